This design comes from an exercise in tuning for small area on the open sky130 flow, not from production work. Function was checked by simulation only, so behaviour that the tests miss may differ from the original. The runs stand in the order in which they began. Some may have run side by side, so a run need not build on the results above it, and the first need not be the original design. Some runs may be left out. An edit can pass the tests and still lose a function that they never use. Power figures rest on the tool's default switching activity, not on a simulated workload.

[flow/run.sh]
#!/bin/bash
# synth_recipe.tcl (not shown) runs the flow's synth.tcl, then flattens the netlist and writes it again
# the make line also repeats each setting of config.mk as NAME=value (left out here)
make -C /OpenROAD-flow-scripts/flow DESIGN_CONFIG=/design/flow/config.mk WORK_HOME=/design/flow/orfs CLKGATE_MAP_FILE= SYNTH_SCRIPT=/design/flow/synth_recipe.tcl finish
[flow/config.mk]
export PLATFORM = sky130hd
export DESIGN_NAME = control
export DESIGN_NICKNAME = control
export VERILOG_FILES = /design/flow/design.v
export SDC_FILE = /design/flow/constraint.sdc
export NUM_CORES = 4
export LEC_CHECK = 0
export CAP_MARGIN = 20
export CORE_MARGIN = 2
export CORE_UTILIZATION = 40
export PLACE_DENSITY = 0.6
export SLEW_MARGIN = 20
[flow/constraint.sdc]
create_clock -name core_clock -period 10.0 [get_ports {pclk}]
set_input_delay 2.0000 -clock core_clock [delete_from_list [all_inputs] [get_ports {pclk}]]
set_output_delay 2.0000 -clock core_clock [all_outputs]
set_load 0.01 [all_outputs]
[flow/design.v]
module control(
    input pclk,
    input resetn,
    output tx_rinc,
    input [7:0] tx_rdata,
    input tx_rempty,
    output tx,
    output rx_winc,
    output [7:0] rx_wdata,
    input rx_wfull,
    input rx
);
    function [5:0] enc6;
        input [3:0] n;
        case (n)
            4'h0: enc6 = 6'b001110; 4'h1: enc6 = 6'b001101;
            4'h2: enc6 = 6'b010011; 4'h3: enc6 = 6'b010110;
            4'h4: enc6 = 6'b010101; 4'h5: enc6 = 6'b100011;
            4'h6: enc6 = 6'b100110; 4'h7: enc6 = 6'b100101;
            4'h8: enc6 = 6'b011001; 4'h9: enc6 = 6'b011010;
            4'ha: enc6 = 6'b011100; 4'hb: enc6 = 6'b110001;
            4'hc: enc6 = 6'b110010; 4'hd: enc6 = 6'b101001;
            4'he: enc6 = 6'b101010; default: enc6 = 6'b101100;
        endcase
    endfunction
    function [3:0] dec6;
        input [5:0] w;
        case (w)
            6'b001110: dec6 = 4'h0; 6'b001101: dec6 = 4'h1;
            6'b010011: dec6 = 4'h2; 6'b010110: dec6 = 4'h3;
            6'b010101: dec6 = 4'h4; 6'b100011: dec6 = 4'h5;
            6'b100110: dec6 = 4'h6; 6'b100101: dec6 = 4'h7;
            6'b011001: dec6 = 4'h8; 6'b011010: dec6 = 4'h9;
            6'b011100: dec6 = 4'ha; 6'b110001: dec6 = 4'hb;
            6'b110010: dec6 = 4'hc; 6'b101001: dec6 = 4'hd;
            6'b101010: dec6 = 4'he; 6'b101100: dec6 = 4'hf;
            default:   dec6 = 4'h0;
        endcase
    endfunction
    localparam [3:0] E_IDLE = 4'd0, E_SH = 4'd1, E_SL = 4'd2, E_D0 = 4'd3, E_D11 = 4'd14;
    localparam [2:0] C_IDLE = 3'd0, C_WAIT = 3'd1, C_SEND = 3'd2, C_LOW = 3'd3, C_GAP = 3'd4;
    reg [12:0] pwm;         
    reg        encoding;    
    reg        curTx;
    reg [3:0]  est;
    reg [7:0]  cnt;         
    reg [4:0]  sym;         
    reg [7:0]  dbuf;        
    reg [2:0]  cst;
    reg [9:0]  lowcnt;
    wire e_sl   = (est == E_SL);
    wire e_last = (est == E_D11);
    wire sym23  = sym[4] & sym[2] & sym[1] & sym[0];
    wire cnt2   = (cnt == 8'd2);
    wire cnt49  = cnt[5] & cnt[4] & cnt[0];              
    wire cnt249 = &cnt[7:3] & cnt[0];                     
    wire ready  = cnt2 & (e_sl | (e_last & ~sym23));
    wire frameEnd = e_last & cnt49 & sym23;
    wire c_idle = (cst == C_IDLE);
    wire c_wait = (cst == C_WAIT);
    wire c_send = (cst == C_SEND);
    wire c_low  = (cst == C_LOW);
    wire c_gap  = (cst == C_GAP);
    wire low_done = lowcnt[9] & lowcnt[8] & lowcnt[6] & lowcnt[4] & lowcnt[0];             
    wire gap_done = lowcnt[9] & lowcnt[6] & lowcnt[4] & lowcnt[2] & lowcnt[1] & lowcnt[0];  
    reg encode;
    reg [2:0] cst_n;
    always @(*) begin
        cst_n = cst;
        encode = 1'b0;
        case (cst)
            C_IDLE: if (~tx_rempty) begin
                        if (pwm[12]) begin cst_n = C_WAIT; encode = 1'b1; end
                        else cst_n = C_LOW;
                    end
            C_LOW:  if (low_done) begin cst_n = C_WAIT; encode = 1'b1; end
            C_WAIT: begin encode = 1'b1; if (ready) cst_n = C_SEND; end
            C_SEND: begin
                        encode = ~(ready & tx_rempty);
                        if (frameEnd) cst_n = C_GAP;
                        else if (ready & tx_rempty) cst_n = C_IDLE;
                    end
            C_GAP:  if (gap_done) cst_n = C_IDLE;
            default: cst_n = C_IDLE;
        endcase
    end
    assign tx_rinc = ready & (c_wait | (c_send & ~tx_rempty));
    always @(posedge pclk or negedge resetn) begin
        if (~resetn) cst <= C_IDLE;
        else cst <= cst_n;
    end
    always @(posedge pclk) begin
        if (c_low | c_gap) lowcnt <= lowcnt + 1'b1;
        else lowcnt <= 10'd0;
    end
    wire [3:0] nib = (est >= 4'd9) ? dbuf[7:4] : dbuf[3:0];
    wire [5:0] code = enc6(nib);
    reg  [2:0] bidx;
    always @(*) begin
        case (est)
            4'd3, 4'd9:  bidx = 3'd0;
            4'd4, 4'd10: bidx = 3'd1;
            4'd5, 4'd11: bidx = 3'd2;
            4'd6, 4'd12: bidx = 3'd3;
            4'd7, 4'd13: bidx = 3'd4;
            default:     bidx = 3'd5;
        endcase
    end
    wire dbit = code[bidx];
    reg [3:0] est_n;
    reg [7:0] cnt_n;
    reg [4:0] sym_n;
    reg       tx_n;
    always @(*) begin
        est_n = est;
        cnt_n = cnt + 1'b1;
        sym_n = sym;
        tx_n  = curTx;
        case (est)
            E_IDLE: begin
                tx_n = 1'b0; cnt_n = 8'd0; sym_n = 5'd0;
                if (encode) est_n = E_SH;
            end
            E_SH: begin
                tx_n = 1'b1;
                if (cnt249) begin est_n = E_SL; cnt_n = 8'd0; end
            end
            E_SL: begin
                tx_n = 1'b0;
                if (cnt249) begin est_n = E_D0; cnt_n = 8'd0; end
            end
            default: begin
                if (cnt49) begin
                    cnt_n = 8'd0;
                    if (e_last) begin
                        if (encode & ~sym23) begin est_n = E_D0; sym_n = sym + 1'b1; end
                        else begin est_n = E_IDLE; sym_n = 5'd0; end
                    end else est_n = est + 1'b1;
                end else tx_n = dbit;
            end
        endcase
    end
    always @(posedge pclk or negedge resetn) begin
        if (~resetn) begin
            est <= E_IDLE;
            encoding <= 1'b0;
            pwm <= 13'd0;
        end else begin
            est <= est_n;
            encoding <= (est != E_IDLE);
            if (~encoding) pwm <= pwm + 1'b1;
        end
    end
    always @(posedge pclk) begin
        cnt <= cnt_n;
        sym <= sym_n;
        curTx <= tx_n;
        if ((e_sl & (cnt == 8'd248)) | (e_last & (cnt == 8'd48))) dbuf <= tx_rdata;
    end
    assign tx = encoding ? curTx : pwm[12];
    localparam [4:0] R_IDLE = 5'd0, R_SH0 = 5'd1, R_SH4 = 5'd5, R_PEND = 5'd6,
                     R_SL0 = 5'd7, R_SL1 = 5'd8, R_SL4 = 5'd11, R_D0 = 5'd12, R_D11 = 5'd23,
                     R_V0 = 5'd24, R_V1 = 5'd25;
    reg [1:0]  rs;
    reg [4:0]  rst;
    reg [15:0] c;      
    reg [4:0]  v;      
    reg [5:0]  S;      
    reg [1:0]  m;      
    reg [11:0] raw;
    reg        dv;
    reg        winc_q;
    reg [7:0]  wdata_q;
    wire act  = ~((rst == R_IDLE) | (rst == R_PEND));
    wire live = &S;
    wire win  = (v >= 5'd17) & (v <= 5'd21) & (c[0] == v[0]);
    wire ph22 = (v == 5'd22) & ~c[0];
    wire dec  = ph22 & live;
    wire bitv = &m;
    wire wrapzone = &c[15:6] & (c[5] | c[4]);
    reg pass;
    integer i;
    always @(*) begin
        pass = 1'b1;
        for (i = 0; i < 7; i = i + 1)
            if ((&raw[i +: 6]) | ~(|raw[i +: 6])) pass = 1'b0;
    end
    reg [4:0] rst_n;
    always @(*) begin
        rst_n = rst;
        case (rst)
            R_IDLE: if (&rs) rst_n = R_SH0;
            R_PEND: if (~|rs) rst_n = R_SL0;
            R_SL0:  if (dec & ~bitv) rst_n = R_SL1;
            R_V0:   rst_n = R_V1;
            R_V1:   rst_n = pass ? R_D0 : R_IDLE;
            default: begin
                if (dec) begin
                    if (rst <= R_SH4) rst_n = bitv ? rst + 1'b1 : R_IDLE;
                    else if (rst <= R_SL4) rst_n = ~bitv ? rst + 1'b1 : R_IDLE;
                    else rst_n = rst + 1'b1;
                end
            end
        endcase
    end
    always @(posedge pclk or negedge resetn) begin
        if (~resetn) begin
            rst <= R_IDLE;
            winc_q <= 1'b0;
            wdata_q <= 8'h0;
        end else begin
            rst <= rst_n;
            winc_q <= dv & ~rx_wfull;
            if (dv & ~rx_wfull) wdata_q <= {dec6(raw[11:6]), dec6(raw[5:0])};
        end
    end
    always @(posedge pclk) begin
        rs <= {rs[0], rx};
        dv <= (rst == R_V1) & pass;
        if (~act) begin
            c <= 16'd0;
            v <= 5'd0;
            S <= 6'h3f;
        end else begin
            c <= c + 1'b1;
            v <= (v == 5'd24) ? 5'd0 : v + 1'b1;
            if (ph22) begin
                if (wrapzone) S <= ~c[5:0];
                else if (~live) S <= S - 1'b1;
            end
        end
        m <= win ? (m + {1'b0, rs[1] & ~bitv}) : 2'd0;
        if (dec & (rst >= R_D0) & (rst <= R_D11)) raw <= {bitv, raw[11:1]};
    end
    assign rx_winc = winc_q;
    assign rx_wdata = wdata_q;
endmodule
==> flow_summary_export.csv, run 1 <==
group,metric,value,unit
hold_path,min-delay-path-class,"flop to flop",
clock_tree,worst_setup_hold_path_clk_slew,70,ps
synthesis,mappedNetlistArea,6480,um^2
power,peakVddDrop,87.3,uV
timing,finalCriticalPeriod,5370,ps
synthesis,ffs_w_async_s_r_synth,0.315,
timing,clock.fmax,186,MHz
power,p_seq_frac,0.516,
synthesis,yosys.area.top_type_share,0.154,
power,proportion_of_total_power_due_to_net_switching,0.262,
placed_design,port_buffers,23,
synthesis,synth-seq-cells,111,
power,power_frac_clock,0.358,
detailed_routing,detailroute.via_count,5176,
timing,rsz0062_at_grt,"false",
worst_setup_path,worst_setup_path_start_kind,"primary input",
worst_setup_path,worst_ep_required_time,8000,ps
detailed_routing,drt-pass1-iter-count,5,
clock_tree,cts_inserted_buffers,9,
floorplan,start_util,0.408,
placed_design,post-dp-hpwl,9070,um
grt,number_of_antenna_violations_at_the_first_check_in_global_routing,0,
power,cellPowerDensity,139,nW/um^2
worst_setup_path,worst-setup-path-type,"primary input to output port",
detailed_routing,routed_via_density,5.47,
timing,timing.slew.headroom,0.349,
layout,area_growth_syn_to_layout,9.95,%
run,max-cap-violations,0,
clock_tree,worstSkewPairLatency,350,ps
synthesis,synthMostInstantiatedCell,"sky130_fd_sc_hd__nor2_1",
synthesis,ys_top_cells_by_count,"sky130_fd_sc_hd__nor2_1, sky130_fd_sc_hd__nand2_1, sky130_fd_sc_hd__dfxtp_1",
synthesis,yosysUniqueCellTypes,68,
detailed_routing,remaining_drc_errors,0,
floorplan,chipHeight,131,um
detailed_routing,count_of_antenna_violating_nets_left_after_detailed_routing,0,
timing,timing_worst_slew_pin_value,976,ps
clock_tree,cts_max_level,3,
worst_setup_path,max_fanout_on_critical_path,5,
synthesis,synth_nets,780,
power,post-layout-total-power,0.989,mW
detailed_routing,route.final.wire_length,12700,um
layout,layout.filler_cells,1532,
synthesis,most_used_dff_post_synth,"sky130_fd_sc_hd__dfxtp_1",
power,p_leak,2.81,nW
worst_setup_path,worst-endpoint-arrival,3370,ps
placed_design,gp_congestion,0.793,
timing,totalNegativeSetupSlack,0,ps
grt,grt_first_pass_wirelength,22300,um
grt,first_global_vias,4855,
timing,post-route-period-util,0.537,
timing,final_critical_path_setup_slack,4630,ps
clock_tree,number_of_gates_given_a_new_drive_strength_after_cts,0,
timing,report.final.setup_viol,0,
synthesis,synth_sequential_area_ratio,0.410,
synthesis,postSynthCellCount,728,
layout,final_cell_count_no_fill,946,
worst_setup_path,timing.critical_path.to_type,"output port",
synthesis,yosysTopAreaCell,"sky130_fd_sc_hd__dfxtp_1",
floorplan,fp.dieArea,17200,um^2
placed_design,dp_slack,4630,ps
clock_tree,clock-root-buffer,"sky130_fd_sc_hd__clkbuf_16",
layout,drive_above_1_share,0.0411,
synthesis,synth_warnings,1,
timing,finalClockSkew,6.75,ps
timing,hold_slack,368,ps
layout,design.final.nets,777,
status,outcome,"finished clean",
synthesis,syn_area_per_cell,8.90,um^2
grt,grt_max_degree,36,
grt,groute.usage.overall,0.151,
power,p_switching,0.259,mW
clock_tree,number_of_sinks_on_the_clock_net,111,
detailed_routing,routed_wire_length_per_instance,13.4,um
clock_tree,clockBufferDepth,2,
timing,slew_violations,0,
timing,final_hold_viol_count,0,
clock_tree,post_cts.repair.setup_buffers,0,
floorplan,width_of_the_die,131,um
floorplan,coreArea,15900,um^2
power,p_int,0.730,mW
power,comb_power_share,0.126,
synthesis,synth_edf_count,26,
synthesis,ys_top_cells_by_area,"sky130_fd_sc_hd__dfxtp_1, sky130_fd_sc_hd__dfrtp_1, sky130_fd_sc_hd__edfxtp_1, sky130_fd_sc_hd__ha_1, sky130_fd_sc_hd__nor2_1",
clock_tree,cts_hold_buffers,0,
clock_tree,cts_tree,"yes",
detailed_routing,detail_route.iter0.violations,391,
floorplan,rows,46,
floorplan,top_level_ports,24,
placed_design,placed_cells,930,
grt,grt_remaining_overflow,0,
layout,diodes,0,
cell families after synthesis:
group,count (synthesis),synth area share
AOI/OAI and AO/OA,153,0.161
xor gates and xnor gates,49,0.0662
adders and majority gates,39,0.0753
buffers and inverters,75,0.0438
DFF,111,0.410
muxes,12,0.0199
and+or+nand+nor,289,0.224
worst paths after layout:
path                               startpoint                     end  slack (ps)  depth (start not counted)
min in group asynchronous              resetn  wdata_q[6]$_DFFE_PN0P_        1710                          1
setup / recovery                    tx_rempty                 tx_rinc        4630                          5
hold / removal                  rs[0]$_DFF_P_           rs[1]$_DFF_P_         370                          0
setup reg to reg           est[0]$_DFFE_PN0P_         curTx$_DFFE_PP_        6140                         11
max in group asynchronous              resetn      cst[1]$_DFFE_PN0P_        7790                          1
hold reg to reg                 rs[0]$_DFF_P_           rs[1]$_DFF_P_         370                          0
layout make-up:
type                            count  area [um^2]  area share
Sequential cell                   111         2660       0.373
Inverter                           38          143      0.0200
Timing Repair Buffer               23          225      0.0316
Clock buffer                       11          243      0.0341
Multi-Input combinational cell    542         3540       0.497
Clock inverter                      5         47.5     0.00667
Tap cell                          216          270      0.0379
state kept, by name, summed over array words and instances (netlist names):
signal    count
S             6
c            16
cnt           8
cst           3
curTx         1
dbuf          8
dv            1
encoding      1
est           4
lowcnt       10
m             2
pwm          13
raw          12
rs            2
rst           5
sym           5
v             5
wdata_q       8
winc_q        1
metal layers:
layer  global-route usage  wire length, um  vias up
li1                     -                -     2584
met1                0.202             6150     2477
met2                0.242             5900       90
met3               0.0297              422       25
met4               0.0568              208        0
met5                    0                0        -
metrics by stage:
step	cell area, um^2	utilization
after floorplan	6480	-
after global placement	6830	0.430
after detailed placement	6830	0.430
after CTS	7120	0.448
after global routing	7120	0.448
final	7120	0.448
critical path, stage by stage:
cell and delay, ps:
sky130_fd_sc_hd__clkdlybuf4s50_1 490, sky130_fd_sc_hd__nor2_1 140, sky130_fd_sc_hd__a21oi_1 50, sky130_fd_sc_hd__nor3_1 130, sky130_fd_sc_hd__clkdlybuf4s50_1 560
cells in the final DEF, fill, tap and decap left out, drive strengths merged, types with 4 or more instances in the layout:
master / Yosys / layout
a211oi: 8 / 8
a21oi: 41 / 41
a31oi: 8 / 8
a32oi: 4 / 4
and2: 8 / 8
and3: 24 / 24
clkbuf: 32 / 11
clkdlybuf4s50: 0 / 22
clkinv: 0 / 4
dfrtp: 35 / 35
dfxtp: 50 / 50
edfxtp: 26 / 26
ha: 39 / 39
inv: 38 / 38
mux2: 7 / 7
mux2i: 5 / 5
nand2: 63 / 63
nand2b: 7 / 7
nand3: 29 / 29
nand3b: 4 / 4
nand4: 15 / 15
nor2: 82 / 82
nor2b: 13 / 13
nor3: 14 / 14
nor3b: 7 / 7
o2111ai: 5 / 5
o211ai: 5 / 5
o21ai: 34 / 34
o22ai: 8 / 8
o311ai: 4 / 4
o31ai: 5 / 5
or3: 6 / 6
or4: 4 / 4
xnor2: 28 / 28
xor2: 21 / 21
power groups by stage:
stage	Sequential, mW	Combinational, mW	Clock, mW
floorplan	0.512	0.0970	0
global placement	0.519	0.121	0
detailed placement	0.520	0.126	0
CTS	0.510	0.127	0.366
global route	0.515	0.144	0.386
finish	0.510	0.125	0.354
==> inputs of run 2 (changes only) <==
==> flow/flow/run.sh (new file) <==
#!/bin/bash
# Own layout flow: the standard ORFS flow (standard.sh), with a synthesis script that
# maps the logic for area: no half/full-adder cell extraction and an area-only ABC script.
# Registers, names and the rest of the flow are those of the standard flow.
set -euo pipefail
W=$(pwd)
F=$W/flow
sed "s#@ABC@#$F/area.abc#" "$F/synth_own.tcl" > "$W/synth_own.tcl"
sed "s#SYNTH_SCRIPT=[^ ]*#SYNTH_SCRIPT=$W/synth_own.tcl#" "$W/standard.sh" > "$W/own_standard.sh"
grep -q "SYNTH_SCRIPT=$W/synth_own.tcl" "$W/own_standard.sh"
bash "$W/own_standard.sh" > "$W/orfs_make.log" 2>&1
==> flow/flow/area.abc (new file) <==
strash
ifraig
scorr
dc2
strash
&get -n
&dch -f
&nf -a -R 1000
&put
==> flow/flow/synth_own.tcl (new file) <==
proc synth {args} { yosys synth -nofsm -noshare {*}$args }
set ::env(ADDER_MAP_FILE) ""
proc abc {args} {
  set i [lsearch -exact $args -script]
  if {$i >= 0} { set args [lreplace $args $i [expr {$i + 1}] -script @ABC@] }
  yosys abc {*}$args
}
source $::env(SCRIPTS_DIR)/synth.tcl
# left out here: clear keep_hierarchy, flatten, clean up, hide names made inside functions, write 1_2_yosys.v
==> flow/standard.sh (new file) <==
#!/bin/bash
# synth_recipe.tcl (not shown) runs the flow's synth.tcl, then flattens the netlist and writes it again
# the make line also repeats each setting of config.mk as NAME=value (left out here)
make -C /OpenROAD-flow-scripts/flow DESIGN_CONFIG=/design/flow/config.mk WORK_HOME=/design/flow/orfs CLKGATE_MAP_FILE= SYNTH_SCRIPT=/design/flow/synth_recipe.tcl "${@:-finish}"
removed: flow/run.sh
==> run 2 against run 1 <==
  * Still clean on timing, DRC and antenna
  * Worst setup slack improved by 35 ps
  * Fmax up 0.66%
  * Final cell count shrank 15%
  * Die area down 19%
  * Design area down 16%
  * Largest cell class is now flip-flops and latches
  * Largest power group unchanged
  * Highest routed layer unchanged
==> flow_summary_export.csv, run 2 <==
group,metric,value,unit
detailed_routing,detailroute.via_count,4410,
timing,report.final.setup_viol,0,
synthesis,yosysTopAreaCell,"sky130_fd_sc_hd__dfxtp_1",
synthesis,synth_edf_count,26,
worst_setup_path,longest_individual_stage_delay_on_the_worst_path,550,ps
worst_setup_path,worst-endpoint-arrival,3330,ps
synthesis,yosysUniqueCellTypes,49,
timing,finalClockSkew,7.51,ps
timing,slew_violations,0,
clock_tree,post_cts.repair.setup_buffers,0,
layout,drive_above_1_share,0.0285,
layout,area_growth_syn_to_layout,14.1,%
grt,groute.usage.overall,0.156,
power,cellPowerDensity,198,nW/um^2
detailed_routing,detail_route.iter0.violations,343,
detailed_routing,drt-pass1-iter-count,5,
power,peakVddDrop,107,uV
synthesis,ys_top_cells_by_area,"sky130_fd_sc_hd__dfxtp_1, sky130_fd_sc_hd__dfrtp_1, sky130_fd_sc_hd__edfxtp_1, sky130_fd_sc_hd__nor2_1, sky130_fd_sc_hd__a21oi_1",
power,p_leak,2.32,nW
worst_setup_path,timing.critical_path.max_delay_family,"buffers and inverters",
clock_tree,cts_max_level,3,
synthesis,synth-seq-cells,111,
timing,clock.fmax,187,MHz
layout,most-common-layout-cells,"sky130_fd_sc_hd__nor2_1, sky130_fd_sc_hd__nand2_1, sky130_fd_sc_hd__a21oi_1, sky130_fd_sc_hd__dfxtp_1, sky130_fd_sc_hd__nor3_1",
timing,totalNegativeSetupSlack,0,ps
synthesis,synthMostInstantiatedCell,"sky130_fd_sc_hd__nor2_1",
clock_tree,clock-root-buffer,"sky130_fd_sc_hd__clkbuf_16",
synthesis,synth_warnings,1,
layout,diodes,0,
timing,timing.slew.headroom,0.359,
clock_tree,cts_inserted_buffers,9,
detailed_routing,remaining_drc_errors,0,
synthesis,most_used_dff_post_synth,"sky130_fd_sc_hd__dfxtp_1",
detailed_routing,routed_wire_length_per_instance,13.1,um
grt,grt_max_degree,36,
detailed_routing,count_of_antenna_violating_nets_left_after_detailed_routing,0,
synthesis,postSynthCellCount,590,
worst_setup_path,critical-path-top-cell-by-count,"sky130_fd_sc_hd__nor2_1",
detailed_routing,route.final.wire_length,10500,um
placed_design,gp_congestion,0.873,
status,outcome,"finished clean",
synthesis,ys_top_cells_by_count,"sky130_fd_sc_hd__nor2_1, sky130_fd_sc_hd__nand2_1, sky130_fd_sc_hd__a21oi_1",
timing,post-route-period-util,0.533,
clock_tree,worst_setup_hold_path_clk_slew,70,ps
timing,finalCriticalPeriod,5330,ps
grt,grt_remaining_overflow,0,
floorplan,chipHeight,118,um
floorplan,top_level_ports,24,
layout,design.final.nets,639,
layout,largest_register,"c",
clock_tree,number_of_sinks_on_the_clock_net,111,
synthesis,mappedNetlistArea,5240,um^2
worst_setup_path,cpMaxStageDelayCell,"sky130_fd_sc_hd__clkdlybuf4s50_1",
floorplan,width_of_the_die,118,um
timing,timing_worst_slew_pin_value,953,ps
clock_tree,clockBufferDepth,2,
timing,final_hold_viol_count,0,
timing,rsz0062_at_grt,"false",
clock_tree,worstSkewPairLatency,350,ps
power,post-layout-total-power,1.18,mW
floorplan,start_util,0.411,
worst_setup_path,worstPathBufferInverterCount,2,
layout,largest_register_ffs,16,
worst_setup_path,worst-setup-path-type,"primary input to output port",
synthesis,synth_sequential_area_ratio,0.508,
placed_design,placed_cells,787,
timing,hold_slack,368,ps
floorplan,fp.dieArea,14000,um^2
worst_setup_path,worst_ep_required_time,8000,ps
clock_tree,cts_tree,"yes",
synthesis,yosys.area.top_type_share,0.191,
worst_setup_path,worstPathCellList,"clkdlybuf4s50_1, nor2_1, nor2_1, nor2_1, clkdlybuf4s50_1",
synthesis,synth_nets,603,
floorplan,coreArea,12700,um^2
clock_tree,cts_hold_buffers,0,
placed_design,port_buffers,23,
hold_path,min-delay-path-class,"flop to flop",
layout,top_regs,"c (16), pwm (13), raw (12)",
run,max-cap-violations,0,
grt,number_of_antenna_violations_at_the_first_check_in_global_routing,0,
synthesis,ffs_w_async_s_r_synth,0.315,
worst_setup_path,max_fanout_on_critical_path,3,
worst_setup_path,timing.critical_path.to_type,"output port",
floorplan,rows,41,
grt,first_global_vias,4044,
placed_design,post-dp-hpwl,7420,um
layout,mostFrequentLayoutCell,"sky130_fd_sc_hd__nor2_1",
grt,grt_first_pass_wirelength,18100,um
placed_design,place_area,5700,um^2
clock_tree,number_of_gates_given_a_new_drive_strength_after_cts,0,
layout,final_cell_count_no_fill,803,
detailed_routing,routed_via_density,5.49,
worst_setup_path,worst_setup_path_start_kind,"primary input",
layout,finish.instance_area,5970,um^2
synthesis,syn_area_per_cell,8.87,um^2
-- run 2: changes by cell type after synthesis, sizes merged, moves of 8 or more --
cell / change
nor3: +27
ha: -39
xor2: -11
nand4: -8
xnor2: -11
clkbuf: -32
a21oi: +21
clkinv: +13
nand3: -12
inv: -38
-- run 2: power by group --
part	leakage (nW)	switching (mW)	internal, mW
clock network	0.135	0.163	0.172
registers	1.10	0.0670	0.520
logic	1.08	0.142	0.118
-- run 2: final timing paths --
check | startpoint | end | slack, ps | cells past startpoint
setup / recovery | tx_rempty | tx_rinc | 4670 | 5
hold / removal | rs[0]$_DFF_P_ | rs[1]$_DFF_P_ | 370 | 0
setup reg to reg | est[0]$_DFFE_PN0P_ | curTx$_DFFE_PP_ | 6800 | 9
hold reg to reg | rs[0]$_DFF_P_ | rs[1]$_DFF_P_ | 370 | 0
max in group asynchronous | resetn | rst[4]$_DFFE_PN0P_ | 7770 | 1
min in group asynchronous | resetn | wdata_q[3]$_DFFE_PN0P_ | 1730 | 1
-- run 2: layer usage --
| metal | routed length [um] | part of all wire | global-route usage | vias up |
|---|---|---|---|---|
| met4 | 143 | 0.014 | 0.0506 | 0 |
| met3 | 523 | 0.050 | 0.0458 | 10 |
| met1 | 4970 | 0.47 | 0.198 | 2058 |
| met2 | 4870 | 0.46 | 0.255 | 99 |
| met5 | 0 | 0 | 0 | - |
| li1 | - | - | - | 2243 |
-- run 2: cells by family after synthesis --
logic type | share of synthesized area
AO/OA/AOI/OAI | 0.173
AND/OR/NAND/NOR | 0.260
flip-flops | 0.508
XOR/XNOR | 0.0452
multiplexers | 0.00574
buffers and inverters | 0.00932
-- run 2: area by class of cell --
type	count	area, um^2
clock inverters	5	41.3
multi-input cells	466	2530
well taps	172	215
repair buffers	25	240
inverters	13	48.8
clock buffers	11	233
fillers	1254	6750
flip-flops and latches	111	2660
-- run 2: stage by stage --
step	setup slack, ps	util
6_report	4670	0.469
5_1_grt	4600	0.469
4_1_cts	4660	0.469
3_5_place_dp	4670	0.448
3_3_place_gp	4680	0.448
2_1_floorplan	5650	-
==> inputs of run 3 (changes only) <==
--- a/flow/flow/run.sh
+++ b/flow/flow/run.sh
@@ -9,3 +9,6 @@
 sed "s#SYNTH_SCRIPT=[^ ]*#SYNTH_SCRIPT=$W/synth_own.tcl#" "$W/standard.sh" > "$W/own_standard.sh"
 grep -q "SYNTH_SCRIPT=$W/synth_own.tcl" "$W/own_standard.sh"
+# port buffers: the smallest buffer; clock tree: small buffers, no dummy loads
+export BUFFER_PORTS_ARGS="-buffer_cell sky130_fd_sc_hd__buf_1"
+export CTS_ARGS="-sink_clustering_enable -repair_clock_nets -dont_use_dummy_load -buf_list sky130_fd_sc_hd__clkbuf_8 -root_buf sky130_fd_sc_hd__clkbuf_8"
 bash "$W/own_standard.sh" > "$W/orfs_make.log" 2>&1
==> run 3 against run 2 <==
  * Area after synthesis stayed put
  * Die area stayed put
  * Critical path depth stayed put
  * Power is 12% lower
  * Clock-buffer cell count is 2 lower
  * Non-clock buffer count stayed put
  * Via count is 1.8% lower
  * Register-to-register slack better by 50 ps
  * Sequential cell count stayed put
  * Combinational power is 7% lower
  * Critical endpoint unchanged
==> flow_summary_export.csv, run 3 <==
group,metric,value,unit
synthesis,yosys.area.top_type_share,0.191,
synthesis,yosysTopAreaCell,"sky130_fd_sc_hd__dfxtp_1",
synthesis,mappedNetlistArea,5240,um^2
grt,grt_first_pass_wirelength,17600,um
floorplan,top_level_ports,24,
timing,report.final.setup_viol,0,
clock_tree,worst_setup_hold_path_clk_slew,80,ps
placed_design,post-dp-hpwl,7470,um
floorplan,fp.dieArea,14000,um^2
synthesis,synth_warnings,1,
detailed_routing,detailroute.via_count,4330,
clock_tree,worstSkewPairLatency,380,ps
layout,diodes,0,
clock_tree,cts_tree,"yes",
timing,timing.slew.headroom,0.370,
worst_setup_path,reg2reg_setup_slack,6850,ps
layout,top_regs,"c (16), pwm (13), raw (12)",
worst_setup_path,worst-endpoint-arrival,2580,ps
floorplan,rows,41,
worst_setup_path,worst_setup_path_start_kind,"primary input",
worst_setup_path,worst_ep_required_time,8000,ps
clock_tree,clock-root-buffer,"sky130_fd_sc_hd__clkbuf_8",
detailed_routing,routed_wire_length_per_instance,13.1,um
synthesis,synth_sequential_area_ratio,0.508,
hold_path,min-delay-path-class,"flop to flop",
layout,largest_register_ffs,16,
detailed_routing,drt-pass1-iter-count,5,
status,outcome,"finished clean",
timing,slew_violations,0,
layout,area_growth_syn_to_layout,8.56,%
timing,finalCriticalPeriod,4580,ps
placed_design,port_buffers,23,
floorplan,chipHeight,118,um
clock_tree,cts_hold_buffers,0,
power,p_leak,2.19,nW
floorplan,width_of_the_die,118,um
layout,layout.filler_cells,1296,
run,max-cap-violations,0,
clock_tree,cts_inserted_buffers,9,
detailed_routing,count_of_antenna_violating_nets_left_after_detailed_routing,0,
synthesis,synthMostInstantiatedCell,"sky130_fd_sc_hd__nor2_1",
grt,grt_max_degree,36,
worst_setup_path,max_fanout_on_critical_path,3,
synthesis,ffs_w_async_s_r_synth,0.315,
synthesis,ys_top_cells_by_count,"sky130_fd_sc_hd__nor2_1, sky130_fd_sc_hd__nand2_1, sky130_fd_sc_hd__a21oi_1",
timing,final_hold_viol_count,0,
synthesis,postSynthCellCount,590,
detailed_routing,route.final.wire_length,10400,um
timing,post-route-period-util,0.458,
power,peakVddDrop,74.2,uV
layout,drive_above_1_share,0.0208,
layout,most-common-layout-cells,"sky130_fd_sc_hd__nor2_1, sky130_fd_sc_hd__nand2_1, sky130_fd_sc_hd__a21oi_1, sky130_fd_sc_hd__dfxtp_1, sky130_fd_sc_hd__nor3_1",
synthesis,synth-seq-cells,111,
timing,timing_worst_slew_pin_value,938,ps
timing,clock.fmax,218,MHz
floorplan,coreArea,12700,um^2
placed_design,gp_congestion,0.877,
detailed_routing,remaining_drc_errors,0,
clock_tree,clockBufferDepth,2,
timing,rsz0062_at_grt,"false",
clock_tree,cts_max_level,3,
worst_setup_path,timing.critical_path.to_type,"output port",
synthesis,syn_area_per_cell,8.87,um^2
clock_tree,post_cts.repair.setup_buffers,0,
synthesis,ys_top_cells_by_area,"sky130_fd_sc_hd__dfxtp_1, sky130_fd_sc_hd__dfrtp_1, sky130_fd_sc_hd__edfxtp_1, sky130_fd_sc_hd__nor2_1, sky130_fd_sc_hd__a21oi_1",
synthesis,most_used_dff_post_synth,"sky130_fd_sc_hd__dfxtp_1",
layout,mostFrequentLayoutCell,"sky130_fd_sc_hd__nor2_1",
power,cellPowerDensity,184,nW/um^2
grt,grt_remaining_overflow,0,
floorplan,start_util,0.411,
synthesis,synth_edf_count,26,
layout,design.final.nets,639,
timing,totalNegativeSetupSlack,0,ps
detailed_routing,detail_route.iter0.violations,389,
timing,finalClockSkew,14.8,ps
timing,hold_slack,372,ps
synthesis,yosysUniqueCellTypes,49,
grt,groute.usage.overall,0.152,
layout,largest_register,"c",
grt,number_of_antenna_violations_at_the_first_check_in_global_routing,0,
worst_setup_path,worst-setup-path-type,"primary input to output port",
clock_tree,number_of_sinks_on_the_clock_net,111,
grt,first_global_vias,3943,
detailed_routing,routed_via_density,5.44,
clock_tree,number_of_gates_given_a_new_drive_strength_after_cts,0,
synthesis,synth_nets,603,
run 3: critical path, stage by stage:
cell and delay, ps:
sky130_fd_sc_hd__buf_1 100, sky130_fd_sc_hd__nor2_1 140, sky130_fd_sc_hd__nor2_1 60, sky130_fd_sc_hd__nor2_1 110, sky130_fd_sc_hd__buf_1 170
run 3: worst paths after layout:
kind / from / end / cells past startpoint
min in group asynchronous: resetn / wdata_q[0]$_DFFE_PN0P_ / 1
min reg2reg: rs[0]$_DFF_P_ / rs[1]$_DFF_P_ / 0
max reg2reg: est[0]$_DFFE_PN0P_ / curTx$_DFFE_PP_ / 9
min: rs[0]$_DFF_P_ / rs[1]$_DFF_P_ / 0
max in group asynchronous: resetn / rst[3]$_DFFE_PN0P_ / 1
max: tx_rempty / tx_rinc / 5
run 3: power breakdown:
| group | switching (mW) | total, mW | internal (mW) |
|---|---|---|---|
| Combinational | 0.143 | 0.243 | 0.0999 |
| Clock | 0.132 | 0.213 | 0.0812 |
| Sequential | 0.0682 | 0.588 | 0.520 |
run 3: final cells by class:
type / count / area (um^2) / share of cell area
tap: 172 / 215 / 0.0379
multi-input combinational: 466 / 2530 / 0.446
sequential: 111 / 2660 / 0.468
timing repair buffer: 25 / 103 / 0.0181
clock buffer: 9 / 124 / 0.0218
inverter: 13 / 48.8 / 0.00859
run 3: routing by layer:
| metal | up-vias | global-route usage | share of wire |
|---|---|---|---|
| met2 | 95 | 0.242 | 0.47 |
| met3 | 11 | 0.0343 | 0.045 |
| met4 | 0 | 0.0655 | 0.015 |
| met5 | - | 0 | 0 |
| li1 | 2226 | - | - |
| met1 | 1998 | 0.199 | 0.48 |
run 3: metrics by stage:
| stage | setup WS [ps] | cells | power [mW] | util | area, um^2 |
|---|---|---|---|---|---|
| after global placement | 5420 | 787 | 0.831 | 0.437 | 5560 |
| after CTS | 5420 | 796 | 1.06 | 0.447 | 5680 |
| after global routing | 5370 | 796 | 1.12 | 0.447 | 5680 |
| after detailed placement | 5420 | 787 | 0.844 | 0.437 | 5560 |
| final | 5420 | 796 | 1.04 | 0.447 | 5680 |
| after floorplan | 5650 | 590 | 0.770 | - | 5240 |
run 3: cells by family after synthesis:
| group | count (synthesis) | synth area share |
|---|---|---|
| AO/OA/AOI/OAI | 151 | 0.173 |
| flip-flops | 111 | 0.508 |
| multiplexers | 3 | 0.00574 |
| buffers and inverters | 13 | 0.00932 |
| XOR/XNOR | 27 | 0.0452 |
| AND/OR/NAND/NOR | 285 | 0.260 |
==> inputs of run 4 (changes only) <==
==> flow/design.v (replaced) <==
module control(
    input pclk,
    input resetn,
    output tx_rinc,
    input [7:0] tx_rdata,
    input tx_rempty,
    output tx,
    output rx_winc,
    output [7:0] rx_wdata,
    input rx_wfull,
    input rx
);
    vlc_tx u_tx(.pclk(pclk), .resetn(resetn), .tx_rinc(tx_rinc), .tx_rdata(tx_rdata),
                .tx_rempty(tx_rempty), .tx(tx));
    vlc_rx u_rx(.pclk(pclk), .resetn(resetn), .rx_winc(rx_winc), .rx_wdata(rx_wdata),
                .rx_wfull(rx_wfull), .rx(rx));
endmodule
module vlc_tx(
    input pclk,
    input resetn,
    output tx_rinc,
    input [7:0] tx_rdata,
    input tx_rempty,
    output tx
);
    function [5:0] enc6;
        input [3:0] n;
        case (n)
            4'h0: enc6 = 6'b001110; 4'h1: enc6 = 6'b001101;
            4'h2: enc6 = 6'b010011; 4'h3: enc6 = 6'b010110;
            4'h4: enc6 = 6'b010101; 4'h5: enc6 = 6'b100011;
            4'h6: enc6 = 6'b100110; 4'h7: enc6 = 6'b100101;
            4'h8: enc6 = 6'b011001; 4'h9: enc6 = 6'b011010;
            4'ha: enc6 = 6'b011100; 4'hb: enc6 = 6'b110001;
            4'hc: enc6 = 6'b110010; 4'hd: enc6 = 6'b101001;
            4'he: enc6 = 6'b101010; default: enc6 = 6'b101100;
        endcase
    endfunction
    function [3:0] dec6;
        input [5:0] w;
        case (w)
            6'b001110: dec6 = 4'h0; 6'b001101: dec6 = 4'h1;
            6'b010011: dec6 = 4'h2; 6'b010110: dec6 = 4'h3;
            6'b010101: dec6 = 4'h4; 6'b100011: dec6 = 4'h5;
            6'b100110: dec6 = 4'h6; 6'b100101: dec6 = 4'h7;
            6'b011001: dec6 = 4'h8; 6'b011010: dec6 = 4'h9;
            6'b011100: dec6 = 4'ha; 6'b110001: dec6 = 4'hb;
            6'b110010: dec6 = 4'hc; 6'b101001: dec6 = 4'hd;
            6'b101010: dec6 = 4'he; 6'b101100: dec6 = 4'hf;
            default:   dec6 = 4'h0;
        endcase
    endfunction
    localparam [3:0] E_IDLE = 4'd0, E_SH = 4'd1, E_SL = 4'd2, E_D0 = 4'd3, E_D11 = 4'd14;
    localparam [2:0] C_IDLE = 3'd0, C_WAIT = 3'd1, C_SEND = 3'd2, C_LOW = 3'd3, C_GAP = 3'd4;
    reg [12:0] pwm;         
    reg        encoding;    
    reg        curTx;
    reg [3:0]  est;
    reg [5:0]  cnt;         
    reg [4:0]  sym;         
    reg [7:0]  dbuf;        
    reg [2:0]  cst;
    reg [9:0]  lowcnt;
    wire e_sl   = (est == E_SL);
    wire e_last = (est == E_D11);
    wire sym23  = sym[4] & sym[2] & sym[1] & sym[0];
    wire cnt2   = (cnt == 6'd2);
    wire cnt48  = cnt[5] & cnt[4] & ~cnt[0];
    wire cnt49  = cnt[5] & cnt[4] & cnt[0];
    wire sym4   = sym[2];                                 
    wire ready  = cnt2 & ((e_sl & (sym == 5'd0)) | (e_last & ~sym23));
    wire frameEnd = e_last & cnt49 & sym23;
    wire c_idle = (cst == C_IDLE);
    wire c_wait = (cst == C_WAIT);
    wire c_send = (cst == C_SEND);
    wire c_low  = (cst == C_LOW);
    wire c_gap  = (cst == C_GAP);
    wire low_done = lowcnt[9] & lowcnt[8] & lowcnt[6] & lowcnt[4] & lowcnt[0];             
    wire gap_done = lowcnt[9] & lowcnt[6] & lowcnt[4] & lowcnt[2] & lowcnt[1] & lowcnt[0];  
    reg encode;
    reg [2:0] cst_n;
    always @(*) begin
        cst_n = cst;
        encode = 1'b0;
        case (cst)
            C_IDLE: if (~tx_rempty) begin
                        if (pwm[12]) begin cst_n = C_WAIT; encode = 1'b1; end
                        else cst_n = C_LOW;
                    end
            C_LOW:  if (low_done) begin cst_n = C_WAIT; encode = 1'b1; end
            C_WAIT: begin encode = 1'b1; if (ready) cst_n = C_SEND; end
            C_SEND: begin
                        encode = ~(ready & tx_rempty);
                        if (frameEnd) cst_n = C_GAP;
                        else if (ready & tx_rempty) cst_n = C_IDLE;
                    end
            C_GAP:  if (gap_done) cst_n = C_IDLE;
            default: cst_n = C_IDLE;
        endcase
    end
    assign tx_rinc = ready & (c_wait | (c_send & ~tx_rempty));
    always @(posedge pclk or negedge resetn) begin
        if (~resetn) cst <= C_IDLE;
        else cst <= cst_n;
    end
    always @(posedge pclk) begin
        if (c_low | c_gap) lowcnt <= lowcnt + 1'b1;
        else lowcnt <= 10'd0;
    end
    wire [3:0] nib = (est >= 4'd9) ? dbuf[7:4] : dbuf[3:0];
    wire [5:0] code = enc6(nib);
    reg  [2:0] bidx;
    always @(*) begin
        case (est)
            4'd3, 4'd9:  bidx = 3'd0;
            4'd4, 4'd10: bidx = 3'd1;
            4'd5, 4'd11: bidx = 3'd2;
            4'd6, 4'd12: bidx = 3'd3;
            4'd7, 4'd13: bidx = 3'd4;
            default:     bidx = 3'd5;
        endcase
    end
    wire dbit = code[bidx];
    reg [3:0] est_n;
    reg [5:0] cnt_n;
    reg [4:0] sym_n;
    reg       tx_n;
    always @(*) begin
        est_n = est;
        cnt_n = cnt49 ? 6'd0 : cnt + 1'b1;
        sym_n = sym;
        tx_n  = curTx;
        case (est)
            E_IDLE: begin
                tx_n = 1'b0; cnt_n = 6'd0; sym_n = 5'd0;
                if (encode) est_n = E_SH;
            end
            E_SH: begin
                tx_n = 1'b1;
                if (cnt49) begin
                    if (sym4) begin est_n = E_SL; sym_n = 5'd0; end
                    else sym_n = sym + 1'b1;
                end
            end
            E_SL: begin
                tx_n = 1'b0;
                if (cnt49) begin
                    if (sym4) begin est_n = E_D0; sym_n = 5'd0; end
                    else sym_n = sym + 1'b1;
                end
            end
            default: begin
                if (cnt49) begin
                    if (e_last) begin
                        if (encode & ~sym23) begin est_n = E_D0; sym_n = sym + 1'b1; end
                        else begin est_n = E_IDLE; sym_n = 5'd0; end
                    end else est_n = est + 1'b1;
                end else tx_n = dbit;
            end
        endcase
    end
    always @(posedge pclk or negedge resetn) begin
        if (~resetn) begin
            est <= E_IDLE;
            encoding <= 1'b0;
            pwm <= 13'd0;
        end else begin
            est <= est_n;
            encoding <= (est != E_IDLE);
            if (~encoding) pwm <= pwm + 1'b1;
        end
    end
    always @(posedge pclk) begin
        cnt <= cnt_n;
        sym <= sym_n;
        curTx <= tx_n;
        if (cnt48 & ((e_sl & sym4) | e_last)) dbuf <= tx_rdata;
    end
    assign tx = encoding ? curTx : pwm[12];
endmodule
module vlc_rx(
    input pclk,
    input resetn,
    output rx_winc,
    output [7:0] rx_wdata,
    input rx_wfull,
    input rx
);
    function [5:0] enc6;
        input [3:0] n;
        case (n)
            4'h0: enc6 = 6'b001110; 4'h1: enc6 = 6'b001101;
            4'h2: enc6 = 6'b010011; 4'h3: enc6 = 6'b010110;
            4'h4: enc6 = 6'b010101; 4'h5: enc6 = 6'b100011;
            4'h6: enc6 = 6'b100110; 4'h7: enc6 = 6'b100101;
            4'h8: enc6 = 6'b011001; 4'h9: enc6 = 6'b011010;
            4'ha: enc6 = 6'b011100; 4'hb: enc6 = 6'b110001;
            4'hc: enc6 = 6'b110010; 4'hd: enc6 = 6'b101001;
            4'he: enc6 = 6'b101010; default: enc6 = 6'b101100;
        endcase
    endfunction
    function [3:0] dec6;
        input [5:0] w;
        case (w)
            6'b001110: dec6 = 4'h0; 6'b001101: dec6 = 4'h1;
            6'b010011: dec6 = 4'h2; 6'b010110: dec6 = 4'h3;
            6'b010101: dec6 = 4'h4; 6'b100011: dec6 = 4'h5;
            6'b100110: dec6 = 4'h6; 6'b100101: dec6 = 4'h7;
            6'b011001: dec6 = 4'h8; 6'b011010: dec6 = 4'h9;
            6'b011100: dec6 = 4'ha; 6'b110001: dec6 = 4'hb;
            6'b110010: dec6 = 4'hc; 6'b101001: dec6 = 4'hd;
            6'b101010: dec6 = 4'he; 6'b101100: dec6 = 4'hf;
            default:   dec6 = 4'h0;
        endcase
    endfunction
    localparam [4:0] R_IDLE = 5'd0, R_SH0 = 5'd1, R_SH4 = 5'd5, R_PEND = 5'd6,
                     R_SL0 = 5'd7, R_SL1 = 5'd8, R_SL4 = 5'd11, R_D0 = 5'd12, R_D11 = 5'd23,
                     R_V0 = 5'd24, R_V1 = 5'd25;
    reg [1:0]  rs;
    reg [4:0]  rst;
    reg [15:0] c;      
    reg [4:0]  v;      
    reg [5:0]  S;      
    reg [1:0]  m;      
    reg [11:0] raw;
    reg        dv;
    reg [3:0]  lo_nib;
    reg        winc_q;
    reg [7:0]  wdata_q;
    wire act  = ~((rst == R_IDLE) | (rst == R_PEND));
    wire live = &S;
    wire win  = (v >= 5'd17) & (v <= 5'd21) & (c[0] == v[0]);
    wire ph22 = (v == 5'd22) & ~c[0];
    wire dec  = ph22 & live;
    wire bitv = &m;
    wire wrapzone = &c[15:6] & (c[5] | c[4]);
    reg pass;
    integer i;
    always @(*) begin
        pass = 1'b1;
        for (i = 0; i < 7; i = i + 1)
            if ((&raw[i +: 6]) | ~(|raw[i +: 6])) pass = 1'b0;
    end
    reg [4:0] rst_n;
    always @(*) begin
        rst_n = rst;
        case (rst)
            R_IDLE: if (&rs) rst_n = R_SH0;
            R_PEND: if (~|rs) rst_n = R_SL0;
            R_SL0:  if (dec & ~bitv) rst_n = R_SL1;
            R_V0:   rst_n = R_V1;
            R_V1:   rst_n = pass ? R_D0 : R_IDLE;
            default: begin
                if (dec) begin
                    if (rst <= R_SH4) rst_n = bitv ? rst + 1'b1 : R_IDLE;
                    else if (rst <= R_SL4) rst_n = ~bitv ? rst + 1'b1 : R_IDLE;
                    else rst_n = rst + 1'b1;
                end
            end
        endcase
    end
    always @(posedge pclk or negedge resetn) begin
        if (~resetn) begin
            rst <= R_IDLE;
            winc_q <= 1'b0;
            wdata_q <= 8'h0;
        end else begin
            rst <= rst_n;
            winc_q <= dv & ~rx_wfull;
            if (dv & ~rx_wfull) wdata_q <= {dec6(raw[11:6]), lo_nib};
        end
    end
    always @(posedge pclk) begin
        rs <= {rs[0], rx};
        dv <= (rst == R_V1) & pass;
        if (~act) begin
            c <= 16'd0;
            v <= 5'd0;
            S <= 6'h3f;
        end else begin
            c <= c + 1'b1;
            v <= (v == 5'd24) ? 5'd0 : v + 1'b1;
            if (ph22) begin
                if (wrapzone) S <= ~c[5:0];
                else if (~live) S <= S - 1'b1;
            end
        end
        m <= win ? (m + {1'b0, rs[1] & ~bitv}) : 2'd0;
        if (dec & (rst >= R_D0) & (rst <= R_D11)) raw <= {bitv, raw[11:1]};
        if (dec & (rst == R_D0 + 5'd6)) lo_nib <= dec6(raw[11:6]);
    end
    assign rx_winc = winc_q;
    assign rx_wdata = wdata_q;
endmodule
==> run 4 against run 3 <==
  * Non-clock buffer count is 1 higher
  * First-iteration DRC count is 51% lower
  * Clock power is 38% higher
  * Via count is 7.7% lower
  * Sequential cell count is 2 higher
  * Die area is 3.0% lower
  * Clock skew is 9.6 ps higher
  * Worst hold slack worse by 0.94 ps
  * Critical path type unchanged
  * Largest cell class unchanged
  * Largest power group unchanged
  * Highest routed layer unchanged
==> flow_summary_export.csv, run 4 <==
group,metric,value,unit
synthesis,syn_area_per_cell,9.46,um^2
power,post-layout-total-power,1.03,mW
layout,diodes,0,
layout,area_growth_syn_to_layout,11.1,%
layout,most-common-layout-cells,"sky130_fd_sc_hd__nor2_1, sky130_fd_sc_hd__nand2_1, sky130_fd_sc_hd__a21oi_1, sky130_fd_sc_hd__dfxtp_1, sky130_fd_sc_hd__o21ai_0",
worst_setup_path,timing.critical_path.max_delay_family,"buffers and inverters",
worst_setup_path,worst_ep_required_time,8000,ps
detailed_routing,drt-pass1-iter-count,4,
hold_path,min-delay-path-class,"flop to flop",
synthesis,most_used_dff_post_synth,"sky130_fd_sc_hd__dfxtp_1",
floorplan,coreArea,12500,um^2
clock_tree,clock-root-buffer,"sky130_fd_sc_hd__clkbuf_8",
worst_setup_path,worst_setup_path_start_kind,"primary input",
synthesis,ys_top_cells_by_count,"sky130_fd_sc_hd__nor2_1, sky130_fd_sc_hd__a21oi_1, sky130_fd_sc_hd__nand2_1",
clock_tree,number_of_sinks_on_the_clock_net,113,
synthesis,synth_nets,549,
power,power_frac_clock,0.284,
clock_tree,post_cts.repair.setup_buffers,0,
clock_tree,number_of_gates_given_a_new_drive_strength_after_cts,0,
hold_path,whs_path_depth,0,
status,outcome,"finished clean",
timing,final_hold_viol_count,0,
floorplan,fp.dieArea,13600,um^2
timing,timing.slew.headroom,0.362,
clock_tree,cts_hold_buffers,0,
grt,global_route.usage.met1,0.183,
synthesis,synthSimpleGateAreaFrac,0.241,
detailed_routing,detailroute.via_count,3995,
power,p_switching,0.295,mW
worst_setup_path,reg2reg_setup_slack,7010,ps
power,comb_power_share,0.156,
synthesis,synth_edf_count,30,
layout,mostFrequentLayoutCell,"sky130_fd_sc_hd__nor2_1",
layout,largest_register_ffs,16,
synthesis,synth_sequential_area_ratio,0.540,
clock_tree,worst_setup_hold_path_clk_slew,50,ps
synthesis,main_combinational_cell_family_by_area_after_synthesis,"simple AND/OR/NAND/NOR gates",
run,max-cap-violations,0,
timing,finalClockSkew,24.4,ps
worst_setup_path,worst-setup-path-type,"primary input to output port",
grt,first_global_vias,3592,
worst_setup_path,max_fanout_on_critical_path,3,
synthesis,ffs_w_async_s_r_synth,0.310,
detailed_routing,route.final.wire_length,9410,um
detailed_routing,detail_route.iter0.violations,189,
clock_tree,clockBufferDepth,2,
timing,timing_worst_slew_pin_value,948,ps
power,p_int,0.738,mW
worst_setup_path,worstPathBufferInverterCount,3,
worst_setup_path,longest_individual_stage_delay_on_the_worst_path,160,ps
timing,post-route-period-util,0.449,
clock_tree,worstSkewPairLatency,430,ps
worst_setup_path,worst-endpoint-arrival,2490,ps
grt,grt_remaining_overflow,0,
synthesis,synth_xor_xnor_area_share,0.0328,
layout,drive_above_1_share,0.0380,
hold_path,endpoint_of_the_worst_hold_path,"u_rx.rs[1]$_DFF_P_",
placed_design,port_buffers,23,
power,p_seq_frac,0.560,
synthesis,synth-seq-cells,113,
synthesis,yosysTopAreaCell,"sky130_fd_sc_hd__dfxtp_1",
synthesis,postSynthCellCount,536,
placed_design,post-dp-hpwl,6680,um
layout,top_regs,"u_rx.c (16), u_tx.pwm (13), u_rx.raw (12)",
grt,grt_first_pass_wirelength,15600,um
floorplan,top_level_ports,24,
layout,finish.instance_area,5640,um^2
synthesis,mappedNetlistArea,5070,um^2
synthesis,synth_warnings,2,
grt,grt_util_met2,0.224,
grt,busiest_layer,"met2",
grt,number_of_antenna_violations_at_the_first_check_in_global_routing,0,
clock_tree,cts_inserted_buffers,17,
layout,largest_register,"u_rx.c",
timing,finalCriticalPeriod,4490,ps
clock_tree,cts_max_level,4,
synthesis,ys_top_cells_by_area,"sky130_fd_sc_hd__dfxtp_1, sky130_fd_sc_hd__edfxtp_1, sky130_fd_sc_hd__dfrtp_1, sky130_fd_sc_hd__a21oi_1, sky130_fd_sc_hd__nor2_1",
timing,clock.fmax,223,MHz
detailed_routing,count_of_antenna_violating_nets_left_after_detailed_routing,0,
detailed_routing,routed_via_density,5.32,
worst_setup_path,critical-path-top-cell-by-count,"sky130_fd_sc_hd__buf_1",
grt,grt_max_degree,36,
floorplan,start_util,0.405,
detailed_routing,routed_wire_length_per_instance,12.5,um
synthesis,yosys.area.top_type_share,0.189,
detailed_routing,remaining_drc_errors,0,
hold_path,hold_path.startpoint,"u_rx.rs[0]$_DFF_P_",
worst_setup_path,worstPathCellList,"buf_1, clkinv_1, nand2_1, a21oi_1, buf_1",
grt,grtUsageMet3,0.0519,
synthesis,synth_compound_gate_area_share,0.152,
timing,slew_violations,0,
grt,groute.usage.overall,0.145,
layout,design.final.nets,594,
worst_setup_path,crit_path_start,"tx_rempty",
placed_design,gp_congestion,0.809,
floorplan,rows,41,
worst_setup_path,cpMaxStageDelayCell,"sky130_fd_sc_hd__buf_1",
worst_setup_path,crit-reg2reg-capture,"u_tx.curTx$_DFFE_PP_",
synthesis,synth.mux.area_fraction,0.0279,
worst_setup_path,timing.rr.start,"u_tx.est[0]$_DFFE_PN0P_",
placed_design,place_area,5400,um^2
worst_setup_path,timing.critical_path.to_type,"output port",
worst_setup_path,r2r.worst_path.cells,11,
power,p_leak,2.20,nW
synthesis,synthMostInstantiatedCell,"sky130_fd_sc_hd__nor2_1",
synthesis,yosysUniqueCellTypes,46,
power,cellPowerDensity,183,nW/um^2
timing,rsz0062_at_grt,"false",
floorplan,chipHeight,117,um
clock_tree,cts_tree,"yes",
timing,report.final.setup_viol,0,
timing,totalNegativeSetupSlack,0,ps
power,peakVddDrop,126,uV
synthesis,post_synth_fa_ha_maj_area_fraction,0,
floorplan,width_of_the_die,117,um
power,proportion_of_total_power_due_to_net_switching,0.286,
## run 4: per-layer routing
metal / wire [um] / part of all wire / vias up
met5: 0 / 0 / -
met3: 277 / 0.029 / 16
li1: - / - / 2050
met4: 147 / 0.016 / 0
met2: 4260 / 0.45 / 59
met1: 4720 / 0.50 / 1870
## run 4: how the worst max path moves through the flow
stage,cells past startpoint,slack (ps),to
2_1_floorplan,3,5700,tx_rinc
3_3_place_gp,5,5520,tx_rinc
3_5_place_dp,5,5510,tx_rinc
4_1_cts,5,5510,tx_rinc
5_1_grt,5,5460,tx_rinc
6_report,5,5510,tx_rinc
## run 4: final cells by class
type / instances / area, um^2
clock buffers: 17 / 234
flip-flops and latches: 113 / 2740
inverters: 8 / 30.0
well taps: 172 / 215
repair buffers: 26 / 110
multi-input cells: 415 / 2310
fillers: 1223 / 6880
## run 4: kinds of logic (layout without fill, tap and decap cells)
kind of cell,after synthesis,count (layout)
buf+inv,8,51
compound gates,134,134
simple gates,249,249
mux,13,13
flops,113,113
xor+xnor,19,19
## run 4: power groups by stage
stage	registers [mW]	clock network (mW)	logic (mW)
after floorplan	0.575	0	0.120
after global placement	0.583	0	0.157
after detailed placement	0.585	0	0.163
after CTS	0.577	0.309	0.163
after global routing	0.587	0.327	0.183
final	0.579	0.293	0.161
## run 4: stage by stage
| stage | hold slack, ps | cells | setup slack [ps] | util |
|---|---|---|---|---|
| final | 372 | 751 | 5510 | 0.450 |
| after CTS | 374 | 751 | 5510 | 0.450 |
| after global placement | 365 | 734 | 5520 | 0.431 |
| after global routing | 390 | 751 | 5460 | 0.450 |
| after floorplan | 346 | 536 | 5700 | - |
| after detailed placement | 367 | 734 | 5510 | 0.431 |
==> inputs of run 5 (changes only) <==
--- a/flow/design.v
+++ b/flow/design.v
@@ -216,5 +216,5 @@
     localparam [4:0] R_IDLE = 5'd0, R_SH0 = 5'd1, R_SH4 = 5'd5, R_PEND = 5'd6,
                      R_SL0 = 5'd7, R_SL1 = 5'd8, R_SL4 = 5'd11, R_D0 = 5'd12, R_D11 = 5'd23,
-                     R_V0 = 5'd24, R_V1 = 5'd25;
+                     R_V0 = 5'd24, R_V1 = 5'd25, R_DV = 5'd26;
     reg [1:0]  rs;
     reg [4:0]  rst;
@@ -224,5 +224,5 @@
     reg [1:0]  m;      
     reg [11:0] raw;
-    reg        dv;
+    wire       dv = (rst == R_DV);    
     reg [3:0]  lo_nib;
     reg        winc_q;
@@ -230,6 +230,6 @@
     wire act  = ~((rst == R_IDLE) | (rst == R_PEND));
     wire live = &S;
-    wire win  = (v >= 5'd17) & (v <= 5'd21) & (c[0] == v[0]);
-    wire ph22 = (v == 5'd22) & ~c[0];
+    wire win  = ((v == 5'd8) & c[0]) | (v == 5'd9) | (v == 5'd10);
+    wire ph22 = (v == 5'd11) & ~c[0];
     wire dec  = ph22 & live;
     wire bitv = &m;
@@ -250,5 +250,6 @@
             R_SL0:  if (dec & ~bitv) rst_n = R_SL1;
             R_V0:   rst_n = R_V1;
-            R_V1:   rst_n = pass ? R_D0 : R_IDLE;
+            R_V1:   rst_n = pass ? R_DV : R_IDLE;
+            R_DV:   rst_n = R_D0;
             default: begin
                 if (dec) begin
@@ -273,5 +274,4 @@
     always @(posedge pclk) begin
         rs <= {rs[0], rx};
-        dv <= (rst == R_V1) & pass;
         if (~act) begin
             c <= 16'd0;
@@ -280,5 +280,5 @@
         end else begin
             c <= c + 1'b1;
-            v <= (v == 5'd24) ? 5'd0 : v + 1'b1;
+            if (c[0]) v <= (v == 5'd24) ? 5'd0 : v + 1'b1;
             if (ph22) begin
                 if (wrapzone) S <= ~c[5:0];
--- a/flow/flow/run.sh
+++ b/flow/flow/run.sh
@@ -1,5 +1,6 @@
 #!/bin/bash
 # Own layout flow: the standard ORFS flow (standard.sh), with a synthesis script that
-# maps the logic for area: no half/full-adder cell extraction and an area-only ABC script.
+# maps the logic for area: no half/full-adder cell extraction and an area-oriented ABC script
+# (deepsyn restructuring, then area mapping).
 # Registers, names and the rest of the flow are those of the standard flow.
 set -euo pipefail
==> flow/flow/area.abc (replaced) <==
strash
ifraig
scorr
dc2
strash
&get -n
&deepsyn -T 30
&put
dch -f
amap
==> run 5 against run 4 <==
  * Die area shrank 3.2%
  * Final cell count shrank 2.5%
  * Global-route usage grew 0.75 points
  * Critical path depth grew 2
  * Worst hold slack gained 12 ps
  * Register-to-register slack lost 290 ps
  * First-iteration DRC count grew 29%
  * Sequential share of layout area grew 2.7 points
  * Via count shrank 0.88%
  * Largest power group unchanged
  * Synthesized cell count grew 3.0%
  * Critical endpoint unchanged
  * Still clean
==> flow_summary_export.csv, run 5 <==
group,metric,value,unit
power,post-layout-total-power,0.967,mW
layout,diodes,0,
timing,timing_worst_slew_pin_value,895,ps
grt,grt_remaining_overflow,0,
synthesis,mappedNetlistArea,4900,um^2
grt,grt_max_degree,36,
clock_tree,cts_tree,"yes",
grt,number_of_antenna_violations_at_the_first_check_in_global_routing,0,
floorplan,chipHeight,115,um
synthesis,ffs_w_async_s_r_synth,0.313,
worst_setup_path,crit-reg2reg-capture,"u_tx.sym[0]$_DFFE_PP_",
timing,hold_slack,383,ps
synthesis,yosysUniqueCellTypes,43,
layout,top_regs,"u_rx.c (16), u_tx.pwm (13), u_rx.raw (12)",
worst_setup_path,worst_ep_required_time,8000,ps
power,p_leak,1.95,nW
layout,most-common-layout-cells,"sky130_fd_sc_hd__nor2_1, sky130_fd_sc_hd__clkinv_1, sky130_fd_sc_hd__nand2_1, sky130_fd_sc_hd__dfxtp_1, sky130_fd_sc_hd__dfrtp_1",
clock_tree,cts_hold_buffers,0,
clock_tree,clock-root-buffer,"sky130_fd_sc_hd__clkbuf_8",
worst_setup_path,timing.critical_path.to_type,"output port",
hold_path,hold_path.startpoint,"u_rx.rs[0]$_DFF_P_",
synthesis,synth_nets,565,
synthesis,most_used_dff_post_synth,"sky130_fd_sc_hd__dfxtp_1",
run,max-cap-violations,0,
power,cellPowerDensity,182,nW/um^2
detailed_routing,detail_route.iter0.violations,243,
timing,totalNegativeSetupSlack,0,ps
synthesis,synthMostInstantiatedCell,"sky130_fd_sc_hd__nor2_1",
timing,finalClockSkew,22.3,ps
layout,area_growth_syn_to_layout,8.22,%
worst_setup_path,cpMaxStageDelayCell,"sky130_fd_sc_hd__nor4_1",
synthesis,ys_top_cells_by_area,"sky130_fd_sc_hd__dfxtp_1, sky130_fd_sc_hd__edfxtp_1, sky130_fd_sc_hd__dfrtp_1, sky130_fd_sc_hd__nor2_1, sky130_fd_sc_hd__clkinv_1",
layout,layout.filler_cells,1184,
placed_design,gp_congestion,0.896,
timing,timing.slew.headroom,0.403,
floorplan,top_level_ports,24,
detailed_routing,route.final.wire_length,9310,um
worst_setup_path,reg2reg_setup_slack,6720,ps
power,peakVddDrop,63.7,uV
synthesis,synth_warnings,2,
clock_tree,worst_setup_hold_path_clk_slew,80,ps
clock_tree,cts_inserted_buffers,9,
synthesis,ys_top_cells_by_count,"sky130_fd_sc_hd__nor2_1, sky130_fd_sc_hd__clkinv_1, sky130_fd_sc_hd__dfxtp_1, sky130_fd_sc_hd__nand2_1, sky130_fd_sc_hd__dfrtp_1",
layout,largest_register_ffs,16,
layout,largest_register,"u_rx.c",
floorplan,start_util,0.408,
synthesis,yosys.area.top_type_share,0.192,
placed_design,place_area,5180,um^2
timing,report.final.setup_viol,0,
timing,post-route-period-util,0.476,
clock_tree,post_cts.repair.setup_buffers,0,
status,outcome,"finished clean",
layout,mostFrequentLayoutCell,"sky130_fd_sc_hd__nor2_1",
layout,design.final.nets,600,
worst_setup_path,worst_setup_path_start_kind,"flop",
worst_setup_path,worst_setup_path_endpoint,"tx_rinc",
worst_setup_path,worstPathCellList,"clkinv_1, nor2_1, a21oi_1, or4_1, nor4_1, nor2b_1, buf_1",
layout,combined_area_of_the_multi_input_logic_cells,1920,um^2
floorplan,rows,40,
worst_setup_path,r2r.worst_path.cells,10,
clock_tree,worstSkewPairLatency,370,ps
hold_path,min-delay-path-class,"flop to flop",
detailed_routing,remaining_drc_errors,0,
synthesis,yosysTopAreaCell,"sky130_fd_sc_hd__dfxtp_1",
placed_design,port_buffers,23,
detailed_routing,routed_via_density,5.41,
floorplan,fp.dieArea,13200,um^2
clock_tree,number_of_sinks_on_the_clock_net,112,
worst_setup_path,worst-setup-path-type,"flop to output port",
timing,final_hold_viol_count,0,
timing,finalCriticalPeriod,4760,ps
detailed_routing,count_of_antenna_violating_nets_left_after_detailed_routing,0,
grt,groute.usage.overall,0.152,
clock_tree,number_of_gates_given_a_new_drive_strength_after_cts,0,
timing,rsz0062_at_grt,"false",
detailed_routing,detailroute.via_count,3960,
synthesis,syn_area_per_cell,8.88,um^2
worst_setup_path,worst-endpoint-arrival,2760,ps
timing,slew_violations,0,
layout,finish.utilization,0.442,
layout,finish.instance_area,5310,um^2
synthesis,synth-seq-cells,112,
worst_setup_path,longest_individual_stage_delay_on_the_worst_path,530,ps
detailed_routing,drt-pass1-iter-count,5,
synthesis,postSynthCellCount,552,
grt,first_global_vias,3706,
layout,seq_area,2720,um^2
timing,clock.fmax,210,MHz
floorplan,width_of_the_die,115,um
synthesis,synth_sequential_area_ratio,0.554,
worst_setup_path,crit_path_start,"u_tx.est[3]$_DFFE_PN0P_",
grt,grt_first_pass_wirelength,16300,um
detailed_routing,routed_wire_length_per_instance,12.7,um
synthesis,synth_edf_count,30,
clock_tree,cts_max_level,3,
floorplan,coreArea,12000,um^2
worst_setup_path,max_fanout_on_critical_path,7,
worst_setup_path,timing.rr.start,"u_tx.est[3]$_DFFE_PN0P_",
placed_design,post-dp-hpwl,6830,um
layout,drive_above_1_share,0.0188,
clock_tree,clockBufferDepth,2,
## run 5: worst max-delay path: cells and delay by family, from the launching register on
family	cells	cell delay [ps]
flops	1	430
buf+inv	2	370
compound gates	1	120
simple gates	4	1500
## run 5: cell families after synthesis
group | count (synthesis) | synth area share
xor gates and xnor gates | 1 | 0.00179
AOI/OAI and AO/OA | 121 | 0.170
and+or+nand+nor | 247 | 0.220
DFF | 112 | 0.554
buffers and inverters | 71 | 0.0544
## run 5: cell type report
cell class	instances	area share
well taps	147	0.0347
inverters	71	0.0502
clock buffers	9	0.0233
multi-input cells	369	0.362
flip-flops and latches	112	0.512
repair buffers	24	0.0179
## run 5: routing by layer
layer / vias to the layer above / wire length (um) / track usage
met5: - / 0 / 0
met4: 0 / 156 / 0.0651
met3: 13 / 341 / 0.0254
met2: 79 / 4330 / 0.252
met1: 1841 / 4480 / 0.198
li1: 2027 / - / -
## run 5: worst min path at each step
stage,cells after the start,endpoint
floorplan,0,u_rx.rs[1]$_DFF_P_
global placement,0,u_rx.rs[1]$_DFF_P_
detailed placement,0,u_rx.rs[1]$_DFF_P_
CTS,0,u_rx.rs[1]$_DFF_P_
global route,0,u_rx.rs[1]$_DFF_P_
finish,0,u_rx.rs[1]$_DFF_P_
## run 5: where the power goes
group          total [mW]  switching [mW]  internal [mW]
clock               0.210           0.129         0.0813
sequential          0.565          0.0412          0.524
combinational       0.191           0.117         0.0737
total               0.967           0.287          0.679
## run 5: metrics by stage
step / setup WS, ps / cells
2_1_floorplan: 5680 / 552
3_3_place_gp: 5480 / 723
3_5_place_dp: 5460 / 723
4_1_cts: 5260 / 732
5_1_grt: 4950 / 732
6_report: 5240 / 732
==> inputs of run 6 (changes only) <==
--- a/flow/design.v
+++ b/flow/design.v
@@ -51,5 +51,5 @@
         endcase
     endfunction
-    localparam [3:0] E_IDLE = 4'd0, E_SH = 4'd1, E_SL = 4'd2, E_D0 = 4'd3, E_D11 = 4'd14;
+    localparam [3:0] E_IDLE = 4'b0110, E_SH = 4'b0111, E_SL = 4'b1111, E_D0 = 4'b0000, E_D11 = 4'b1101;
     localparam [2:0] C_IDLE = 3'd0, C_WAIT = 3'd1, C_SEND = 3'd2, C_LOW = 3'd3, C_GAP = 3'd4;
     reg [12:0] pwm;         
@@ -108,18 +108,8 @@
         else lowcnt <= 10'd0;
     end
-    wire [3:0] nib = (est >= 4'd9) ? dbuf[7:4] : dbuf[3:0];
+    wire [3:0] nib = est[3] ? dbuf[7:4] : dbuf[3:0];
     wire [5:0] code = enc6(nib);
-    reg  [2:0] bidx;
-    always @(*) begin
-        case (est)
-            4'd3, 4'd9:  bidx = 3'd0;
-            4'd4, 4'd10: bidx = 3'd1;
-            4'd5, 4'd11: bidx = 3'd2;
-            4'd6, 4'd12: bidx = 3'd3;
-            4'd7, 4'd13: bidx = 3'd4;
-            default:     bidx = 3'd5;
-        endcase
-    end
-    wire dbit = code[bidx];
+    wire [7:0] code8 = {code[1:0], code};    
+    wire dbit = code8[est[2:0]];
     reg [3:0] est_n;
     reg [5:0] cnt_n;
@@ -155,5 +145,5 @@
                         if (encode & ~sym23) begin est_n = E_D0; sym_n = sym + 1'b1; end
                         else begin est_n = E_IDLE; sym_n = 5'd0; end
-                    end else est_n = est + 1'b1;
+                    end else est_n = (est[2:0] == 3'd5) ? {~est[3], 3'd0} : est + 1'b1;
                 end else tx_n = dbit;
             end
==> flow/flow/area.abc (replaced) <==
strash
ifraig
scorr
dc2
strash
&get -n
&deepsyn -T 300 -J 200
&put
dch -f
amap
==> run 6 against run 5 <==
  * Still clean
  * Design area fell by 0.61%
  * Via count is 2.6% lower
  * Worst setup slack better by 150 ps
  * Power is 4.7% lower
  * Sequential power fell by 3.7%
  * Area after synthesis is 1.2% lower
  * Register-to-register slack gained 400 ps
  * Largest cell class unchanged
  * Largest power group unchanged
==> flow_summary_export.csv, run 6 <==
group,metric,value,unit
timing,finalCriticalPeriod,4610,ps
synthesis,synth_edf_count,30,
clock_tree,worst_setup_hold_path_clk_slew,100,ps
grt,number_of_antenna_violations_at_the_first_check_in_global_routing,0,
floorplan,chipHeight,114,um
detailed_routing,route.final.wire_length,9130,um
hold_path,min-delay-path-class,"flop to flop",
layout,finish.instance_area,5270,um^2
layout,largest_register_ffs,16,
timing,finalClockSkew,26.0,ps
timing,totalNegativeSetupSlack,0,ps
grt,grt_max_degree,36,
placed_design,placed_cells,711,
worst_setup_path,worst_ep_required_time,8000,ps
detailed_routing,drt-pass1-iter-count,5,
synthesis,mappedNetlistArea,4840,um^2
synthesis,postSynthCellCount,539,
synthesis,synthMostInstantiatedCell,"sky130_fd_sc_hd__nor2_1",
placed_design,post-dp-hpwl,6710,um
grt,first_global_vias,3632,
grt,groute.usage.overall,0.151,
layout,mostFrequentLayoutCell,"sky130_fd_sc_hd__nor2_1",
synthesis,most_used_dff_post_synth,"sky130_fd_sc_hd__dfxtp_1",
layout,top_regs,"u_rx.c (16), u_tx.pwm (13), u_rx.raw (12)",
layout,design.final.nets,588,
detailed_routing,routed_via_density,5.36,
synthesis,syn_area_per_cell,8.99,um^2
clock_tree,worstSkewPairLatency,370,ps
clock_tree,clock-root-buffer,"sky130_fd_sc_hd__clkbuf_8",
timing,report.final.setup_viol,0,
detailed_routing,detail_route.iter0.violations,228,
synthesis,ffs_w_async_s_r_synth,0.313,
timing,timing_worst_slew_pin_value,863,ps
worst_setup_path,max_fanout_on_critical_path,3,
clock_tree,cts_tree,"yes",
floorplan,width_of_the_die,114,um
power,peakVddDrop,78.9,uV
power,cellPowerDensity,175,nW/um^2
synthesis,synth-seq-cells,112,
clock_tree,cts_inserted_buffers,9,
clock_tree,number_of_gates_given_a_new_drive_strength_after_cts,0,
detailed_routing,detailroute.via_count,3856,
timing,slew_violations,0,
floorplan,fp.dieArea,13000,um^2
detailed_routing,count_of_antenna_violating_nets_left_after_detailed_routing,0,
timing,timing.slew.headroom,0.425,
placed_design,port_buffers,23,
status,outcome,"finished clean",
synthesis,yosysTopAreaCell,"sky130_fd_sc_hd__dfxtp_1",
synthesis,yosysUniqueCellTypes,46,
worst_setup_path,worst-setup-path-type,"primary input to output port",
layout,final_cell_count_no_fill,720,
detailed_routing,routed_wire_length_per_instance,12.7,um
detailed_routing,remaining_drc_errors,0,
synthesis,ys_top_cells_by_count,"sky130_fd_sc_hd__nor2_1, sky130_fd_sc_hd__clkinv_1, sky130_fd_sc_hd__dfxtp_1",
layout,largest_register,"u_rx.c",
layout,diodes,0,
clock_tree,clockBufferDepth,2,
synthesis,yosys.area.top_type_share,0.194,
clock_tree,post_cts.repair.setup_buffers,0,
floorplan,rows,40,
worst_setup_path,worst-endpoint-arrival,2610,ps
grt,grt_first_pass_wirelength,16100,um
layout,drive_above_1_share,0.0297,
synthesis,synth_nets,552,
floorplan,top_level_ports,24,
layout,finish.utilization,0.443,
layout,area_growth_syn_to_layout,8.83,%
floorplan,coreArea,11900,um^2
power,p_leak,1.91,nW
layout,most-common-layout-cells,"sky130_fd_sc_hd__nor2_1, sky130_fd_sc_hd__clkinv_1, sky130_fd_sc_hd__dfxtp_1, sky130_fd_sc_hd__nand2_1, sky130_fd_sc_hd__nor3_1",
grt,grt_remaining_overflow,0,
timing,clock.fmax,217,MHz
placed_design,gp_congestion,0.886,
timing,post-route-period-util,0.461,
placed_design,place_area,5140,um^2
synthesis,synth_sequential_area_ratio,0.561,
clock_tree,cts_hold_buffers,0,
timing,rsz0062_at_grt,"false",
synthesis,ys_top_cells_by_area,"sky130_fd_sc_hd__dfxtp_1, sky130_fd_sc_hd__edfxtp_1, sky130_fd_sc_hd__dfrtp_1, sky130_fd_sc_hd__nor2_1, sky130_fd_sc_hd__clkinv_1",
floorplan,start_util,0.407,
worst_setup_path,worst_setup_path_start_kind,"primary input",
synthesis,synth_warnings,2,
worst_setup_path,timing.critical_path.to_type,"output port",
clock_tree,cts_max_level,3,
clock_tree,number_of_sinks_on_the_clock_net,112,
timing,final_hold_viol_count,0,
run,max-cap-violations,0,
## run 6: changes by cell type in the layout (fill, tap and decap cells not counted), sizes merged, moves of 5 or more
| cell | previous run | this run |
|---|---|---|
| clkinv | 71 | 66 |
| o21a | 9 | 4 |
| nor3 | 29 | 40 |
| nand4 | 7 | 2 |
| and2 | 3 | 9 |
| a21oi | 12 | 17 |
| o21ai | 28 | 18 |
| nand2 | 47 | 40 |
## run 6: cell type report
type | instances | area, um^2
clock buffer | 9 | 124
fill | 1185 | 6640
inverter | 66 | 248
multi-input combinational | 361 | 1890
sequential | 112 | 2720
tap | 147 | 184
timing repair buffer | 25 | 103
## run 6: worst max-delay path: stages
cell	delay [ps]
sky130_fd_sc_hd__buf_1	70
sky130_fd_sc_hd__clkinv_1	90
sky130_fd_sc_hd__o21ai_0	230
sky130_fd_sc_hd__nor3_1	80
sky130_fd_sc_hd__buf_1	130
## run 6: through the flow
| step | setup slack [ps] | hold WS [ps] | total power [mW] |
|---|---|---|---|
| 2_1_floorplan | 5590 | 346 | 0.671 |
| 3_3_place_gp | 5390 | 384 | 0.711 |
| 3_5_place_dp | 5390 | 387 | 0.718 |
| 4_1_cts | 5370 | 403 | 0.934 |
| 5_1_grt | 5300 | 420 | 0.982 |
| 6_report | 5390 | 412 | 0.921 |
## run 6: kinds of logic after synthesis
| logic type | after synthesis | synth area share |
|---|---|---|
| buffers and inverters | 66 | 0.0511 |
| AO/OA/AOI/OAI | 110 | 0.159 |
| XOR/XNOR | 1 | 0.00181 |
| flip-flops | 112 | 0.561 |
| AND/OR/NAND/NOR | 250 | 0.227 |
## run 6: where the power goes
part / internal, mW / switching, mW / total (mW)
Sequential: 0.510 / 0.0346 / 0.544
Clock: 0.0813 / 0.132 / 0.213
Combinational: 0.0562 / 0.107 / 0.164
Total: 0.647 / 0.274 / 0.921
## run 6: final timing paths
| kind | startpoint | end | slack, ps | cells after the start |
|---|---|---|---|---|
| min in group asynchronous | resetn | u_rx.rst[4]$_DFFE_PN0P_ | 1730 | 1 |
| max in group asynchronous | resetn | u_tx.est[3]$_DFFE_PN0P_ | 7710 | 1 |
| hold reg to reg | u_rx.rs[0]$_DFF_P_ | u_rx.rs[1]$_DFF_P_ | 410 | 0 |
| hold / removal | u_rx.rs[0]$_DFF_P_ | u_rx.rs[1]$_DFF_P_ | 410 | 0 |
| setup reg to reg | u_tx.est[3]$_DFFE_PN0P_ | u_tx.curTx$_DFFE_PP_ | 7120 | 9 |
| setup / recovery | tx_rempty | tx_rinc | 5390 | 5 |
## run 6: routing by layer
metal  part of all wire  vias up  GRT usage
met3              0.031       12     0.0334
met1               0.51     1802      0.205
li1                   -     1979          -
met2               0.44       63      0.235
met4              0.017        0     0.0642
met5                  0        -          0
==> inputs of run 7 (changes only) <==
==> flow/flow/area.abc (replaced) <==
strash
ifraig
scorr
dc2
strash
&get -n
&deepsyn -T 300 -J 200
&put
dch -f
amap
strash
dch -f
amap
==> run 7 against run 6 <==
  * First-iteration DRC count is 24% lower
  * Area after synthesis is 0.34% lower
  * Critical path type unchanged
  * Non-clock buffer count stayed put
  * Clock power hardly changed
  * Sequential cell count stayed put
==> flow_summary_export.csv, run 7 <==
group,metric,value,unit
status,outcome,"finished clean",
placed_design,post-dp-hpwl,6580,um
timing,rsz0062_at_grt,"false",
worst_setup_path,worst-setup-path-type,"primary input to output port",
layout,diodes,0,
placed_design,gp_congestion,0.885,
timing,final_hold_viol_count,0,
worst_setup_path,crit-reg2reg-capture,"u_tx.sym[3]$_DFFE_PP_",
synthesis,synth_warnings,2,
worst_setup_path,worst_ep_required_time,8000,ps
grt,groute.usage.overall,0.149,
timing,hold_slack,387,ps
hold_path,endpoint_of_the_worst_hold_path,"u_rx.rs[1]$_DFF_P_",
layout,design.final.nets,587,
clock_tree,cts_inserted_buffers,9,
worst_setup_path,timing.critical_path.to_type,"output port",
layout,largest_register_ffs,16,
worst_setup_path,cpMaxStageDelayCell,"sky130_fd_sc_hd__buf_1",
grt,grt_remaining_overflow,0,
layout,largest_register,"u_rx.c",
placed_design,placed_cells,710,
clock_tree,cts_tree,"yes",
synthesis,synthSimpleGateAreaFrac,0.240,
floorplan,top_level_ports,24,
synthesis,postSynthCellCount,538,
layout,most-common-layout-cells,"sky130_fd_sc_hd__nor2_1, sky130_fd_sc_hd__clkinv_1, sky130_fd_sc_hd__dfxtp_1, sky130_fd_sc_hd__nand2_1, sky130_fd_sc_hd__nor3_1",
synthesis,synthMostInstantiatedCell,"sky130_fd_sc_hd__nor2_1",
synthesis,synth.mux.area_fraction,0,
layout,final_cell_count_no_fill,719,
clock_tree,clockBufferDepth,2,
grt,grt_max_degree,36,
placed_design,port_buffers,23,
clock_tree,number_of_sinks_on_the_clock_net,112,
floorplan,coreArea,11900,um^2
hold_path,whs_path_depth,0,
hold_path,min-delay-path-class,"flop to flop",
worst_setup_path,reg2reg_setup_slack,7180,ps
layout,area_growth_syn_to_layout,8.84,%
synthesis,ys_top_cells_by_count,"sky130_fd_sc_hd__nor2_1, sky130_fd_sc_hd__clkinv_1, sky130_fd_sc_hd__dfxtp_1",
detailed_routing,detail_route.iter0.violations,174,
synthesis,synth_nets,551,
worst_setup_path,worst_setup_path_start_kind,"primary input",
worst_setup_path,max_fanout_on_critical_path,2,
grt,first_global_vias,3532,
synthesis,synth-seq-cells,112,
timing,finalCriticalPeriod,4520,ps
synthesis,synth_compound_gate_area_share,0.151,
clock_tree,worst_setup_hold_path_clk_slew,80,ps
grt,number_of_antenna_violations_at_the_first_check_in_global_routing,0,
timing,post-route-period-util,0.452,
power,p_leak,1.95,nW
detailed_routing,route.final.wire_length,8930,um
synthesis,synth_edf_count,30,
clock_tree,number_of_gates_given_a_new_drive_strength_after_cts,0,
synthesis,synth_xor_xnor_area_share,0,
worst_setup_path,worstPathCellList,"buf_1, nand2_1, nand2_1, nor3_1, buf_1",
clock_tree,post_cts.repair.setup_buffers,0,
timing,report.final.setup_viol,0,
hold_path,hold_path.startpoint,"u_rx.rs[0]$_DFF_P_",
synthesis,main_combinational_cell_family_by_area_after_synthesis,"simple AND/OR/NAND/NOR gates",
synthesis,yosysTopAreaCell,"sky130_fd_sc_hd__dfxtp_1",
detailed_routing,count_of_antenna_violating_nets_left_after_detailed_routing,0,
timing,slew_violations,0,
clock_tree,clock-root-buffer,"sky130_fd_sc_hd__clkbuf_8",
timing,finalClockSkew,29.5,ps
layout,mostFrequentLayoutCell,"sky130_fd_sc_hd__nor2_1",
floorplan,fp.dieArea,13000,um^2
floorplan,start_util,0.405,
timing,timing_worst_slew_pin_value,870,ps
worst_setup_path,worst-endpoint-arrival,2520,ps
worst_setup_path,r2r.worst_path.cells,9,
synthesis,mappedNetlistArea,4830,um^2
detailed_routing,remaining_drc_errors,0,
power,peakVddDrop,101,uV
synthesis,most_used_dff_post_synth,"sky130_fd_sc_hd__dfxtp_1",
timing,totalNegativeSetupSlack,0,ps
floorplan,width_of_the_die,114,um
layout,drive_above_1_share,0.0297,
detailed_routing,drt-pass1-iter-count,4,
synthesis,ffs_w_async_s_r_synth,0.313,
clock_tree,cts_max_level,3,
worst_setup_path,timing.rr.start,"u_tx.est[3]$_DFFE_PN0P_",
grt,grt_first_pass_wirelength,15300,um
timing,clock.fmax,221,MHz
detailed_routing,routed_wire_length_per_instance,12.4,um
detailed_routing,detailroute.via_count,3775,
detailed_routing,routed_via_density,5.25,
timing,timing.slew.headroom,0.420,
synthesis,yosys.area.top_type_share,0.195,
floorplan,rows,40,
worst_setup_path,longest_individual_stage_delay_on_the_worst_path,170,ps
clock_tree,cts_hold_buffers,0,
run,max-cap-violations,0,
power,cellPowerDensity,178,nW/um^2
layout,top_regs,"u_rx.c (16), u_tx.pwm (13), u_rx.raw (12)",
synthesis,post_synth_fa_ha_maj_area_fraction,0,
synthesis,yosysUniqueCellTypes,41,
layout,finish.utilization,0.441,
floorplan,chipHeight,114,um
synthesis,ys_top_cells_by_area,"sky130_fd_sc_hd__dfxtp_1, sky130_fd_sc_hd__edfxtp_1, sky130_fd_sc_hd__dfrtp_1, sky130_fd_sc_hd__nor2_1, sky130_fd_sc_hd__clkinv_1",
clock_tree,worstSkewPairLatency,390,ps
synthesis,synth_sequential_area_ratio,0.563,
synthesis,syn_area_per_cell,8.97,um^2
-- run 7: cell types whose count changed in the layout (fill, tap and decap cells not counted), sizes merged, moves of 4 or more --
cell,before,now
a31oi,11,7
nand2,40,35
a22oi,1,5
nor2,126,134
a21oi,17,21
nor3,40,36
clkinv,66,58
-- run 7: how the worst max path moves through the flow --
stage              start       to  slack (ps)  cells past startpoint
2_1_floorplan  tx_rempty  tx_rinc        5620                      3
3_3_place_gp   tx_rempty  tx_rinc        5490                      5
3_5_place_dp   tx_rempty  tx_rinc        5470                      5
4_1_cts        tx_rempty  tx_rinc        5470                      5
5_1_grt        tx_rempty  tx_rinc        5420                      5
6_report       tx_rempty  tx_rinc        5480                      5
-- run 7: worst max-delay path, delay by kind of cell --
family / cells / cell delay (ps)
buffers and inverters: 2 / 250
and+or+nand+nor: 3 / 270
-- run 7: cell families after synthesis --
logic type             count (synthesis)
AND/OR/NAND/NOR                      260
flip-flops                           112
AO/OA/AOI/OAI                        108
buffers and inverters                 58
-- run 7: power by group --
| part | switching, mW | total (mW) | leakage, nW | internal [mW] |
|---|---|---|---|---|
| clock | 0.131 | 0.212 | 0.0647 | 0.0811 |
| combinational | 0.116 | 0.178 | 0.792 | 0.0619 |
| sequential | 0.0346 | 0.546 | 1.09 | 0.511 |
-- run 7: cell type report --
| class | instances | area, um^2 |
|---|---|---|
| multi-input combinational | 368 | 1910 |
| clock buffer | 9 | 124 |
| sequential | 112 | 2720 |
| timing repair buffer | 25 | 103 |
| tap | 147 | 184 |
| inverter | 58 | 218 |
| fill | 1152 | 6660 |
-- run 7: layer usage --
metal / GRT usage / up-vias / routed length (um)
met4: 0.0634 / 0 / 174
li1: - / 1968 / -
met1: 0.193 / 1729 / 4440
met3: 0.0468 / 13 / 401
met5: 0 / - / 0
met2: 0.230 / 65 / 3910
-- run 7: per-stage QoR --
stage | setup slack (ps) | power [mW] | instance area [um^2]
after global routing | 5420 | 1.00 | 5260
after global placement | 5490 | 0.727 | 5130
after floorplan | 5620 | 0.685 | 4830
final | 5480 | 0.936 | 5260
after CTS | 5470 | 0.950 | 5250
after detailed placement | 5470 | 0.734 | 5130
==> inputs of run 8 (changes only) <==
--- a/flow/config.mk
+++ b/flow/config.mk
@@ -6,7 +6,7 @@
 export NUM_CORES = 4
 export LEC_CHECK = 0
-export CAP_MARGIN = 20
+export CAP_MARGIN = 0
 export CORE_MARGIN = 2
 export CORE_UTILIZATION = 40
 export PLACE_DENSITY = 0.6
-export SLEW_MARGIN = 20
+export SLEW_MARGIN = 0
==> run 8 against run 7 <==
  * Worst hold slack hardly changed
  * Combinational power hardly changed
  * Clock-buffer cell count stayed put
  * Area after synthesis stayed put
  * Worst setup slack hardly changed
  * Sequential cell count stayed put
  * First-iteration DRC count is 3.4% higher
  * Sequential share of layout area hardly changed
  * Via count is 0.24% lower
  * Die area stayed put
==> flow_summary_export.csv, run 8 <==
group,metric,value,unit
run,max-cap-violations,0,
clock_tree,cts_hold_buffers,0,
synthesis,postSynthCellCount,538,
timing,rsz0062_at_grt,"false",
grt,grt_max_degree,36,
timing,timing_worst_slew_pin_value,1120,ps
timing,finalCriticalPeriod,4520,ps
floorplan,fp.dieArea,13000,um^2
detailed_routing,detailroute.via_count,3766,
grt,grt_remaining_overflow,0,
timing,totalNegativeSetupSlack,0,ps
layout,final_cell_count_no_fill,719,
layout,diodes,0,
timing,slew_violations,0,
timing,clock.fmax,221,MHz
synthesis,synthMostInstantiatedCell,"sky130_fd_sc_hd__nor2_1",
worst_setup_path,timing.rr.start,"u_tx.sym[0]$_DFFE_PP_",
worst_setup_path,crit-reg2reg-capture,"u_tx.sym[3]$_DFFE_PP_",
synthesis,most_used_dff_post_synth,"sky130_fd_sc_hd__dfxtp_1",
grt,first_global_vias,3532,
worst_setup_path,timing.critical_path.to_type,"output port",
placed_design,place_area,5130,um^2
power,peakVddDrop,101,uV
worst_setup_path,r2r.worst_path.cells,10,
layout,seq_area,2720,um^2
synthesis,mappedNetlistArea,4830,um^2
floorplan,rows,40,
grt,grt_first_pass_wirelength,15300,um
worst_setup_path,reg2reg_setup_slack,7180,ps
detailed_routing,remaining_drc_errors,0,
placed_design,post-dp-hpwl,6580,um
detailed_routing,drt-pass1-iter-count,4,
synthesis,yosysTopAreaCell,"sky130_fd_sc_hd__dfxtp_1",
detailed_routing,detail_route.iter0.violations,180,
clock_tree,clockBufferDepth,2,
placed_design,gp_congestion,0.885,
layout,finish.utilization,0.441,
timing,finalClockSkew,31.1,ps
worst_setup_path,worst_setup_path_start_kind,"primary input",
floorplan,top_level_ports,24,
synthesis,ys_top_cells_by_area,"sky130_fd_sc_hd__dfxtp_1, sky130_fd_sc_hd__edfxtp_1, sky130_fd_sc_hd__dfrtp_1, sky130_fd_sc_hd__nor2_1, sky130_fd_sc_hd__clkinv_1",
layout,layout.filler_cells,1152,
placed_design,placed_cells,710,
layout,drive_above_1_share,0.0280,
floorplan,start_util,0.405,
detailed_routing,route.final.wire_length,8850,um
floorplan,width_of_the_die,114,um
synthesis,synth_sequential_area_ratio,0.563,
grt,number_of_antenna_violations_at_the_first_check_in_global_routing,0,
synthesis,synth_edf_count,30,
clock_tree,worstSkewPairLatency,390,ps
timing,post-route-period-util,0.452,
power,cellPowerDensity,178,nW/um^2
hold_path,hold_path.startpoint,"u_rx.rs[0]$_DFF_P_",
clock_tree,number_of_gates_given_a_new_drive_strength_after_cts,0,
timing,timing.slew.headroom,0.248,
synthesis,syn_area_per_cell,8.97,um^2
worst_setup_path,worst_ep_required_time,8000,ps
synthesis,ffs_w_async_s_r_synth,0.313,
worst_setup_path,max_fanout_on_critical_path,2,
synthesis,yosys.area.top_type_share,0.195,
synthesis,yosysUniqueCellTypes,41,
layout,top_regs,"u_rx.c (16), u_tx.pwm (13), u_rx.raw (12)",
layout,area_growth_syn_to_layout,8.73,%
hold_path,endpoint_of_the_worst_hold_path,"u_rx.rs[1]$_DFF_P_",
power,p_leak,1.94,nW
synthesis,synth-seq-cells,112,
timing,report.final.setup_viol,0,
grt,groute.usage.overall,0.149,
detailed_routing,routed_wire_length_per_instance,12.3,um
layout,largest_register_ffs,16,
synthesis,synth_nets,551,
floorplan,coreArea,11900,um^2
hold_path,whs_path_depth,0,
timing,hold_slack,387,ps
clock_tree,clock-root-buffer,"sky130_fd_sc_hd__clkbuf_8",
detailed_routing,routed_via_density,5.24,
layout,design.final.nets,587,
timing,final_hold_viol_count,0,
clock_tree,number_of_sinks_on_the_clock_net,112,
layout,most-common-layout-cells,"sky130_fd_sc_hd__nor2_1, sky130_fd_sc_hd__clkinv_1, sky130_fd_sc_hd__dfxtp_1, sky130_fd_sc_hd__nand2_1, sky130_fd_sc_hd__nor3_1",
layout,largest_register,"u_rx.c",
worst_setup_path,worst-endpoint-arrival,2520,ps
floorplan,chipHeight,114,um
clock_tree,cts_tree,"yes",
status,outcome,"finished clean",
timing,final_critical_path_setup_slack,5480,ps
worst_setup_path,worst-setup-path-type,"primary input to output port",
placed_design,dp_slack,5470,ps
detailed_routing,count_of_antenna_violating_nets_left_after_detailed_routing,0,
layout,mostFrequentLayoutCell,"sky130_fd_sc_hd__nor2_1",
clock_tree,cts_inserted_buffers,9,
synthesis,ys_top_cells_by_count,"sky130_fd_sc_hd__nor2_1, sky130_fd_sc_hd__clkinv_1, sky130_fd_sc_hd__dfxtp_1",
clock_tree,post_cts.repair.setup_buffers,0,
placed_design,port_buffers,23,
clock_tree,worst_setup_hold_path_clk_slew,80,ps
clock_tree,cts_max_level,3,
layout,finish.instance_area,5250,um^2
synthesis,synth_warnings,2,
hold_path,min-delay-path-class,"flop to flop",
layout,combined_area_of_the_multi_input_logic_cells,1900,um^2
power,post-layout-total-power,0.935,mW
-- run 8: cell families after synthesis --
family,after synthesis,share of synthesized area
AND/OR/NAND/NOR,260,0.240
buffers and inverters,58,0.0451
AO/OA/AOI/OAI,108,0.151
flip-flops,112,0.563
-- run 8: worst max path at each step --
stage	start	endpoint	slack, ps
6_report	tx_rempty	tx_rinc	5480
5_1_grt	tx_rempty	tx_rinc	5420
4_1_cts	tx_rempty	tx_rinc	5470
3_5_place_dp	tx_rempty	tx_rinc	5470
3_3_place_gp	tx_rempty	tx_rinc	5490
2_1_floorplan	tx_rempty	tx_rinc	5620
-- run 8: metal layers --
layer | vias to the layer above | share of wire | global-route usage
met5 | - | 0 | 0
met4 | 0 | 0.020 | 0.0634
met3 | 13 | 0.045 | 0.0468
met2 | 67 | 0.44 | 0.230
met1 | 1716 | 0.50 | 0.193
li1 | 1970 | - | -
-- run 8: area by class of cell --
cell class,count,area share
tap,147,0.0350
multi-input combinational,368,0.362
sequential,112,0.518
timing repair buffer,25,0.0195
inverter,58,0.0415
clock buffer,9,0.0236
-- run 8: worst max-delay path: stages --
cell	delay [ps]
sky130_fd_sc_hd__buf_1	80
sky130_fd_sc_hd__nand2_1	70
sky130_fd_sc_hd__nand2_1	70
sky130_fd_sc_hd__nor3_1	130
sky130_fd_sc_hd__buf_1	170
-- run 8: power by group --
part           switching (mW)  leakage (nW)  internal [mW]  total, mW
registers              0.0346          1.09          0.511      0.546
logic                   0.115         0.787         0.0617      0.177
clock network           0.131        0.0647         0.0811      0.212
==> inputs of run 9 (changes only) <==
--- a/flow/flow/area.abc
+++ b/flow/flow/area.abc
@@ -12,2 +12,5 @@
 dch -f
 amap
+strash
+dch -f
+amap
--- a/flow/config.mk
+++ b/flow/config.mk
@@ -6,7 +6,7 @@
 export NUM_CORES = 4
 export LEC_CHECK = 0
-export CAP_MARGIN = 0
+export CAP_MARGIN = 20
 export CORE_MARGIN = 2
 export CORE_UTILIZATION = 40
 export PLACE_DENSITY = 0.6
-export SLEW_MARGIN = 0
+export SLEW_MARGIN = 20
==> run 9 against run 8 <==
  * Critical endpoint unchanged
  * Worst hold slack worse by 9.7 ps
  * Critical path depth stayed put
  * Sequential power hardly changed
  * Worst setup slack worse by 110 ps
  * Global-route usage is 0.49 points lower
  * Largest power group unchanged
  * Core utilization is 0.19 points higher
  * Clock power is 2% higher
  * Final cell count is 1.1% higher
  * Combinational power is 7% lower
  * Register-to-register slack worse by 60 ps
  * Design area is 0.43% higher
  * Non-clock buffer count is 1 higher
==> flow_summary_export.csv, run 9 <==
group,metric,value,unit
status,outcome,"finished clean",
timing,final_hold_viol_count,0,
clock_tree,cts_inserted_buffers,9,
synthesis,synth.mux.area_fraction,0,
detailed_routing,routed_wire_length_per_instance,11.9,um
clock_tree,worstSkewPairLatency,380,ps
synthesis,yosys.area.top_type_share,0.194,
grt,grt_first_pass_wirelength,15100,um
synthesis,ffs_w_async_s_r_synth,0.313,
floorplan,rows,40,
clock_tree,post_cts.repair.setup_buffers,0,
layout,largest_register,"u_rx.c",
timing,slew_violations,0,
detailed_routing,drt-pass1-iter-count,4,
worst_setup_path,longest_individual_stage_delay_on_the_worst_path,250,ps
worst_setup_path,cpMaxStageDelayCell,"sky130_fd_sc_hd__o21ai_0",
clock_tree,worst_setup_hold_path_clk_slew,100,ps
synthesis,yosysUniqueCellTypes,39,
floorplan,coreArea,11900,um^2
synthesis,main_combinational_cell_family_by_area_after_synthesis,"simple AND/OR/NAND/NOR gates",
floorplan,chipHeight,114,um
power,cellPowerDensity,176,nW/um^2
clock_tree,clock-root-buffer,"sky130_fd_sc_hd__clkbuf_8",
placed_design,port_buffers,23,
detailed_routing,remaining_drc_errors,0,
synthesis,synth_nets,558,
synthesis,synth_sequential_area_ratio,0.561,
synthesis,synth_compound_gate_area_share,0.147,
clock_tree,number_of_gates_given_a_new_drive_strength_after_cts,0,
layout,largest_register_ffs,16,
synthesis,yosysTopAreaCell,"sky130_fd_sc_hd__dfxtp_1",
timing,hold_slack,377,ps
synthesis,syn_area_per_cell,8.89,um^2
grt,groute.usage.overall,0.144,
floorplan,top_level_ports,24,
layout,top_regs,"u_rx.c (16), u_tx.pwm (13), u_rx.raw (12)",
clock_tree,cts_max_level,3,
synthesis,synthMostInstantiatedCell,"sky130_fd_sc_hd__nor2_1",
timing,finalCriticalPeriod,4630,ps
clock_tree,number_of_sinks_on_the_clock_net,112,
timing,clock.fmax,216,MHz
worst_setup_path,worst-setup-path-type,"primary input to output port",
synthesis,most_used_dff_post_synth,"sky130_fd_sc_hd__dfxtp_1",
clock_tree,cts_hold_buffers,0,
worst_setup_path,timing.critical_path.to_type,"output port",
synthesis,postSynthCellCount,545,
clock_tree,clockBufferDepth,2,
layout,combined_area_of_the_multi_input_logic_cells,1900,um^2
synthesis,synthSimpleGateAreaFrac,0.244,
detailed_routing,route.final.wire_length,8680,um
detailed_routing,count_of_antenna_violating_nets_left_after_detailed_routing,0,
floorplan,width_of_the_die,114,um
synthesis,synth_warnings,2,
timing,timing_worst_slew_pin_value,1030,ps
grt,first_global_vias,3415,
worst_setup_path,worst-endpoint-arrival,2630,ps
synthesis,mappedNetlistArea,4850,um^2
timing,finalClockSkew,16.4,ps
synthesis,ys_top_cells_by_count,"sky130_fd_sc_hd__nor2_1, sky130_fd_sc_hd__clkinv_1, sky130_fd_sc_hd__dfxtp_1",
synthesis,synth_xor_xnor_area_share,0,
grt,grt_remaining_overflow,0,
timing,post-route-period-util,0.463,
worst_setup_path,worst_ep_required_time,8000,ps
worst_setup_path,worst_setup_path_start_kind,"primary input",
layout,finish.utilization,0.443,
worst_setup_path,worstPathCellList,"buf_1, clkinv_1, o21ai_0, nor3_1, buf_1",
power,peakVddDrop,74.2,uV
layout,drive_above_1_share,0.0293,
floorplan,fp.dieArea,13000,um^2
layout,area_growth_syn_to_layout,8.80,%
grt,grt_max_degree,36,
timing,report.final.setup_viol,0,
hold_path,min-delay-path-class,"flop to flop",
detailed_routing,detail_route.iter0.violations,204,
floorplan,start_util,0.407,
timing,timing.slew.headroom,0.307,
detailed_routing,routed_via_density,5.24,
run,max-cap-violations,0,
timing,rsz0062_at_grt,"false",
timing,totalNegativeSetupSlack,0,ps
worst_setup_path,critical-path-top-cell-by-count,"sky130_fd_sc_hd__buf_1",
worst_setup_path,max_fanout_on_critical_path,2,
detailed_routing,detailroute.via_count,3808,
worst_setup_path,crit_path_start,"tx_rempty",
layout,most-common-layout-cells,"sky130_fd_sc_hd__nor2_1, sky130_fd_sc_hd__clkinv_1, sky130_fd_sc_hd__dfxtp_1, sky130_fd_sc_hd__nand2_1, sky130_fd_sc_hd__nor3_1",
worst_setup_path,timing.rr.start,"u_tx.cnt[1]$_SDFF_PP0_",
hold_path,hold_path.startpoint,"u_rx.rs[0]$_DFF_P_",
layout,layout.filler_cells,1183,
grt,number_of_antenna_violations_at_the_first_check_in_global_routing,0,
placed_design,gp_congestion,0.898,
synthesis,ys_top_cells_by_area,"sky130_fd_sc_hd__dfxtp_1, sky130_fd_sc_hd__edfxtp_1, sky130_fd_sc_hd__dfrtp_1, sky130_fd_sc_hd__nor2_1, sky130_fd_sc_hd__clkinv_1",
layout,seq_area,2720,um^2
placed_design,post-dp-hpwl,6330,um
synthesis,synth-seq-cells,112,
synthesis,post_synth_fa_ha_maj_area_fraction,0,
layout,diodes,0,
layout,design.final.nets,595,
clock_tree,cts_tree,"yes",
power,p_leak,1.95,nW
layout,mostFrequentLayoutCell,"sky130_fd_sc_hd__nor2_1",
synthesis,synth_edf_count,30,
-- run 9: cell type report --
class,count,area share
Inverter,62,0.0441
Sequential cell,112,0.516
Timing Repair Buffer,26,0.0204
Multi-Input combinational cell,371,0.361
Tap cell,147,0.0349
Clock buffer,9,0.0235
-- run 9: kinds of logic after synthesis --
logic type	count (synthesis)
compound gates	106
flops	112
buf+inv	62
simple gates	265
-- run 9: worst paths after layout --
path | endpoint | cells after the start | slack, ps
max | tx_rinc | 5 | 5370
min | u_rx.rs[1]$_DFF_P_ | 0 | 380
max reg2reg | u_tx.est[2]$_DFFE_PN1P_ | 11 | 7120
min reg2reg | u_rx.rs[1]$_DFF_P_ | 0 | 380
max in group asynchronous | u_tx.est[3]$_DFFE_PN0P_ | 1 | 7740
min in group asynchronous | u_rx.wdata_q[3]$_DFFE_PN0P_ | 1 | 1710
-- run 9: metal layers --
metal  up-vias  wire, um  global-route usage
met5         -         0                   0
met4         0       219              0.0780
met3        15       351              0.0334
met2        69      3730               0.215
met1      1732      4380               0.194
li1       1992         -                   -
-- run 9: worst max-delay path: cells and delay by family --
kind / cells / cell delay, ps
AO/OA/AOI/OAI: 1 / 250
AND/OR/NAND/NOR: 1 / 70
buffers and inverters: 3 / 310
-- run 9: power by group --
part           leakage (nW)  total (mW)  internal (mW)  switching (mW)
Sequential             1.09       0.545          0.510          0.0351
Clock                0.0647       0.217         0.0812           0.136
Combinational         0.798       0.164         0.0598           0.104
Total                  1.95       0.926          0.651           0.275
-- run 9: through the flow --
| step | cells | worst slack, ps | cell area, um^2 | total power, mW |
|---|---|---|---|---|
| finish | 727 | 5370 | 5270 | 0.926 |
| global placement | 717 | 5440 | 5140 | 0.713 |
| detailed placement | 717 | 5370 | 5140 | 0.719 |
| global route | 727 | 5250 | 5270 | 0.985 |
| floorplan | 545 | 5610 | 4850 | 0.674 |
| CTS | 726 | 5370 | 5270 | 0.939 |
==> inputs of run 10 (changes only) <==
==> flow/flow/area.abc (replaced) <==
strash
ifraig
scorr
dc2
strash
&get -n
&deepsyn -T 300 -J 200
&put
dch -f
amap
strash
dch -f
amap
--- a/flow/config.mk
+++ b/flow/config.mk
@@ -6,7 +6,8 @@
 export NUM_CORES = 4
 export LEC_CHECK = 0
-export CAP_MARGIN = 20
+export CAP_MARGIN = 0
 export CORE_MARGIN = 2
 export CORE_UTILIZATION = 40
+export GPL_TIMING_DRIVEN = 0
 export PLACE_DENSITY = 0.6
-export SLEW_MARGIN = 20
+export SLEW_MARGIN = 0
==> run 10 against run 9 <==
  * Register-to-register slack improved by 80 ps
  * Wire length rose by 3.9%
  * Fmax down 0.80%
  * Still clean on timing, DRC and antenna
==> flow_summary_export.csv, run 10 <==
group,metric,value,unit
timing,final_critical_path_setup_slack,5340,ps
timing,timing_worst_slew_pin_value,1030,ps
detailed_routing,drt-pass1-iter-count,4,
synthesis,synthSimpleGateAreaFrac,0.240,
synthesis,yosys.area.top_type_share,0.195,
timing,totalNegativeSetupSlack,0,ps
worst_setup_path,timing.critical_path.to_type,"output port",
detailed_routing,routed_wire_length_per_instance,12.5,um
timing,rsz0062_at_grt,"false",
floorplan,chipHeight,114,um
layout,design.final.nets,587,
clock_tree,cts_max_level,3,
timing,timing.slew.headroom,0.306,
synthesis,yosysTopAreaCell,"sky130_fd_sc_hd__dfxtp_1",
synthesis,synth_xor_xnor_area_share,0,
detailed_routing,detailroute.via_count,3818,
synthesis,synth_nets,551,
synthesis,synth_compound_gate_area_share,0.151,
detailed_routing,route.layer.met1.wl,4340,um
floorplan,width_of_the_die,114,um
timing,report.final.setup_viol,0,
layout,largest_register,"u_rx.c",
layout,most-common-layout-cells,"sky130_fd_sc_hd__nor2_1, sky130_fd_sc_hd__clkinv_1, sky130_fd_sc_hd__dfxtp_1, sky130_fd_sc_hd__nand2_1, sky130_fd_sc_hd__nor3_1",
grt,first_global_vias,3571,
clock_tree,number_of_gates_given_a_new_drive_strength_after_cts,0,
worst_setup_path,crit-reg2reg-capture,"u_tx.sym[3]$_DFFE_PP_",
placed_design,post-dp-hpwl,6610,um
detailed_routing,count_of_antenna_violating_nets_left_after_detailed_routing,0,
synthesis,synth_sequential_area_ratio,0.563,
worst_setup_path,timing.rr.start,"u_tx.est[3]$_DFFE_PN0P_",
detailed_routing,wl_met2,4160,um
power,peakVddDrop,98.5,uV
clock_tree,worst_setup_hold_path_clk_slew,90,ps
detailed_routing,detail_route.iter0.violations,249,
detailed_routing,routed_via_density,5.31,
worst_setup_path,worst_ep_required_time,8000,ps
clock_tree,number_of_sinks_on_the_clock_net,112,
worst_setup_path,worst-setup-path-type,"primary input to output port",
synthesis,post_synth_fa_ha_maj_area_fraction,0,
placed_design,port_buffers,23,
synthesis,mappedNetlistArea,4830,um^2
run,max-cap-violations,0,
timing,finalCriticalPeriod,4660,ps
layout,top_regs,"u_rx.c (16), u_tx.pwm (13), u_rx.raw (12)",
worst_setup_path,timing.critical_path.max_delay_family,"simple AND/OR/NAND/NOR gates",
timing,final_hold_viol_count,0,
layout,final_cell_count_no_fill,719,
grt,groute.usage.overall,0.148,
synthesis,syn_area_per_cell,8.97,um^2
placed_design,placed_cells,710,
layout,drive_above_1_share,0.0280,
layout,mostFrequentLayoutCell,"sky130_fd_sc_hd__nor2_1",
synthesis,synthMostInstantiatedCell,"sky130_fd_sc_hd__nor2_1",
clock_tree,post_cts.repair.setup_buffers,0,
timing,post-route-period-util,0.466,
grt,grt_max_degree,36,
synthesis,synth-seq-cells,112,
grt,grt_remaining_overflow,0,
synthesis,most_used_dff_post_synth,"sky130_fd_sc_hd__dfxtp_1",
synthesis,synth.mux.area_fraction,0,
layout,diodes,0,
floorplan,rows,40,
clock_tree,worstSkewPairLatency,370,ps
worst_setup_path,critical_path_depth,5,
clock_tree,clock-root-buffer,"sky130_fd_sc_hd__clkbuf_8",
worst_setup_path,reg2reg_setup_slack,7200,ps
status,outcome,"finished clean",
worst_setup_path,worst_setup_path_start_kind,"primary input",
worst_setup_path,cpMaxStageDelayCell,"sky130_fd_sc_hd__nor3_1",
detailed_routing,met3WireLength,401,um
synthesis,ffs_w_async_s_r_synth,0.313,
grt,grt_first_pass_wirelength,15500,um
synthesis,ys_top_cells_by_count,"sky130_fd_sc_hd__nor2_1, sky130_fd_sc_hd__clkinv_1, sky130_fd_sc_hd__dfxtp_1",
layout,area_growth_syn_to_layout,8.81,%
timing,finalClockSkew,13.9,ps
synthesis,postSynthCellCount,538,
worst_setup_path,worstPathBufferInverterCount,2,
worst_setup_path,crit_path_start,"tx_rempty",
worst_setup_path,worstPathCellList,"buf_1, nand2_1, nand2_1, nor3_1, buf_1",
detailed_routing,remaining_drc_errors,0,
synthesis,yosysUniqueCellTypes,41,
grt,number_of_antenna_violations_at_the_first_check_in_global_routing,0,
clock_tree,cts_tree,"yes",
timing,slew_violations,0,
power,p_leak,1.94,nW
clock_tree,cts_hold_buffers,0,
layout,largest_register_ffs,16,
floorplan,top_level_ports,24,
detailed_routing,maxUsedRoutingLayer,"met4",
detailed_routing,route.final.wire_length,9020,um
power,cellPowerDensity,178,nW/um^2
worst_setup_path,longest_individual_stage_delay_on_the_worst_path,220,ps
worst_setup_path,worst_setup_path_endpoint,"tx_rinc",
placed_design,gp_congestion,0.925,
placed_design,dp_slack,5370,ps
layout,finish.utilization,0.441,
worst_setup_path,r2r.worst_path.cells,9,
worst_setup_path,max_fanout_on_critical_path,2,
hold_path,min-delay-path-class,"flop to flop",
floorplan,coreArea,11900,um^2
clock_tree,clockBufferDepth,2,
synthesis,synth_edf_count,30,
synthesis,synth_warnings,2,
synthesis,main_combinational_cell_family_by_area_after_synthesis,"simple AND/OR/NAND/NOR gates",
synthesis,ys_top_cells_by_area,"sky130_fd_sc_hd__dfxtp_1, sky130_fd_sc_hd__edfxtp_1, sky130_fd_sc_hd__dfrtp_1, sky130_fd_sc_hd__nor2_1, sky130_fd_sc_hd__clkinv_1",
floorplan,start_util,0.405,
timing,clock.fmax,214,MHz
floorplan,fp.dieArea,13000,um^2
clock_tree,cts_inserted_buffers,9,
worst_setup_path,worst-endpoint-arrival,2660,ps
run 10: cell types whose count changed after synthesis, sizes merged, moves of 2 or more:
cell / previous run / this run
nor3: 39 / 36
nand2: 39 / 35
nand4: 2 / 4
o21a: 5 / 1
and3: 13 / 15
a21oi: 23 / 21
a22o: 2 / 4
o211ai: 1 / 4
clkinv: 62 / 58
run 10: how the worst min path moves through the flow:
stage | startpoint | end | cells after the start
after floorplan | u_rx.rs[0]$_DFF_P_ | u_rx.rs[1]$_DFF_P_ | 0
after global placement | u_rx.rs[0]$_DFF_P_ | u_rx.rs[1]$_DFF_P_ | 0
after detailed placement | u_rx.rs[0]$_DFF_P_ | u_rx.rs[1]$_DFF_P_ | 0
after CTS | u_rx.rs[0]$_DFF_P_ | u_rx.rs[1]$_DFF_P_ | 0
after global routing | u_rx.rs[0]$_DFF_P_ | u_rx.rs[1]$_DFF_P_ | 0
final | u_rx.rs[0]$_DFF_P_ | u_rx.rs[1]$_DFF_P_ | 0
run 10: logic make-up after synthesis:
| group | Yosys count |
|---|---|
| simple gates | 260 |
| flops | 112 |
| compound gates | 108 |
| buf+inv | 58 |
run 10: cell type report:
cell class,instances,area [um^2]
multi-input cells,368,1900
fillers,1150,6660
clock buffers,9,124
flip-flops and latches,112,2720
repair buffers,25,106
well taps,147,184
inverters,58,218
run 10: worst register-to-register path: cells and delay by family, from the launching register on:
family	cells	cell delay, ps
AOI/OAI and AO/OA	2	540
buffers and inverters	1	270
DFF	1	520
and+or+nand+nor	6	1230
run 10: layer usage:
metal  GRT usage  vias up
li1            -     1975
met1       0.185     1756
met2       0.238       79
met3      0.0547        8
met4      0.0463        0
met5           0        -
run 10: report_power, final:
| group | leakage (nW) | switching [mW] | total (mW) | internal (mW) |
|---|---|---|---|---|
| Sequential | 1.09 | 0.0360 | 0.547 | 0.511 |
| Clock | 0.0647 | 0.130 | 0.211 | 0.0812 |
| Combinational | 0.788 | 0.115 | 0.178 | 0.0626 |
run 10: per-stage QoR:
step / total power, mW / instance area, um^2 / hold WS, ps
4_1_cts: 0.950 / 5250 / 373
5_1_grt: 1.00 / 5250 / 391
3_5_place_dp: 0.736 / 5130 / 379
2_1_floorplan: 0.685 / 4830 / 346
6_report: 0.936 / 5250 / 381
3_3_place_gp: 0.721 / 5100 / 377

## re-timing with driven ports
The results above use ideal ports. As a check the final layouts listed here were re-extracted and re-timed, cells and wires unchanged. Step 1: set_driving_cell puts a clkbuf_16 on pclk and a buf_2 on each other input, an assumption about the parent block. Step 2 also shifts input and output timing later by t, the mid clock arrival at the registers, as if the neighbouring blocks saw the same clock. Slacks: no drivers / after step 1 / after step 2; pairs: no drivers / after step 1.
| run | t (ns) | setup WS [ns] | hold WS [ns] |
|---|---|---|---|
| run 1 | 0.389 | 4.631 / 4.608 / 4.608 | 0.368 / 0.368 / 0.368 |
| run 2 | 0.389 | 4.666 / 4.642 / 4.642 | 0.368 / 0.368 / 0.368 |
| run 3 | 0.403 | 5.421 / 5.392 / 5.392 | 0.372 / 0.372 / 0.372 |
| run 4 | 0.445 | 5.513 / 5.492 / 5.492 | 0.372 / 0.372 / 0.372 |
| run 5 | 0.392 | 5.240 / 5.204 / 5.442 | 0.383 / 0.383 / 0.383 |
| run 6 | 0.392 | 5.386 / 5.354 / 5.354 | 0.412 / 0.412 / 0.412 |
| run 7 | 0.405 | 5.482 / 5.463 / 5.463 | 0.387 / 0.387 / 0.387 |
| run 8 | 0.404 | 5.482 / 5.463 / 5.463 | 0.387 / 0.387 / 0.387 |
| run 9 | 0.406 | 5.375 / 5.353 / 5.353 | 0.377 / 0.377 / 0.377 |
| run 10 | 0.398 | 5.337 / 5.309 / 5.309 | 0.381 / 0.381 / 0.381 |
After both steps setup and hold are still met in every run listed. The setup slack of run 6, which loses most, moves by -0.032 ns with the drivers and by -0.032 ns with both steps.
